This is an optimization exercise on Yosys and OpenROAD, whose aim is small area and a short achievable clock period, not a production implementation.
Only simulation tests tie the RTL to the original design; equivalence was not proved.
The runs stand in the order in which they began. Some may have run side by side, so a run need not build on the results above it, and the first need not be the original design.
Some runs may be left out. An edit can pass the tests and still lose a function that they never use.
Power figures rest on the tool's default switching activity, not on a simulated workload.

### design/flow/run.sh
#!/bin/bash
# synth_recipe.tcl (not shown) runs the flow's synth.tcl, then flattens the netlist and writes it again
# the make line also repeats each setting of config.mk as NAME=value (left out here)
make -C /OpenROAD-flow-scripts/flow DESIGN_CONFIG=/design/flow/config.mk WORK_HOME=/design/flow/orfs CLKGATE_MAP_FILE= SYNTH_SCRIPT=/design/flow/synth_recipe.tcl finish
### design/flow/config.mk
export PLATFORM = sky130hd
export DESIGN_NAME = CPU
export DESIGN_NICKNAME = CPU
export VERILOG_FILES = /design/flow/design.v
export SDC_FILE = /design/flow/constraint.sdc
export NUM_CORES = 4
export LEC_CHECK = 0
export CAP_MARGIN = 20
export CORE_MARGIN = 2
export CORE_UTILIZATION = 40
export SLEW_MARGIN = 20
### design/flow/constraint.sdc
create_clock -name core_clock -period 15.0 [get_ports {clk}]
set_input_delay 3.0000 -clock core_clock [delete_from_list [all_inputs] [get_ports {clk}]]
set_output_delay 3.0000 -clock core_clock [all_outputs]
set_load 0.01 [all_outputs]
### design/flow/design.v
module reg_32bit(out, in, enable, reset, clk);
output [31:0] out;
reg [31:0] out;
input  [31:0] in;
input enable, clk, reset;
always @(posedge clk)
begin
	if(reset)
		out <= 0;
	else
	if(enable)
		out <= in;
end
endmodule
module reg_32bitne(out, in, reset, clk);
output [31:0] out;
reg [31:0] out;
input  [31:0] in;
input clk, reset;
always @(posedge clk)
begin
	if(reset == 1'b1)
		out <= 0;
	else
		out <= in;
end
endmodule
module reg_2bitne(out, in, reset, clk);
output 	[1:0] 	out;
reg 		[1:0] 	out;
input  	[1:0] 	in;
input 			clk, reset;
always @(posedge clk)
begin
	if(reset == 1'b1)
		out <= 0;
	else
		out <= in;
end
endmodule
module reg_5bitne(out, in, reset, clk);
output 	[4:0] 	out;
reg 		[4:0] 	out;
input  	[4:0] 	in;
input 			clk, reset;
always @(posedge clk)
begin
	if(reset == 1'b1)
		out <= 0;
	else
		out <= in;
end
endmodule
module reg_14bitne(out, in, reset, clk);
output 	[13:0] 	out;
reg 		[13:0] 	out;
input  	[13:0] 	in;
input 			clk, reset;
always @(posedge clk)
begin
	if(reset == 1'b1)
		out <= 0;
	else
		out <= in;
end
endmodule
module mux2to1(out, in0, in1, sel);
output [31:0] out;
reg [31:0] out;
input [31:0] in0, in1;
input sel;
always @(in0, in1, sel)
	out = sel ? in1: in0;
endmodule
module mux2to1_1bit(out, in0, in1, sel);
output  out;
reg  out;
input  in0, in1;
input sel;
always @(in0, in1, sel)
	out = sel ? in1: in0;
endmodule
module mux2to1_5bit(out, in0, in1, sel);
output [4:0] out;
reg [4:0] out;
input [4:0] in0, in1;
input sel;
always @(in0, in1, sel)
	out = sel ? in1: in0;
endmodule
module mux3to1_32bit(out, in0,in1,in2,select);
	output	[31:0] 	out;
	reg		[31:0] 	out;
	input 	[31:0] in0, in1, in2;
	input 	[1:0] select;
always @(select or in0 or in2 or in1)
begin
	 case(select)
	 	0:	out = in0;
		1:	out = in1;
		2:	out = in2;
		default: out = in0;
	endcase
end
endmodule
module incrementer(out, in);
output [31:0] out;
input [31:0] in;
reg [31:0] out;
always @(in)
	out = in + 1;
endmodule
module signextend(extendout, in);
input [15:0] in;
output [31:0] extendout;
reg [31:0] extendout;
always @(in)
if (in[15] == 1)
	extendout = {16'hffff,in};
else
	extendout = {16'h0000,in};
endmodule
module signextend26(extendout, in);
input [25:0] in;
output [31:0] extendout;
reg [31:0] extendout;
always @(in)
if (in[25] == 1)
	extendout = {6'b111111,in};
else
	extendout = {6'b000000,in};
endmodule
module memory2(clk, mem_read, mem_write, address, data_in, data_out);
  input  clk, mem_read, mem_write;
  input  [31:0] address, data_in;
  output [31:0] data_out;
  reg [31:0] mem_array [0:31];
  always @(posedge clk)
  begin
	if(mem_write)
		mem_array[address[4:0]] <= data_in;
  end
  assign data_out = mem_array[address[4:0]];
endmodule
module dmem(clk, reset, mem_write, address, data_in, data_out);
  input  clk, reset, mem_write;
  input  [31:0] address, data_in;
  output [31:0] data_out;
  integer i;
  reg [31:0] mem_array [0:31];
  always @(posedge clk)
  begin
	if(reset)
		for (i=0; i<32; i=i+1)
			mem_array[i] <= i;
	else if(mem_write)
		mem_array[address[4:0]] <= data_in;
  end
  assign data_out = mem_array[address[4:0]];
endmodule
module load_in_counter(countout,clk,reset);
	output 	[31:0]	countout;
	input			clk,reset;
	reg		[31:0]	countout;
always @ (posedge clk)
	if (reset)
	countout <= 0;
	else
	countout <= countout + 1;
endmodule
module RegFile(clk, reset, WriteData, WriteRegister, RegWrite, ReadReg1, ReadReg2, 
			ReadData1, ReadData2);
	output [31:0] ReadData1, ReadData2;
	reg [31:0] ReadData1, ReadData2;
	input reset;
	input [31:0] WriteData;
	input [4:0] WriteRegister, ReadReg1, ReadReg2;
	input RegWrite, clk;
	integer i;
	reg [31:0] Reg_File[31:0];  
	always @(*)
	begin
	ReadData1 = Reg_File[ReadReg1];
	ReadData2 = Reg_File[ReadReg2];
	if (ReadReg1 == WriteRegister && (ReadReg1 != 0) )
		ReadData1 = WriteData;
	if (ReadReg2 == WriteRegister && (ReadReg2 != 0) )
		ReadData2 = WriteData;
	end
	always @(posedge clk)
	begin
	if (reset) 
	begin
		for (i=0; i<32; i=i+1)
		Reg_File[i] <= 0;
	end
	else if (RegWrite)
		begin
		if (WriteRegister != 32'd0)
		Reg_File[WriteRegister] <= WriteData;
		end
	end
endmodule
module alu(a, b, aluop, shamt,  result, hi, lo);
	input signed	[31:0]	a, b;
	input 		[3:0]	aluop;
	input 		[4:0]	shamt;
	output signed  [31:0]	result, hi, lo;
	reg signed		[31:0]	result, hi, lo;
always @(a or b or aluop or shamt)
begin
	lo = 0;
	hi = 0;
	result = 0;
	case (aluop)
		4'b0000:	result = a & b;			 
		4'b0001:	result = a | b;			 
		4'b0010:	result = a+b;				 
		4'b0011:	result = b << shamt;		 
		4'b0100:	result = b >> shamt;	    
		4'b0101:	result = b << 16;   		 
		4'b0110:	result = a-b;				 
		4'b0111:	if (a < b) result = 1;
				else result = 0;			 
		4'b1000:	begin
				{hi,lo} = a*b;				 
				end
		default: 	result =0;
	endcase
end
endmodule
module alucontrol(funct,opcode,aluop, shamt, aluout);
    input		[5:0]	funct,opcode;
    input		[1:0]	aluop;
    output	[8:0]	aluout;
    reg		[3:0]	alu;
    input		[4:0]	shamt;	
assign  aluout = {shamt, alu};
always @(funct or aluop or opcode)
	begin
	case (aluop)
		2'b00:	alu = 4'b0010;	     
		2'b01:	alu = 4'b0110;	     
		2'b10: begin
  			case (funct)
				0:	alu = 4'b0011;		 
				2:	alu = 4'b0100;		 
				32:	alu = 4'b0010;		 
				34:	alu = 4'b0110;		 
				33:	alu = 4'b0010;		 
				35:	alu = 4'b0110;		 
				24: 	alu = 4'b1000;		 
				26:	alu = 4'b1001;		 
				16:	alu = 4'b0010;		 
				18: 	alu = 4'b0010;		 
				36: 	alu = 4'b0000;		 
				37:	alu = 4'b0001;		 
				42:	alu = 4'b0111;		 
 				default: alu = 4'b1111; 
			endcase
		end
		2'b11: begin				 
				case (opcode)
				8:	alu = 4'b0010;		 
				12:	alu = 4'b0000;		 
				13:	alu = 4'b0001;		 
				10:	alu = 4'b0111;		 
				15:	alu = 4'b0101;		 
				default: alu = 4'b1111;
				endcase
			end
		endcase
	end
endmodule
module multiplycontrol(Opcode,Funct,AluMux,HiLoEnable);
	input	[5:0]	Funct, Opcode;
	output	[1:0]	AluMux;
	output			HiLoEnable;
	reg		[1:0]	AluMux;
	reg				HiLoEnable;
always @ (Funct or Opcode)
begin
		AluMux = 0;
		HiLoEnable = 0;
	 if (Opcode == 0)
	 begin
		if (Funct == 24)
			begin
			HiLoEnable = 1;
			AluMux = 0;
			end
		if (Funct == 16)
			begin
				HiLoEnable = 0;
			AluMux = 2'b01;
			end
		if (Funct == 18)
			begin
			HiLoEnable = 0;
			AluMux = 2'b10;
			end
	  end
end
endmodule
module pipecontrol(opcode, equal, RegDst, AluOp, AluSrc, BranchMux, MemRead, MemWrite, ZeroMux, RegWrite, MemToReg, IfFlush);
	input 	[5:0] opcode;
	input		 equal;
	output 	[1:0] AluOp, BranchMux;
	output		 RegDst, AluSrc, MemRead, MemWrite, ZeroMux, RegWrite, MemToReg, IfFlush;
	reg		[1:0] AluOp;
	reg			 RegDst, AluSrc, MemRead, MemWrite, ZeroMux, RegWrite, MemToReg, IfFlush;
	reg		[2:0] caseoperation;
	reg		[1:0] BranchMux;
	parameter rformat = 0;
	parameter	iformat = 1;
	parameter lw	= 2;
	parameter	sw = 3;
	parameter	beq = 4;
	parameter	bne = 5;
	parameter 	j = 6;
always @ (opcode)
	begin
	caseoperation = 0;
	if (opcode == 0)
		caseoperation = rformat;
	if (opcode == 6'd8 || opcode == 6'd10 || opcode == 6'd12 || opcode == 6'd13 || opcode == 6'd15)
		caseoperation = iformat;
	if (opcode == 6'd35)
		caseoperation = lw;
	if (opcode == 6'd43)
		caseoperation = sw;
	if (opcode == 6'd4)
		caseoperation = beq;
	if (opcode == 6'd5)
		caseoperation = bne;
	if (opcode == 6'd2)
		caseoperation = j;
	end 
always @ (caseoperation or equal)
	begin
		case (caseoperation)
			rformat: begin
				RegDst = 1;
				AluOp = 2'b10;
				AluSrc = 0;
				BranchMux = 0;
				MemRead = 0;
				MemWrite = 0;
				ZeroMux = 1;		 
				RegWrite = 1;
				MemToReg = 0;
				IfFlush = 0;
				end
			iformat: begin
				RegDst = 0; 		 
				AluOp = 2'b11;
				AluSrc = 1;
				BranchMux = 0;
				MemRead = 0;
				MemWrite = 0;
				ZeroMux = 1;		 
				RegWrite = 1;
				MemToReg = 0;
				IfFlush = 0;
				end
			lw: begin
				RegDst = 0;
				AluOp = 2'b00;
				AluSrc = 1;
				BranchMux = 0;
				MemRead = 1;
				MemWrite = 0;
				ZeroMux = 1;		 
				RegWrite = 1;
				MemToReg = 1;
				IfFlush = 0;
				end
			sw: begin
				RegDst = 0;			 
				AluOp = 2'b00;
				AluSrc = 1;
				BranchMux = 0;
				MemRead = 0;
				MemWrite = 1;
				ZeroMux = 1;		 
				RegWrite = 0;
				MemToReg = 0;		 
				IfFlush = 0;
				end
			beq: begin
				RegDst = 0;			 
				AluOp = 2'b01;
				AluSrc = 0;
				MemRead = 0;
				MemWrite = 0;
				ZeroMux = 0;		 
				RegWrite = 0;
				MemToReg = 0;		 
				if (equal == 1)
					begin IfFlush = 1; BranchMux = 1; end
				else begin IfFlush = 0; BranchMux = 0; end
				end
			bne: begin
				RegDst = 0;			 
				AluOp = 2'b01;
				AluSrc = 0;
				MemRead = 0;
				MemWrite = 0;
				ZeroMux = 1;		 
				RegWrite = 0;
				MemToReg = 0;		 
				if (equal == 1)
					begin IfFlush = 1; BranchMux = 1; end
				else begin IfFlush = 0; BranchMux = 0; end
				end
			j: begin
				RegDst = 0;			 
				AluOp = 2'b00;		 
				AluSrc = 0;			 
				BranchMux = 2;			
				MemRead = 0;
				MemWrite = 0;		
				ZeroMux = 0;		 
				RegWrite = 0;
				MemToReg = 0;		 
				IfFlush = 1;
				end
			default: begin	 
				RegDst = 1;
				AluOp = 2'b10;
				AluSrc = 0;
				BranchMux = 0;
				MemRead = 0;
				MemWrite = 0;
				ZeroMux = 1;
				RegWrite = 1;
				MemToReg = 0;
				IfFlush = 0;
				end
		endcase
	end
endmodule
module hazardunit(OpCode, IFIDWrite, PCWrite, HazardMux, IDEX_Rt, IFID_Rs, IFID_Rt, MemRead, MemDest, WriteBackDest);
	output 	IFIDWrite, PCWrite, HazardMux;
	input [5:0] OpCode;
	input [4:0] IDEX_Rt;  
	input [4:0] IFID_Rs;  
	input [4:0] IFID_Rt; 
	input [4:0] MemDest;
	input [4:0] WriteBackDest;
	input MemRead;
    assign IFIDWrite = ((MemRead) && ((IDEX_Rt == IFID_Rs) || (IDEX_Rt == IFID_Rt))) ? 0 : 1;
    assign PCWrite   = ((MemRead) && ((IDEX_Rt == IFID_Rs) || (IDEX_Rt == IFID_Rt))) ? 0 : 1;
    assign HazardMux = ((MemRead) && ((IDEX_Rt == IFID_Rs) || (IDEX_Rt == IFID_Rt))) ? 1 : 0;
endmodule
module forwarding_unit( Select_A, Select_B, EX_A, EX_B, EXMEM_Dst, EXMEM_RegWrite, MEMWB_Dst, MEMWB_RegWrite);
    output reg [1:0]    Select_A;
    output reg [1:0]    Select_B;
    input      [4:0]    EX_A;
    input      [4:0]    EX_B;
    input      [4:0]    EXMEM_Dst;
    input               EXMEM_RegWrite;
    input      [4:0]    MEMWB_Dst;
    input               MEMWB_RegWrite;
    always @(*) begin
        if (EXMEM_Dst == EX_A && EXMEM_RegWrite == 1)
            Select_A = 2;
        else if (MEMWB_Dst == EX_A && MEMWB_RegWrite == 1)
            Select_A = 1;
        else
            Select_A = 0;
    end
    always @(*) begin
        if (EXMEM_Dst == EX_B && EXMEM_RegWrite == 1)
            Select_B = 2;
        else if (MEMWB_Dst == EX_B && MEMWB_RegWrite == 1)
            Select_B = 1;
        else
            Select_B = 0;
    end
endmodule
module stallmux(wb, m, ex, MemToReg, RegWrite,
					  MemRead, MemWrite,
					  RegDst, AluOp, AluSrc, AluMux, HiLoEnable,
					  HazardMuxSelect);
output [1:0] wb;
output [1:0] m;
output [13:0] ex;
reg [1:0] wb;
reg [1:0] m;
reg [13:0] ex;
input  MemToReg, RegWrite, MemRead, MemWrite, RegDst, AluSrc, HazardMuxSelect;
input [1:0] AluMux;
input HiLoEnable;
input [8:0] AluOp;
always @(MemToReg or RegWrite or MemRead or MemWrite or RegDst or AluOp or AluSrc or HazardMuxSelect
		or AluMux or HiLoEnable)
begin
	if(~HazardMuxSelect)
	begin
		wb = {MemToReg, RegWrite};
		m  = {MemRead, MemWrite};
		ex =	{RegDst, AluOp, AluSrc, AluMux, HiLoEnable};
	end
	else
	begin
		wb = 0;
		m  = 0;
		ex =	0;
	end
end	
endmodule
module jumpadd(BranchAddress, JOffset, BOffset, OpCode, IDEX_PC);
output         [31:0] BranchAddress;
reg            [31:0] BranchAddress;
input [25:0] JOffset;
input [31:0] IDEX_PC;
input [15:0] BOffset;
input [5:0] OpCode;
always @ (JOffset or BOffset or IDEX_PC or OpCode)
	if(OpCode == 2)
		if(JOffset[25] == 1)
			BranchAddress = {6'b111111,JOffset} + IDEX_PC;
		else
			BranchAddress = {6'b0000,JOffset} + IDEX_PC;
	else
		if(BOffset[15] == 1)
			BranchAddress = {16'hffff,BOffset} + IDEX_PC;
		else
			BranchAddress = {16'h0000,BOffset} + IDEX_PC;
endmodule
module CPU(out, wb_valid, wb_reg, clk, Reset, LoadInstructions, Instruction);
output [31:0] out;
output wb_valid;
output [4:0] wb_reg;
input Reset, LoadInstructions, clk;
input [31:0] Instruction;
wire [31:0] PCIn, PCOut, IncrementedAddress, BranchAddress, InstructionOut;
wire [31:0] LoadAddress, InstructionAddress, JumpAddress;
wire PCWrite, IF_Flush, IF_FlushorReset, IFID_Enable;
wire [1:0]  PCSelect;
wire [31:0] IDEX_Instruction, IDEX_PC;
wire HazardMuxSelect;
wire [5:0] OpCode;
assign OpCode = IDEX_Instruction[31:26];
wire RegDst, Equal, AluSrc, MemRead, MemWrite;
wire ZeroMuxSelect, RegWrite, MemToReg;
wire [1:0] AluOp;
wire [5:0] Funct;
assign Funct = IDEX_Instruction[5:0];
wire [1:0] AluMux;
wire HiLoEnable;
wire [1:0] WBControl, MEMControl;
wire [13:0] EXControl;
wire [15:0] BOffset;
assign BOffset = IDEX_Instruction[15:0];
wire [25:0] JOffset;
assign JOffset	 = IDEX_Instruction[25:0];
wire CompareOut;
assign CompareOut = (RegSrcA == RegSrcB);
wire [4:0] ReadReg1, ReadReg2;
assign ReadReg1 = IDEX_Instruction[25:21];
assign ReadReg2 = IDEX_Instruction[20:16];
wire [31:0] RegSrcA, RegSrcB;
wire [31:0] Immediate;
wire [8:0] AluCntrlOut;
wire [4:0] Shamt;
assign Shamt = IDEX_Instruction[10:6];
wire [1:0] IDEX_WBControl, IDEX_MEMControl;
wire [13:0] IDEX_EXControl;
wire [31:0] IDEX_A, IDEX_B;
wire [31:0] IDEX_Immediate;
wire [4:0]  IDEX_Rs, IDEX_Rt, IDEX_Rd;
wire MemReadEx;
assign MemReadEx = IDEX_MEMControl[1];
wire [1:0] MuxASelect;
wire [1:0] MuxBSelect;
wire [31:0] AluA, AluB, AluIB;
wire EX_AluSrc,  EX_HiLoEnable, EX_RegDst;
wire [8:0] EX_AluCntrlOut;
wire	[1:0] EX_AluMuxSelect;
assign EX_HiLoEnable = IDEX_EXControl[0];
assign EX_AluMuxSelect = IDEX_EXControl[2:1];
assign EX_AluSrc = IDEX_EXControl[3];
assign EX_AluCntrlOut = IDEX_EXControl[12:4];
assign EX_RegDst = 	IDEX_EXControl[13];
wire [31:0] AluResult, Hi, Lo, AluMuxResult;
wire [31:0] HiRegOut, LoRegOut;
wire [4:0] RegDestMuxOut;
wire [1:0] EXMEM_WBControl;
wire [1:0] EXMEM_MEMControl;
wire [31:0] MEM_Data;
wire [31:0] MemAluOut;
wire [4:0] MemDest;
wire 	 MEM_RegWrite;
assign MEM_RegWrite = EXMEM_WBControl[0];   
wire		MEM_MemRead;
wire		MEM_MemWrite;
assign MEM_MemRead = EXMEM_MEMControl[1];
assign MEM_MemWrite = EXMEM_MEMControl[0];
wire [31:0] MemOut;
wire [1:0] WB_WBControl;
wire [31:0] WBMemOut, WBAluOut;
wire RegWriteWB;
assign RegWriteWB =  WB_WBControl[0];
wire MemToRegSelect;
assign MemToRegSelect = WB_WBControl[1];
wire [31:0] WriteBackData;
assign out = WriteBackData;
wire [4:0] WriteBackDest;
assign wb_valid = RegWriteWB && (WriteBackDest != 5'd0);
assign wb_reg = WriteBackDest;
wire [32:0] ALU_A, ALU_B;
reg_32bit 			PC(PCOut, PCIn, PCWrite, Reset, clk);
memory2   			InstructionMem(clk, 1'b1, LoadInstructions, InstructionAddress,
					Instruction, InstructionOut);
mux2to1				AddressMux(InstructionAddress, PCOut, LoadAddress, LoadInstructions);
load_in_counter	AddressCounter(LoadAddress,clk,Reset);
incrementer			Increment(IncrementedAddress, PCOut);
mux3to1_32bit				BranchMux(PCIn, IncrementedAddress, BranchAddress, JumpAddress, PCSelect);
reg_32bit			IFID_PCReg(IDEX_PC, IncrementedAddress, IFID_Enable, IF_FlushorReset, clk);
or 					FlushOr(IF_FlushorReset, IF_Flush, Reset);
reg_32bit			IFID_InstructionReg(IDEX_Instruction, InstructionOut, IFID_Enable, IF_FlushorReset, clk);
hazardunit 	  HazardDetectionUnit(OpCode, IFID_Enable, PCWrite, HazardMuxSelect, IDEX_Rt, IDEX_Instruction[25:21], IDEX_Instruction[20:16], IDEX_MEMControl[1], MemDest, WriteBackDest);
pipecontrol 	  Control(OpCode, Equal, RegDst, AluOp, AluSrc, PCSelect, MemRead, MemWrite,
	  			     ZeroMuxSelect, RegWrite, MemToReg, IF_Flush);
multiplycontrol  MultControl(OpCode,Funct,AluMux,HiLoEnable);
stallmux StalMux(WBControl, MEMControl, EXControl, MemToReg, RegWrite,
					  MemRead, MemWrite,
					  RegDst, AluCntrlOut, AluSrc, AluMux, HiLoEnable,
					  HazardMuxSelect);
jumpadd  SmartAddressAdder(BranchAddress, JOffset, BOffset, OpCode, IDEX_PC);
mux2to1_1bit ZeroMux(Equal, CompareOut, ~CompareOut, ZeroMuxSelect);
RegFile RegisterFile(clk, Reset, WriteBackData, WriteBackDest, RegWriteWB, ReadReg1, ReadReg2, 
			RegSrcA, RegSrcB);
signextend SignExtender(Immediate, BOffset);
signextend26 SignExtender26(JumpAddress, IDEX_Instruction[25:0]);
alucontrol AluCntrl(Funct, OpCode, AluOp , Shamt, AluCntrlOut);
reg_2bitne  IDEX_WBReg(IDEX_WBControl, WBControl, Reset, clk);
reg_2bitne  IDEX_MEMReg(IDEX_MEMControl, MEMControl, Reset, clk);
reg_14bitne IDEX_EXReg(IDEX_EXControl, EXControl, Reset, clk);
reg_32bitne IDEX_RegSrcA(IDEX_A, RegSrcA, Reset, clk);
reg_32bitne IDEX_RegSrcB(IDEX_B, RegSrcB, Reset, clk);
reg_32bitne IDEX_ImmediateReg(IDEX_Immediate, HazardMuxSelect?0:Immediate, Reset, clk);
reg_5bitne  IDEX_RsReg(IDEX_Rs, HazardMuxSelect?0:IDEX_Instruction[25:21], Reset, clk);
reg_5bitne  IDEX_RtReg(IDEX_Rt, HazardMuxSelect?0:IDEX_Instruction[20:16], Reset, clk);
reg_5bitne  IDEX_RdReg(IDEX_Rd, HazardMuxSelect?0:IDEX_Instruction[15:11], Reset, clk);
mux2to1 ImmAluBMux(AluIB, ALU_B, IDEX_Immediate, EX_AluSrc);
alu MarkAlu(ALU_A, AluIB, EX_AluCntrlOut[3:0], EX_AluCntrlOut[8:4],  AluResult, Hi, Lo);
reg_32bit HiReg(HiRegOut, Hi, EX_HiLoEnable, Reset, clk);
reg_32bit LoReg(LoRegOut, Lo, EX_HiLoEnable, Reset, clk);
mux3to1_32bit AluResultMux(AluMuxResult, AluResult, HiRegOut, LoRegOut,  EX_AluMuxSelect);
mux2to1_5bit RegDstMux(RegDestMuxOut, IDEX_Rt, IDEX_Rd, EX_RegDst);
wire [1:0] Forward_A, Forward_B;
mux3to1_32bit forwardA(ALU_A, IDEX_A, out, MemAluOut, Forward_A);
mux3to1_32bit forwardB(ALU_B, IDEX_B, out, MemAluOut, Forward_B);
forwarding_unit forward(
           .Select_A( Forward_A          ),
           .Select_B( Forward_B          ),
               .EX_A( IDEX_Rs            ),
               .EX_B( IDEX_Rt            ),
          .EXMEM_Dst( MemDest            ),
     .EXMEM_RegWrite( EXMEM_WBControl[0] ),
          .MEMWB_Dst( WriteBackDest      ),
     .MEMWB_RegWrite( WB_WBControl[0]    )
);
reg_2bitne  EXMEM_WBReg(EXMEM_WBControl, IDEX_WBControl, Reset, clk);
reg_2bitne  EXMEM_MEMReg(EXMEM_MEMControl, IDEX_MEMControl, Reset, clk);
reg_32bitne EXMEM_ALUReg(MemAluOut, AluMuxResult, Reset, clk);
reg_5bitne  EXMEM_RegDest(MemDest, RegDestMuxOut, Reset, clk);
reg_32bitne EXMEM_MemData(MEM_Data, IDEX_B, Reset, clk);
dmem DataMem(clk, Reset, MEM_MemWrite, MemAluOut, MEM_Data, MemOut);
reg_2bitne  MEMWB_WBControl(WB_WBControl, EXMEM_WBControl, Reset, clk);
reg_32bitne MEMWB_MemDataReg(WBMemOut, MemOut, Reset, clk);
reg_32bitne MEMWB_ALUReg(WBAluOut, MemAluOut, Reset, clk);
reg_5bitne MEMWB_DataMem(WriteBackDest, MemDest, Reset, clk);
mux2to1 MemToRegMux(WriteBackData, WBAluOut, WBMemOut, MemToRegSelect);
endmodule
==> flow_metrics.env, run 1 <==
export IMPL_yosysTopAreaCell="edfxtp_1"
export IMPL_top_layer_used="met5"
export IMPL_cpPeakStageDelay_ps=960
export IMPL_netlist_area_mm2=0.194
export IMPL_grt_max_degree=128
export IMPL_outcome="no timing/DRC/antenna violations"
export IMPL_met1_length_um=262000
export IMPL_whs_path_depth=1
export IMPL_cts_sinks=3428
export IMPL_holdBufCountCts=0
export IMPL_ant_nets=0
export IMPL_rsz0062_at_grt="no"
export IMPL_dp_cells=20700
export IMPL_synth_area_per_cell_um2=13.1
export IMPL_timing_rr_end="HiReg.out[30]"
export IMPL_slowest_stage="and4_1"
export IMPL_crit_type="reg -> reg"
export IMPL_r2r_start="MEMWB_DataMem.out[2]"
export IMPL_grt_pass1_wl_um=983000
export IMPL_dr_pass1_iters=6
export IMPL_synth_most_common_cell="edfxtp_1"
export IMPL_grt_pass1_vias=129000
export IMPL_gp_congestion=1.03
export IMPL_fin_crit_sh_pct=83.6
export IMPL_die_h_um=701
export IMPL_skew_ps=114
export IMPL_synthTopCellsByArea="edfxtp_1 (48%), mux4_2 (11%), fa_1 (11%), nor2_1 (3.8%), dfxtp_1 (3.7%)"
export IMPL_cpMostUsedCell="fa_1"
export IMPL_wl_met3_um=87900
export IMPL_worstMarginPinSlew_ps=1300
export IMPL_yosysWarnings=30
export IMPL_reg_top3="DataMem.mem_array x1024, InstructionMem.mem_array x1024, RegisterFile.Reg_File x1024"
export IMPL_antenna_found_initial=64
export IMPL_clk_pin_slew_ps=70
export IMPL_slew_viol_final=0
export IMPL_cts_buffers=364
export IMPL_dieArea_mm2=0.491
export IMPL_fmax_mhz=79.8
export IMPL_synth_top_cell_area_share_pct=47.5
export IMPL_drc=0
export IMPL_netlist_instances=14900
export IMPL_cts_htree_levels=5
export IMPL_io_buffers=72
export IMPL_ctsResizeCount=0
export IMPL_gr_total_overflow=0
export IMPL_drive_gt1_share_pct=16.0
export IMPL_r2r_cells=34
export IMPL_cts_tree="done"
export IMPL_setup_viol=0
export IMPL_synth_seq_cells=3428
export IMPL_io_pins=73
export IMPL_rrSetupSlack_ps=2470
export IMPL_layout_nets=16000
export IMPL_grt_usage_pct=28.0
export IMPL_cap_violations=0
export IMPL_synth_edf_count=3072
export IMPL_core_mm2=0.483
export IMPL_ys_flop_type="edfxtp_1"
export IMPL_path_depth=34
export IMPL_area_growth_pct=10.8
export IMPL_cpLargestDelayFamily="adder cells"
export IMPL_vias=130000
export IMPL_root_buffer="clkbuf_16"
export IMPL_post_cts_setup_buffers=0
export IMPL_vias_per_cell=6.10
export IMPL_yosysUniqueCellTypes=93
export IMPL_critPathCapture="HiReg.out[30]"
export IMPL_drt_iter0_drc=17400
export IMPL_yosysSeqAreaShare_pct=51.2
export IMPL_critPathCaptureType="flip-flop"
export IMPL_startpoint_type="flip-flop"
export IMPL_wire_per_inst_um=32.6
export IMPL_slew_headroom_pct=13.3
export IMPL_period_needed_ps=12530
export IMPL_fin_cells=21400
export IMPL_fp_dieW_um=701
export IMPL_final_hold_violation_count=0
export IMPL_cp_max_fo=32
export IMPL_synthTopCellsByCount="edfxtp_1 (3072), nor2_1 (1952), inv_1 (1110)"
export IMPL_wl_um=696000
export IMPL_finalSetupTns_ps=0
export IMPL_rows=255
export IMPL_initial_utilization_pct=40.2
export IMPL_worstPathRequired_ps=15920
export IMPL_cp_arrival_ps=13450
export IMPL_wl_met2_um=303000
export IMPL_hold_path_class="reg -> reg"
export IMPL_hpwl_um=451000
export IMPL_cts_max_path_buffers=4
export IMPL_clkLatencyLatePin_ps=1050
export IMPL_cp_startpoint="MEMWB_DataMem.out[2]"
export IMPL_path_buf_inv=8
export IMPL_synth_async_reset_ratio_pct=0
==> how the worst min path moves through the flow <==
stage	endpoint	startpoint
final	MEMWB_ALUReg.out[7]	EXMEM_ALUReg.out[7]
after global routing	EXMEM_WBReg.out[0]	IDEX_WBReg.out[0]
after floorplan	EXMEM_MEMReg.out[0]	IDEX_MEMReg.out[0]
after detailed placement	EXMEM_MEMReg.out[0]	IDEX_MEMReg.out[0]
after CTS	MEMWB_ALUReg.out[7]	EXMEM_ALUReg.out[7]
after global placement	EXMEM_MEMReg.out[0]	IDEX_MEMReg.out[0]
==> placed cells by master, fill, tap and decap left out, types with 70 or more instances in the layout <==
cell type,n
nor2b_1,141
edfxtp_1,3072
nor3_1,101
ha_1,291
and2_1,1001
nand2_1,735
inv_1,1109
clkinv_1,84
nand3_1,112
or3_1,89
xnor2_1,99
dfxtp_1,324
clkbuf_16,372
o221ai_1,70
a221oi_1,111
a31oi_1,82
a22oi_1,297
a21oi_1,354
clkbuf_1,92
buf_4,451
nor2_1,1874
fa_1,1085
mux2i_1,223
mux4_2,981
o21ai_0,240
a22o_1,139
==> routing by layer <==
layer | global-route usage (%) | vias up
li1 | - | 52800
met1 | 37.0 | 67300
met2 | 41.7 | 8279
met3 | 8.77 | 1834
met4 | 14.0 | 48
met5 | 0 | -
==> metrics by stage <==
stage	util, %	hold WS, ps	cell area (um2)	setup slack, ps
5_1_grt	44.5	460	215000	1920
6_report	44.5	429	215000	2470
2_1_floorplan	-	414	194000	5310
3_5_place_dp	42.0	433	203000	2600
3_3_place_gp	42.0	427	203000	2530
4_1_cts	44.5	447	215000	2590
==> cell type report <==
cell class                 instances  area, um2
antenna                           29       72.6
clock buffer                     485       9930
clock inverter                   188       1920
fill                           43200     268000
inverter                        1137       4270
multi-input combinational       9123      86900
sequential                      3428      99400
tap                             6425       8040
timing repair buffer             544       4410
==> logic make-up after synthesis <==
group | share of synthesized area, %
multiplexers | 12.8
flip-flops | 51.2
other | 0.00193
buffers and inverters | 4.80
AO/OA/AOI/OAI | 6.54
AND/OR/NAND/NOR | 10.9
adder cells (fa/ha/maj) | 13.1
XOR/XNOR | 0.722
Power of run 1 is not shown: default switching activity piles up to over one toggle a cycle in this logic, so the estimate is an artifact.
==> run 2: too many edits to list; what changed since run 1 <==
design/flow/design.v: 678 -> 1728 lines; modules unchanged: 0
  mul_tree: new, 1425 lines, shown in part
  mul_sum: new, 135 lines
  CPU: edited, 147 -> 168 lines
  removed: reg_32bit, reg_32bitne, reg_2bitne, reg_5bitne, reg_14bitne, mux2to1, mux2to1_1bit, mux2to1_5bit, mux3to1_32bit, incrementer, signextend, signextend26, memory2, dmem, load_in_counter, RegFile, alu, alucontrol, multiplycontrol, pipecontrol, hazardunit, forwarding_unit, stallmux, jumpadd
==> module mul_tree as of run 2, first 38 of 1425 lines <==
module mul_tree(a, b, v0, v1, v2);
  input [31:0] a, b;
  output [63:0] v0;
  output [63:0] v1;
  output [63:0] v2;
  wire t1 = b[0] ^ 1'b0;
  wire t2 = (b[1] & ~b[0] & ~1'b0) | (~b[1] & b[0] & 1'b0);
  wire t3 = ((t1 & a[0]) | (t2 & 1'b0)) ^ b[1];
  wire t4 = ((t1 & a[1]) | (t2 & a[0])) ^ b[1];
  wire t5 = ((t1 & a[2]) | (t2 & a[1])) ^ b[1];
  wire t6 = ((t1 & a[3]) | (t2 & a[2])) ^ b[1];
  wire t7 = ((t1 & a[4]) | (t2 & a[3])) ^ b[1];
  wire t8 = ((t1 & a[5]) | (t2 & a[4])) ^ b[1];
  wire t9 = ((t1 & a[6]) | (t2 & a[5])) ^ b[1];
  wire t10 = ((t1 & a[7]) | (t2 & a[6])) ^ b[1];
  wire t11 = ((t1 & a[8]) | (t2 & a[7])) ^ b[1];
  wire t12 = ((t1 & a[9]) | (t2 & a[8])) ^ b[1];
  wire t13 = ((t1 & a[10]) | (t2 & a[9])) ^ b[1];
  wire t14 = ((t1 & a[11]) | (t2 & a[10])) ^ b[1];
  wire t15 = ((t1 & a[12]) | (t2 & a[11])) ^ b[1];
  wire t16 = ((t1 & a[13]) | (t2 & a[12])) ^ b[1];
  wire t17 = ((t1 & a[14]) | (t2 & a[13])) ^ b[1];
  wire t18 = ((t1 & a[15]) | (t2 & a[14])) ^ b[1];
  wire t19 = ((t1 & a[16]) | (t2 & a[15])) ^ b[1];
  wire t20 = ((t1 & a[17]) | (t2 & a[16])) ^ b[1];
  wire t21 = ((t1 & a[18]) | (t2 & a[17])) ^ b[1];
  wire t22 = ((t1 & a[19]) | (t2 & a[18])) ^ b[1];
  wire t23 = ((t1 & a[20]) | (t2 & a[19])) ^ b[1];
  wire t24 = ((t1 & a[21]) | (t2 & a[20])) ^ b[1];
  wire t25 = ((t1 & a[22]) | (t2 & a[21])) ^ b[1];
  wire t26 = ((t1 & a[23]) | (t2 & a[22])) ^ b[1];
  wire t27 = ((t1 & a[24]) | (t2 & a[23])) ^ b[1];
  wire t28 = ((t1 & a[25]) | (t2 & a[24])) ^ b[1];
  wire t29 = ((t1 & a[26]) | (t2 & a[25])) ^ b[1];
  wire t30 = ((t1 & a[27]) | (t2 & a[26])) ^ b[1];
  wire t31 = ((t1 & a[28]) | (t2 & a[27])) ^ b[1];
  wire t32 = ((t1 & a[29]) | (t2 & a[28])) ^ b[1];
  wire t33 = ((t1 & a[30]) | (t2 & a[29])) ^ b[1];
==> module mul_sum as of run 2 <==
module mul_sum(v0, v1, v2, p);
  input [63:0] v0;
  input [63:0] v1;
  input [63:0] v2;
  output [63:0] p;
  wire t1 = v0[0] ^ v1[0];
  wire t2 = v0[0] & v1[0];
  wire t3 = v0[1] ^ v1[1] ^ v2[1];
  wire t4 = (v0[1] & v1[1]) | (v0[1] & v2[1]) | (v1[1] & v2[1]);
  wire t5 = v0[2] ^ v1[2] ^ v2[2];
  wire t6 = (v0[2] & v1[2]) | (v0[2] & v2[2]) | (v1[2] & v2[2]);
  wire t7 = v0[3] ^ v1[3] ^ v2[3];
  wire t8 = (v0[3] & v1[3]) | (v0[3] & v2[3]) | (v1[3] & v2[3]);
  wire t9 = v0[4] ^ v1[4] ^ v2[4];
  wire t10 = (v0[4] & v1[4]) | (v0[4] & v2[4]) | (v1[4] & v2[4]);
  wire t11 = v0[5] ^ v1[5] ^ v2[5];
  wire t12 = (v0[5] & v1[5]) | (v0[5] & v2[5]) | (v1[5] & v2[5]);
  wire t13 = v0[6] ^ v1[6] ^ v2[6];
  wire t14 = (v0[6] & v1[6]) | (v0[6] & v2[6]) | (v1[6] & v2[6]);
  wire t15 = v0[7] ^ v1[7] ^ v2[7];
  wire t16 = (v0[7] & v1[7]) | (v0[7] & v2[7]) | (v1[7] & v2[7]);
  wire t17 = v0[8] ^ v1[8] ^ v2[8];
  wire t18 = (v0[8] & v1[8]) | (v0[8] & v2[8]) | (v1[8] & v2[8]);
  wire t19 = v0[9] ^ v1[9] ^ v2[9];
  wire t20 = (v0[9] & v1[9]) | (v0[9] & v2[9]) | (v1[9] & v2[9]);
  wire t21 = v0[10] ^ v1[10] ^ v2[10];
  wire t22 = (v0[10] & v1[10]) | (v0[10] & v2[10]) | (v1[10] & v2[10]);
  wire t23 = v0[11] ^ v1[11] ^ v2[11];
  wire t24 = (v0[11] & v1[11]) | (v0[11] & v2[11]) | (v1[11] & v2[11]);
  wire t25 = v0[12] ^ v1[12] ^ v2[12];
  wire t26 = (v0[12] & v1[12]) | (v0[12] & v2[12]) | (v1[12] & v2[12]);
  wire t27 = v0[13] ^ v1[13] ^ v2[13];
  wire t28 = (v0[13] & v1[13]) | (v0[13] & v2[13]) | (v1[13] & v2[13]);
  wire t29 = v0[14] ^ v1[14] ^ v2[14];
  wire t30 = (v0[14] & v1[14]) | (v0[14] & v2[14]) | (v1[14] & v2[14]);
  wire t31 = v0[15] ^ v1[15] ^ v2[15];
  wire t32 = (v0[15] & v1[15]) | (v0[15] & v2[15]) | (v1[15] & v2[15]);
  wire t33 = v0[16] ^ v1[16] ^ v2[16];
  wire t34 = (v0[16] & v1[16]) | (v0[16] & v2[16]) | (v1[16] & v2[16]);
  wire t35 = v0[17] ^ v1[17] ^ v2[17];
  wire t36 = (v0[17] & v1[17]) | (v0[17] & v2[17]) | (v1[17] & v2[17]);
  wire t37 = v0[18] ^ v1[18] ^ v2[18];
  wire t38 = (v0[18] & v1[18]) | (v0[18] & v2[18]) | (v1[18] & v2[18]);
  wire t39 = v0[19] ^ v1[19] ^ v2[19];
  wire t40 = (v0[19] & v1[19]) | (v0[19] & v2[19]) | (v1[19] & v2[19]);
  wire t41 = v0[20] ^ v1[20] ^ v2[20];
  wire t42 = (v0[20] & v1[20]) | (v0[20] & v2[20]) | (v1[20] & v2[20]);
  wire t43 = v0[21] ^ v1[21] ^ v2[21];
  wire t44 = (v0[21] & v1[21]) | (v0[21] & v2[21]) | (v1[21] & v2[21]);
  wire t45 = v0[22] ^ v1[22] ^ v2[22];
  wire t46 = (v0[22] & v1[22]) | (v0[22] & v2[22]) | (v1[22] & v2[22]);
  wire t47 = v0[23] ^ v1[23] ^ v2[23];
  wire t48 = (v0[23] & v1[23]) | (v0[23] & v2[23]) | (v1[23] & v2[23]);
  wire t49 = v0[24] ^ v1[24] ^ v2[24];
  wire t50 = (v0[24] & v1[24]) | (v0[24] & v2[24]) | (v1[24] & v2[24]);
  wire t51 = v0[25] ^ v1[25] ^ v2[25];
  wire t52 = (v0[25] & v1[25]) | (v0[25] & v2[25]) | (v1[25] & v2[25]);
  wire t53 = v0[26] ^ v1[26] ^ v2[26];
  wire t54 = (v0[26] & v1[26]) | (v0[26] & v2[26]) | (v1[26] & v2[26]);
  wire t55 = v0[27] ^ v1[27] ^ v2[27];
  wire t56 = (v0[27] & v1[27]) | (v0[27] & v2[27]) | (v1[27] & v2[27]);
  wire t57 = v0[28] ^ v1[28] ^ v2[28];
  wire t58 = (v0[28] & v1[28]) | (v0[28] & v2[28]) | (v1[28] & v2[28]);
  wire t59 = v0[29] ^ v1[29] ^ v2[29];
  wire t60 = (v0[29] & v1[29]) | (v0[29] & v2[29]) | (v1[29] & v2[29]);
  wire t61 = v0[30] ^ v1[30] ^ v2[30];
  wire t62 = (v0[30] & v1[30]) | (v0[30] & v2[30]) | (v1[30] & v2[30]);
  wire t63 = v0[31] ^ v1[31] ^ v2[31];
  wire t64 = (v0[31] & v1[31]) | (v0[31] & v2[31]) | (v1[31] & v2[31]);
  wire t65 = v0[32] ^ v1[32] ^ v2[32];
  wire t66 = (v0[32] & v1[32]) | (v0[32] & v2[32]) | (v1[32] & v2[32]);
  wire t67 = v0[33] ^ v1[33] ^ v2[33];
  wire t68 = (v0[33] & v1[33]) | (v0[33] & v2[33]) | (v1[33] & v2[33]);
  wire t69 = v0[34] ^ v1[34] ^ v2[34];
  wire t70 = (v0[34] & v1[34]) | (v0[34] & v2[34]) | (v1[34] & v2[34]);
  wire t71 = v0[35] ^ v1[35] ^ v2[35];
  wire t72 = (v0[35] & v1[35]) | (v0[35] & v2[35]) | (v1[35] & v2[35]);
  wire t73 = v0[36] ^ v1[36] ^ v2[36];
  wire t74 = (v0[36] & v1[36]) | (v0[36] & v2[36]) | (v1[36] & v2[36]);
  wire t75 = v0[37] ^ v1[37] ^ v2[37];
  wire t76 = (v0[37] & v1[37]) | (v0[37] & v2[37]) | (v1[37] & v2[37]);
  wire t77 = v0[38] ^ v1[38] ^ v2[38];
  wire t78 = (v0[38] & v1[38]) | (v0[38] & v2[38]) | (v1[38] & v2[38]);
  wire t79 = v0[39] ^ v1[39] ^ v2[39];
  wire t80 = (v0[39] & v1[39]) | (v0[39] & v2[39]) | (v1[39] & v2[39]);
  wire t81 = v0[40] ^ v1[40] ^ v2[40];
  wire t82 = (v0[40] & v1[40]) | (v0[40] & v2[40]) | (v1[40] & v2[40]);
  wire t83 = v0[41] ^ v1[41] ^ v2[41];
  wire t84 = (v0[41] & v1[41]) | (v0[41] & v2[41]) | (v1[41] & v2[41]);
  wire t85 = v0[42] ^ v1[42] ^ v2[42];
  wire t86 = (v0[42] & v1[42]) | (v0[42] & v2[42]) | (v1[42] & v2[42]);
  wire t87 = v0[43] ^ v1[43] ^ v2[43];
  wire t88 = (v0[43] & v1[43]) | (v0[43] & v2[43]) | (v1[43] & v2[43]);
  wire t89 = v0[44] ^ v1[44] ^ v2[44];
  wire t90 = (v0[44] & v1[44]) | (v0[44] & v2[44]) | (v1[44] & v2[44]);
  wire t91 = v0[45] ^ v1[45] ^ v2[45];
  wire t92 = (v0[45] & v1[45]) | (v0[45] & v2[45]) | (v1[45] & v2[45]);
  wire t93 = v0[46] ^ v1[46] ^ v2[46];
  wire t94 = (v0[46] & v1[46]) | (v0[46] & v2[46]) | (v1[46] & v2[46]);
  wire t95 = v0[47] ^ v1[47] ^ v2[47];
  wire t96 = (v0[47] & v1[47]) | (v0[47] & v2[47]) | (v1[47] & v2[47]);
  wire t97 = v0[48] ^ v1[48] ^ v2[48];
  wire t98 = (v0[48] & v1[48]) | (v0[48] & v2[48]) | (v1[48] & v2[48]);
  wire t99 = v0[49] ^ v1[49] ^ v2[49];
  wire t100 = (v0[49] & v1[49]) | (v0[49] & v2[49]) | (v1[49] & v2[49]);
  wire t101 = v0[50] ^ v1[50] ^ v2[50];
  wire t102 = (v0[50] & v1[50]) | (v0[50] & v2[50]) | (v1[50] & v2[50]);
  wire t103 = v0[51] ^ v1[51] ^ v2[51];
  wire t104 = (v0[51] & v1[51]) | (v0[51] & v2[51]) | (v1[51] & v2[51]);
  wire t105 = v0[52] ^ v1[52] ^ v2[52];
  wire t106 = (v0[52] & v1[52]) | (v0[52] & v2[52]) | (v1[52] & v2[52]);
  wire t107 = v0[53] ^ v1[53] ^ v2[53];
  wire t108 = (v0[53] & v1[53]) | (v0[53] & v2[53]) | (v1[53] & v2[53]);
  wire t109 = v0[54] ^ v1[54] ^ v2[54];
  wire t110 = (v0[54] & v1[54]) | (v0[54] & v2[54]) | (v1[54] & v2[54]);
  wire t111 = v0[55] ^ v1[55] ^ v2[55];
  wire t112 = (v0[55] & v1[55]) | (v0[55] & v2[55]) | (v1[55] & v2[55]);
  wire t113 = v0[56] ^ v1[56] ^ v2[56];
  wire t114 = (v0[56] & v1[56]) | (v0[56] & v2[56]) | (v1[56] & v2[56]);
  wire t115 = v0[57] ^ v1[57] ^ v2[57];
  wire t116 = (v0[57] & v1[57]) | (v0[57] & v2[57]) | (v1[57] & v2[57]);
  wire t117 = v0[58] ^ v1[58] ^ v2[58];
  wire t118 = (v0[58] & v1[58]) | (v0[58] & v2[58]) | (v1[58] & v2[58]);
  wire t119 = v0[59] ^ v1[59] ^ v2[59];
  wire t120 = (v0[59] & v1[59]) | (v0[59] & v2[59]) | (v1[59] & v2[59]);
  wire t121 = v0[60] ^ v1[60] ^ v2[60];
  wire t122 = (v0[60] & v1[60]) | (v0[60] & v2[60]) | (v1[60] & v2[60]);
  wire t123 = v0[61] ^ v1[61] ^ v2[61];
  wire t124 = (v0[61] & v1[61]) | (v0[61] & v2[61]) | (v1[61] & v2[61]);
  wire t125 = v0[62] ^ v1[62] ^ v2[62];
  wire t126 = (v0[62] & v1[62]) | (v0[62] & v2[62]) | (v1[62] & v2[62]);
  wire t127 = v0[63] ^ v1[63] ^ v2[63];
  wire t128 = (v0[63] & v1[63]) | (v0[63] & v2[63]) | (v1[63] & v2[63]);
  assign p = {t126, t124, t122, t120, t118, t116, t114, t112, t110, t108, t106, t104, t102, t100, t98, t96, t94, t92, t90, t88, t86, t84, t82, t80, t78, t76, t74, t72, t70, t68, t66, t64, t62, t60, t58, t56, t54, t52, t50, t48, t46, t44, t42, t40, t38, t36, t34, t32, t30, t28, t26, t24, t22, t20, t18, t16, t14, t12, t10, t8, t6, t4, t2, t1} + {t127, t125, t123, t121, t119, t117, t115, t113, t111, t109, t107, t105, t103, t101, t99, t97, t95, t93, t91, t89, t87, t85, t83, t81, t79, t77, t75, t73, t71, t69, t67, t65, t63, t61, t59, t57, t55, t53, t51, t49, t47, t45, t43, t41, t39, t37, t35, t33, t31, t29, t27, t25, t23, t21, t19, t17, t15, t13, t11, t9, t7, t5, t3, v2[0]};
endmodule
==> module CPU as of run 2 <==
module CPU(out, wb_valid, wb_reg, clk, Reset, LoadInstructions, Instruction);
output [31:0] out;
output wb_valid;
output [4:0] wb_reg;
input Reset, LoadInstructions, clk;
input [31:0] Instruction;
integer i;
reg [4:0]  pc, la;                  
reg [31:0] imem [0:31];
reg [31:0] ir;                      
reg [4:0]  ifpc;                    
reg [31:0] ex_a, ex_b;
reg [15:0] ex_imm;
reg [4:0]  ex_dest, ex_sh;
reg        ex_rw, ex_mr, ex_mw, ex_m2r, ex_hle;
reg        ex_and, ex_or, ex_add, ex_sub, ex_slt, ex_sll, ex_srl, ex_lui, ex_hi, ex_lo;
reg        ex_fa_m, ex_fa_w;        
reg        ex_fb_m, ex_fb_w, ex_bimm;
reg [31:0] mem_alu, mem_sd;
reg [4:0]  mem_dest;
reg        mem_rw, mem_mw, mem_m2r;
reg [31:0] wb_data;
reg [4:0]  wb_dest;
reg        wb_rw, wb_v;
reg [31:0] rf [1:31];
reg [31:0] dmem [0:31];
reg [63:0] hl0, hl1, hl2;           
assign out = wb_data;
assign wb_reg = wb_dest;
assign wb_valid = wb_v;
wire [4:0]  faddr = LoadInstructions ? la : pc;
wire [31:0] finstr = imem[faddr];
always @(posedge clk)
	if (LoadInstructions) imem[la] <= Instruction;
always @(posedge clk)
	la <= Reset ? 5'd0 : la + 5'd1;
wire [5:0] op = ir[31:26];
wire [4:0] rs = ir[25:21];
wire [4:0] rt = ir[20:16];
wire [4:0] rd = ir[15:11];
wire [5:0] fn = ir[5:0];
wire isI   = (op == 6'd8) | (op == 6'd10) | (op == 6'd12) | (op == 6'd13) | (op == 6'd15);
wire isLW  = (op == 6'd35);
wire isSW  = (op == 6'd43);
wire isBEQ = (op == 6'd4);
wire isBNE = (op == 6'd5);
wire isJ   = (op == 6'd2);
wire isR   = ~(isI | isLW | isSW | isBEQ | isBNE | isJ);
wire op0   = (op == 6'd0);
wire [31:0] rfa = rf[rs];
wire [31:0] rfb = rf[rt];
wire [31:0] rda = (rs == 5'd0) ? 32'd0 : (rs == wb_dest) ? wb_data : rfa;
wire [31:0] rdb = (rt == 5'd0) ? 32'd0 : (rt == wb_dest) ? wb_data : rfb;
wire eq = (rda == rdb);
wire taken = (isBEQ & eq) | (isBNE & ~eq);
wire flush = taken | isJ;
wire hazard = ex_mr & ((ex_dest == rs) | (ex_dest == rt));
wire [4:0] pc_inc = pc + 5'd1;
wire [4:0] pc_next = isJ ? ir[4:0] : taken ? (ifpc + ir[4:0]) : pc_inc;
always @(posedge clk)
	if (Reset) pc <= 5'd0;
	else if (~hazard) pc <= pc_next;
always @(posedge clk)
	if (Reset | flush) begin
		ir <= 32'd0;
		ifpc <= 5'd0;
	end else if (~hazard) begin
		ir <= finstr;
		ifpc <= pc_inc;
	end
wire fadd = (fn == 6'd32) | (fn == 6'd33) | (~op0 & ((fn == 6'd16) | (fn == 6'd18)));
wire fsub = (fn == 6'd34) | (fn == 6'd35);
wire d_add = (isR & fadd) | (op == 6'd8) | isLW | isSW | isJ;
wire d_sub = (isR & fsub) | isBEQ | isBNE;
wire d_and = (isR & (fn == 6'd36)) | (op == 6'd12);
wire d_or  = (isR & (fn == 6'd37)) | (op == 6'd13);
wire d_slt = (isR & (fn == 6'd42)) | (op == 6'd10);
wire d_sll = isR & (fn == 6'd0);
wire d_srl = isR & (fn == 6'd2);
wire d_lui = (op == 6'd15);
wire d_hi  = op0 & (fn == 6'd16);
wire d_lo  = op0 & (fn == 6'd18);
wire d_hle = op0 & (fn == 6'd24);
wire d_rw  = isR | isI | isLW;
wire [4:0] d_dest = isR ? rd : rt;
wire fa_m = ex_rw & (ex_dest == rs);
wire fa_w = mem_rw & (mem_dest == rs);
wire fb_m = ex_rw & (ex_dest == rt);
wire fb_w = mem_rw & (mem_dest == rt);
wire bimm = isI | isLW | isSW;
always @(posedge clk) begin
	ex_a   <= rda;
	ex_b   <= rdb;
	ex_imm <= ir[15:0];
	ex_sh  <= ir[10:6];
	ex_and <= d_and; ex_or <= d_or; ex_add <= d_add; ex_sub <= d_sub;
	ex_slt <= d_slt; ex_sll <= d_sll; ex_srl <= d_srl; ex_lui <= d_lui;
	ex_hi  <= d_hi;  ex_lo <= d_lo;
	ex_bimm <= bimm;
	ex_fa_m <= fa_m; ex_fa_w <= fa_w & ~fa_m;
	ex_fb_m <= fb_m; ex_fb_w <= fb_w & ~fb_m;
	ex_m2r <= isLW;
	if (Reset | hazard) begin
		ex_dest <= 5'd0;
		ex_rw <= 1'b0; ex_mr <= 1'b0; ex_mw <= 1'b0; ex_hle <= 1'b0;
	end else begin
		ex_dest <= d_dest;
		ex_rw <= d_rw; ex_mr <= isLW; ex_mw <= isSW; ex_hle <= d_hle;
	end
end
wire [31:0] fwa = ex_fa_m ? mem_alu : ex_fa_w ? wb_data : ex_a;
wire [31:0] fwb = ex_fb_m ? mem_alu : ex_fb_w ? wb_data : ex_b;
wire [31:0] immx = {{16{ex_imm[15]}}, ex_imm};
wire [31:0] opb = ex_bimm ? immx : fwb;
wire        subm = ex_sub | ex_slt;
wire [31:0] sum = fwa + (opb ^ {32{subm}}) + {31'd0, subm};
wire        lt = (fwa[31] ^ opb[31]) ? fwa[31] : sum[31];
wire [63:0] pv0, pv1, pv2, hlsum;
mul_tree mt(.a(fwa), .b(fwb), .v0(pv0), .v1(pv1), .v2(pv2));
mul_sum  ms(.v0(hl0), .v1(hl1), .v2(hl2), .p(hlsum));
wire [31:0] res =
	({32{ex_and}} & (fwa & opb)) |
	({32{ex_or}}  & (fwa | opb)) |
	({32{ex_add | ex_sub}} & sum) |
	({32{ex_slt}} & {31'd0, lt}) |
	({32{ex_sll}} & (opb << ex_sh)) |
	({32{ex_srl}} & (opb >> ex_sh)) |
	({32{ex_lui}} & {ex_imm, 16'd0}) |
	({32{ex_hi}}  & hlsum[63:32]) |
	({32{ex_lo}}  & hlsum[31:0]);
always @(posedge clk)
	if (Reset) begin
		hl0 <= 64'd0; hl1 <= 64'd0; hl2 <= 64'd0;
	end else if (ex_hle) begin
		hl0 <= pv0; hl1 <= pv1; hl2 <= pv2;
	end
always @(posedge clk) begin
	mem_alu <= res;
	mem_sd  <= ex_b;
	mem_m2r <= ex_m2r;
	if (Reset) begin
		mem_dest <= 5'd0; mem_rw <= 1'b0; mem_mw <= 1'b0;
	end else begin
		mem_dest <= ex_dest; mem_rw <= ex_rw; mem_mw <= ex_mw;
	end
end
wire [31:0] mrd = dmem[mem_alu[4:0]];
always @(posedge clk)
	if (Reset) begin
		for (i = 0; i < 32; i = i + 1)
			dmem[i] <= i;
	end else if (mem_mw)
		dmem[mem_alu[4:0]] <= mem_sd;
always @(posedge clk) begin
	wb_data <= mem_m2r ? mrd : mem_alu;
	if (Reset) begin
		wb_dest <= 5'd0; wb_rw <= 1'b0; wb_v <= 1'b0;
	end else begin
		wb_dest <= mem_dest; wb_rw <= mem_rw; wb_v <= mem_rw & (mem_dest != 5'd0);
	end
end
always @(posedge clk)
	if (Reset) begin
		for (i = 1; i < 32; i = i + 1)
			rf[i] <= 32'd0;
	end else if (wb_rw & (wb_dest != 5'd0))
		rf[wb_dest] <= wb_data;
endmodule
==> run 2 against run 1 <==
Effect of this change: clock skew shrank 19 ps; clock-buffer cell count grew 25; die area shrank 0.87%; sequential share of layout area grew 1.4 points; utilization shrank 0.18 points; cell count is essentially flat; largest cell class unchanged; still clean on timing, DRC and antenna; global-route usage shrank 0.33 points; non-clock buffer count grew 82.
==> flow_metrics.env, run 2 <==
export IMPL_io_pins=73
export IMPL_holdBufCountCts=0
export IMPL_hold_start="ex_m2r"
export IMPL_yosysTopAreaCell="edfxtp_1"
export IMPL_r2r_cells=15
export IMPL_io_buffers=72
export IMPL_preCtsSetupSlack_ps=6810
export IMPL_grt_pass1_wl_um=982000
export IMPL_hpwl_um=431000
export IMPL_fin_crit_sh_pct=54.0
export IMPL_cts_max_path_buffers=4
export IMPL_hold_path_class="reg -> reg"
export IMPL_dieArea_mm2=0.487
export IMPL_synthTopCellsByArea="edfxtp_1 (48%), mux4_2 (12%), and2_1 (5.7%), dfxtp_1 (4.6%), fa_1 (4.4%)"
export IMPL_whs_path_depth=0
export IMPL_cp_arrival_ps=8940
export IMPL_grt_usage_pct=27.7
export IMPL_rows=254
export IMPL_fin_area_mm2=0.212
export IMPL_cts_tree="done"
export IMPL_gr_total_overflow=0
export IMPL_rrSetupSlack_ps=6900
export IMPL_hold_end="mem_m2r"
export IMPL_vias_per_cell=6.31
export IMPL_crit_type="reg -> reg"
export IMPL_r2r_start="ir[21]"
export IMPL_antenna_found_initial=48
export IMPL_yosysSeqAreaShare_pct=52.6
export IMPL_cp_startpoint="ir[21]"
export IMPL_synth_top_cell_area_share_pct=47.9
export IMPL_rsz0062_at_grt="no"
export IMPL_outcome="no timing/DRC/antenna violations"
export IMPL_slew_viol_final=0
export IMPL_synthTopCellsByCount="edfxtp_1 (3072), and2_1 (1742), clkbuf_1 (1271)"
export IMPL_finalSetupTns_ps=0
export IMPL_timing_rr_end="ifpc[2]"
export IMPL_reg_top3="dmem x1024, imem x1024, rf x1024"
export IMPL_setup_viol=0
export IMPL_finalWorstSetupSlack_ps=6900
export IMPL_fp_dieW_um=698
export IMPL_synth_area_per_cell_um2=12.7
export IMPL_cp_max_fo=94
export IMPL_ys_flop_type="edfxtp_1"
export IMPL_gp_congestion=1.00
export IMPL_ant_nets=0
export IMPL_drive_gt1_share_pct=17.5
export IMPL_drc=0
export IMPL_wl_um=694000
export IMPL_slew_headroom_pct=9.05
export IMPL_drt_iter0_drc=20100
export IMPL_layout_nets=15200
export IMPL_yosysWarnings=1
export IMPL_grt_max_degree=123
export IMPL_post_cts_setup_buffers=0
export IMPL_worstMarginPinSlew_ps=1330
export IMPL_synth_edf_count=3072
export IMPL_netlist_area_mm2=0.192
export IMPL_yosysUniqueCellTypes=93
export IMPL_fin_util_pct=44.4
export IMPL_die_h_um=698
export IMPL_grt_pass1_vias=129000
export IMPL_wire_per_inst_um=32.5
export IMPL_cap_violations=0
export IMPL_cts_htree_levels=5
export IMPL_ctsResizeCount=0
export IMPL_startpoint_type="flip-flop"
export IMPL_synth_seq_cells=3515
export IMPL_initial_utilization_pct=40.2
export IMPL_final_common_cell="edfxtp_1"
export IMPL_synth_most_common_cell="edfxtp_1"
export IMPL_fmax_mhz=123
export IMPL_area_growth_pct=10.4
export IMPL_clkLatencyLatePin_ps=1020
export IMPL_synth_async_reset_ratio_pct=0
export IMPL_final_hold_violation_count=0
export IMPL_core_mm2=0.479
export IMPL_dr_pass1_iters=10
export IMPL_netlist_instances=15200
export IMPL_worstPathRequired_ps=15840
export IMPL_cts_buffers=378
export IMPL_skew_ps=94.4
export IMPL_critPathCaptureType="flip-flop"
export IMPL_root_buffer="clkbuf_16"
export IMPL_clk_pin_slew_ps=60
export IMPL_period_needed_ps=8100
export IMPL_final_cell_mix="edfxtp_1 (3072), and2_1 (1741), mux4_2 (1052)"
export IMPL_cts_sinks=3515
export IMPL_vias=135000
export IMPL_dpl_instance_area_mm2=0.200
## run 2: cell types whose count changed in the layout (fill, tap and decap cells not counted), sizes merged, moves of 106 or more
cell	change
fa	-665
and2	+735
a22oi	-230
nor3	+134
o21ai	+624
nor4	+106
a21oi	+338
ha	-128
o221ai	+246
nor2	-1160
a22o	-133
o22ai	+165
mux2i	+245
inv	-655
## run 2: area by class of cell
type                       instances  area, um2
multi-input combinational       9626      84000
antenna                           20       50.0
sequential                      3515     101000
tap                             6400       8010
timing repair buffer             626       5010
fill                           42900     267000
clock inverter                   195       1830
inverter                         466       1750
clock buffer                     510      10500
## run 2: through the flow
step / hold slack, ps / instances
2_1_floorplan: 310 / 15200
3_3_place_gp: 313 / 20600
3_5_place_dp: 312 / 20600
4_1_cts: 323 / 21300
5_1_grt: 317 / 21300
6_report: 324 / 21400
## run 2: worst max-delay path, cell delays in order, from the launching register on
cell and delay (ps):
dfxtp_4 470, buf_4 540, buf_12 660, buf_4 840, mux4_2 370, mux2i_1 80
mux2_2 370, a2111oi_2 640, nor4bb_1 350, a31oi_1 60, o21ai_0 320, nand4_1 550
nor4_4 950, mux2i_4 520, nand2_4 510, a2111oi_1 500
## run 2: kinds of logic after synthesis
family                   synth area share [%]
AO/OA/AOI/OAI                            9.86
XOR/XNOR                                0.865
adder cells (fa/ha/maj)                  5.45
buffers and inverters                    4.23
flip-flops                               52.6
multiplexers                             15.6
other                                 0.00195
AND/OR/NAND/NOR                          11.4
## run 2: metal layers
layer	global-route usage [%]	part of all wire (%)	vias to the layer above	wire length [um]
li1	-	-	55800	-
met4	14.0	6.2	24	43000
met2	42.7	45	8573	311000
met1	36.6	38	68400	264000
met3	6.51	11	1907	75400
met5	0	0.020	-	141
## run 2: worst max-delay path by stage
stage / to / slack [ps]
2_1_floorplan: hl1[30] / 9010
3_3_place_gp: ir[27] / 6800
3_5_place_dp: ir[27] / 6810
4_1_cts: ifpc[2] / 7060
5_1_grt: ifpc[0] / 6530
6_report: ifpc[2] / 6900
Power of run 2 is left out for the same reason.
==> run 3: changes to the inputs <==
--- a/design/flow/design.v
+++ b/design/flow/design.v
@@ -1,8 +1,9 @@
-module mul_tree(a, b, v0, v1, v2);
+module mul_tree(a, b, v0, v1, v2, v3);
   input [31:0] a, b;
   output [63:0] v0;
   output [63:0] v1;
   output [63:0] v2;
+  output [63:0] v3;
   wire t1 = b[0] ^ 1'b0;
   wire t2 = (b[1] & ~b[0] & ~1'b0) | (~b[1] & b[0] & 1'b0);
   wire t3 = ((t1 & a[0]) | (t2 & 1'b0)) ^ b[1];
@@ -1307,126 +1308,16 @@
   wire t1302 = (t468 & t501) | (t468 & t535) | (t501 & t535);
   wire t1303 = t502 ^ t536;
   wire t1304 = t502 & t536;
-  wire t1305 = t7 ^ t41;
-  wire t1306 = t7 & t41;
-  wire t1307 = t8 ^ t42;
-  wire t1308 = t8 & t42;
-  wire t1309 = t1105 ^ t77 ^ t111;
-  wire t1310 = (t1105 & t77) | (t1105 & t111) | (t77 & t111);
-  wire t1311 = t1106 ^ t1107 ^ t78;
-  wire t1312 = (t1106 & t1107) | (t1106 & t78) | (t1107 & t78);
-  wire t1313 = t1108 ^ t1109 ^ t1111;
-  wire t1314 = (t1108 & t1109) | (t1108 & t1111) | (t1109 & t1111);
-  wire t1315 = t1110 ^ t1112 ^ t1113;
-  wire t1316 = (t1110 & t1112) | (t1110 & t1113) | (t1112 & t1113);
-  wire t1317 = t1114 ^ t1116 ^ t1117;
-  wire t1318 = (t1114 & t1116) | (t1114 & t1117) | (t1116 & t1117);
-  wire t1319 = t1118 ^ t1120 ^ t1121;
-  wire t1320 = (t1118 & t1120) | (t1118 & t1121) | (t1120 & t1121);
-  wire t1321 = t1122 ^ t1124 ^ t1125;
-  wire t1322 = (t1122 & t1124) | (t1122 & t1125) | (t1124 & t1125);
-  wire t1323 = t1126 ^ t1128 ^ t1129;
-  wire t1324 = (t1126 & t1128) | (t1126 & t1129) | (t1128 & t1129);
-  wire t1325 = t1130 ^ t1132 ^ t1133;
-  wire t1326 = (t1130 & t1132) | (t1130 & t1133) | (t1132 & t1133);
-  wire t1327 = t1134 ^ t1136 ^ t1137;
-  wire t1328 = (t1134 & t1136) | (t1134 & t1137) | (t1136 & t1137);
-  wire t1329 = t1138 ^ t1140 ^ t1141;
-  wire t1330 = (t1138 & t1140) | (t1138 & t1141) | (t1140 & t1141);
-  wire t1331 = t1142 ^ t1144 ^ t1145;
-  wire t1332 = (t1142 & t1144) | (t1142 & t1145) | (t1144 & t1145);
-  wire t1333 = t1146 ^ t1148 ^ t1149;
-  wire t1334 = (t1146 & t1148) | (t1146 & t1149) | (t1148 & t1149);
-  wire t1335 = t1150 ^ t1152 ^ t1153;
-  wire t1336 = (t1150 & t1152) | (t1150 & t1153) | (t1152 & t1153);
-  wire t1337 = t1154 ^ t1156 ^ t1157;
-  wire t1338 = (t1154 & t1156) | (t1154 & t1157) | (t1156 & t1157);
-  wire t1339 = t1158 ^ t1160 ^ t1161;
-  wire t1340 = (t1158 & t1160) | (t1158 & t1161) | (t1160 & t1161);
-  wire t1341 = t1162 ^ t1164 ^ t1165;
-  wire t1342 = (t1162 & t1164) | (t1162 & t1165) | (t1164 & t1165);
-  wire t1343 = t1166 ^ t1168 ^ t1169;
-  wire t1344 = (t1166 & t1168) | (t1166 & t1169) | (t1168 & t1169);
-  wire t1345 = t1170 ^ t1172 ^ t1173;
-  wire t1346 = (t1170 & t1172) | (t1170 & t1173) | (t1172 & t1173);
-  wire t1347 = t1174 ^ t1176 ^ t1177;
-  wire t1348 = (t1174 & t1176) | (t1174 & t1177) | (t1176 & t1177);
-  wire t1349 = t1178 ^ t1180 ^ t1181;
-  wire t1350 = (t1178 & t1180) | (t1178 & t1181) | (t1180 & t1181);
-  wire t1351 = t1182 ^ t1184 ^ t1185;
-  wire t1352 = (t1182 & t1184) | (t1182 & t1185) | (t1184 & t1185);
-  wire t1353 = t1186 ^ t1188 ^ t1189;
-  wire t1354 = (t1186 & t1188) | (t1186 & t1189) | (t1188 & t1189);
-  wire t1355 = t1190 ^ t1192 ^ t1193;
-  wire t1356 = (t1190 & t1192) | (t1190 & t1193) | (t1192 & t1193);
-  wire t1357 = t1194 ^ t1196 ^ t1197;
-  wire t1358 = (t1194 & t1196) | (t1194 & t1197) | (t1196 & t1197);
-  wire t1359 = t1198 ^ t1200 ^ t1201;
-  wire t1360 = (t1198 & t1200) | (t1198 & t1201) | (t1200 & t1201);
-  wire t1361 = t1202 ^ t1204 ^ t1205;
-  wire t1362 = (t1202 & t1204) | (t1202 & t1205) | (t1204 & t1205);
-  wire t1363 = t1206 ^ t1208 ^ t1209;
-  wire t1364 = (t1206 & t1208) | (t1206 & t1209) | (t1208 & t1209);
-  wire t1365 = t1210 ^ t1212 ^ t1213;
-  wire t1366 = (t1210 & t1212) | (t1210 & t1213) | (t1212 & t1213);
-  wire t1367 = t1214 ^ t1216 ^ t1217;
-  wire t1368 = (t1214 & t1216) | (t1214 & t1217) | (t1216 & t1217);
-  wire t1369 = t1218 ^ t1220 ^ t1221;
-  wire t1370 = (t1218 & t1220) | (t1218 & t1221) | (t1220 & t1221);
-  wire t1371 = t1222 ^ t1224 ^ t1225;
-  wire t1372 = (t1222 & t1224) | (t1222 & t1225) | (t1224 & t1225);
-  wire t1373 = t1226 ^ t1228 ^ t1229;
-  wire t1374 = (t1226 & t1228) | (t1226 & t1229) | (t1228 & t1229);
-  wire t1375 = t1230 ^ t1232 ^ t1233;
-  wire t1376 = (t1230 & t1232) | (t1230 & t1233) | (t1232 & t1233);
-  wire t1377 = t1234 ^ t1236 ^ t1237;
-  wire t1378 = (t1234 & t1236) | (t1234 & t1237) | (t1236 & t1237);
-  wire t1379 = t1238 ^ t1240 ^ t1241;
-  wire t1380 = (t1238 & t1240) | (t1238 & t1241) | (t1240 & t1241);
-  wire t1381 = t1242 ^ t1244 ^ t1245;
-  wire t1382 = (t1242 & t1244) | (t1242 & t1245) | (t1244 & t1245);
-  wire t1383 = t1246 ^ t1248 ^ t1249;
-  wire t1384 = (t1246 & t1248) | (t1246 & t1249) | (t1248 & t1249);
-  wire t1385 = t1250 ^ t1252 ^ t1253;
-  wire t1386 = (t1250 & t1252) | (t1250 & t1253) | (t1252 & t1253);
-  wire t1387 = t1254 ^ t1256 ^ t1257;
-  wire t1388 = (t1254 & t1256) | (t1254 & t1257) | (t1256 & t1257);
-  wire t1389 = t1258 ^ t1260 ^ t1261;
-  wire t1390 = (t1258 & t1260) | (t1258 & t1261) | (t1260 & t1261);
-  wire t1391 = t1262 ^ t1264 ^ t1265;
-  wire t1392 = (t1262 & t1264) | (t1262 & t1265) | (t1264 & t1265);
-  wire t1393 = t1266 ^ t1268 ^ t1269;
-  wire t1394 = (t1266 & t1268) | (t1266 & t1269) | (t1268 & t1269);
-  wire t1395 = t1270 ^ t1272 ^ t1273;
-  wire t1396 = (t1270 & t1272) | (t1270 & t1273) | (t1272 & t1273);
-  wire t1397 = t1274 ^ t1276 ^ t1277;
-  wire t1398 = (t1274 & t1276) | (t1274 & t1277) | (t1276 & t1277);
-  wire t1399 = t1278 ^ t1280 ^ t1281;
-  wire t1400 = (t1278 & t1280) | (t1278 & t1281) | (t1280 & t1281);
-  wire t1401 = t1282 ^ t1284 ^ t1285;
-  wire t1402 = (t1282 & t1284) | (t1282 & t1285) | (t1284 & t1285);
-  wire t1403 = t1286 ^ t1288 ^ t1289;
-  wire t1404 = (t1286 & t1288) | (t1286 & t1289) | (t1288 & t1289);
-  wire t1405 = t1290 ^ t1292 ^ t1293;
-  wire t1406 = (t1290 & t1292) | (t1290 & t1293) | (t1292 & t1293);
-  wire t1407 = t1294 ^ t1296 ^ t1297;
-  wire t1408 = (t1294 & t1296) | (t1294 & t1297) | (t1296 & t1297);
-  wire t1409 = t1298 ^ t1300 ^ t1301;
-  wire t1410 = (t1298 & t1300) | (t1298 & t1301) | (t1300 & t1301);
-  wire t1411 = t1302 ^ t1303 ^ t570;
-  wire t1412 = (t1302 & t1303) | (t1302 & t570) | (t1303 & t570);
-  wire t1413 = t1304 ^ t504 ^ t537;
-  wire t1414 = (t1304 & t504) | (t1304 & t537) | (t504 & t537);
-  wire t1415 = t538 ^ t572;
-  wire t1416 = t538 & t572;
-  assign v0 = {1'b1, t576, t574, t1416, t1414, t1412, t1410, t1408, t1406, t1404, t1402, t1400, t1398, t1396, t1394, t1392, t1390, t1388, t1386, t1384, t1382, t1380, t1378, t1376, t1374, t1372, t1370, t1368, t1366, t1364, t1362, t1360, t1358, t1356, t1354, t1352, t1350, t1348, t1346, t1344, t1342, t1340, t1338, t1336, t1334, t1332, t1330, t1328, t1326, t1324, t1322, t1320, t1318, t1316, t1314, t1312, t1310, t1308, t1306, t1305, t6, t5, t4, t3};
-  assign v1 = {1'b0, 1'b0, 1'b1, t540, t1415, t1413, t1411, t1409, t1407, t1405, t1403, t1401, t1399, t1397, t1395, t1393, t1391, t1389, t1387, t1385, t1383, t1381, t1379, t1377, t1375, t1373, t1371, t1369, t1367, t1365, t1363, t1361, t1359, t1357, t1355, t1353, t1351, t1349, t1347, t1345, t1343, t1341, t1339, t1337, t1335, t1333, t1331, t1329, t1327, t1325, t1323, t1321, t1319, t1317, t1315, t1313, t1311, t1309, t1307, t75, t40, t39, 1'b0, b[1]};
-  assign v2 = {1'b0, 1'b0, 1'b0, t573, 1'b1, t571, 1'b1, t569, t1299, t1295, t1291, t1287, t1283, t1279, t1275, t1271, t1267, t1263, t1259, t1255, t1251, t1247, t1243, t1239, t1235, t1231, t1227, t1223, t1219, t1215, t1211, t1207, t1203, t1199, t1195, t1191, t1187, t1183, t1179, t1175, t1171, t1167, t1163, t1159, t1155, t1151, t1147, t1143, t1139, t1135, t1131, t1127, t1123, t1119, t1115, b[9], t112, b[7], t76, b[5], 1'b0, b[3], 1'b0, 1'b0};
+  assign v0 = {1'b1, t576, t574, t540, t538, t1304, t1302, t1298, t1294, t1290, t1286, t1282, t1278, t1274, t1270, t1266, t1262, t1258, t1254, t1250, t1246, t1242, t1238, t1234, t1230, t1226, t1222, t1218, t1214, t1210, t1206, t1202, t1198, t1194, t1190, t1186, t1182, t1178, t1174, t1170, t1166, t1162, t1158, t1154, t1150, t1146, t1142, t1138, t1134, t1130, t1126, t1122, t1118, t1114, t1110, t1108, t1106, t1105, t8, t7, t6, t5, t4, t3};
+  assign v1 = {1'b0, 1'b0, 1'b1, t573, t572, t504, t1303, t1300, t1296, t1292, t1288, t1284, t1280, t1276, t1272, t1268, t1264, t1260, t1256, t1252, t1248, t1244, t1240, t1236, t1232, t1228, t1224, t1220, t1216, t1212, t1208, t1204, t1200, t1196, t1192, t1188, t1184, t1180, t1176, t1172, t1168, t1164, t1160, t1156, t1152, t1148, t1144, t1140, t1136, t1132, t1128, t1124, t1120, t1116, t1112, t1109, t1107, t77, t42, t41, t40, t39, 1'b0, b[1]};
+  assign v2 = {1'b0, 1'b0, 1'b0, 1'b0, 1'b1, t537, t570, t1301, t1297, t1293, t1289, t1285, t1281, t1277, t1273, t1269, t1265, t1261, t1257, t1253, t1249, t1245, t1241, t1237, t1233, t1229, t1225, t1221, t1217, t1213, t1209, t1205, t1201, t1197, t1193, t1189, t1185, t1181, t1177, t1173, t1169, t1165, t1161, t1157, t1153, t1149, t1145, t1141, t1137, t1133, t1129, t1125, t1121, t1117, t1113, t1111, t78, t111, t76, t75, 1'b0, b[3], 1'b0, 1'b0};
+  assign v3 = {1'b0, 1'b0, 1'b0, 1'b0, 1'b0, t571, 1'b1, t569, t1299, t1295, t1291, t1287, t1283, t1279, t1275, t1271, t1267, t1263, t1259, t1255, t1251, t1247, t1243, t1239, t1235, t1231, t1227, t1223, t1219, t1215, t1211, t1207, t1203, t1199, t1195, t1191, t1187, t1183, t1179, t1175, t1171, t1167, t1163, t1159, t1155, t1151, t1147, t1143, t1139, t1135, t1131, t1127, t1123, t1119, t1115, b[9], t112, b[7], 1'b0, b[5], 1'b0, 1'b0, 1'b0, 1'b0};
 endmodule
-module mul_sum(v0, v1, v2, p);
+module mul_sum(v0, v1, v2, v3, p);
   input [63:0] v0;
   input [63:0] v1;
   input [63:0] v2;
+  input [63:0] v3;
   output [63:0] p;
   wire t1 = v0[0] ^ v1[0];
   wire t2 = v0[0] & v1[0];
@@ -1556,7 +1447,135 @@
   wire t126 = (v0[62] & v1[62]) | (v0[62] & v2[62]) | (v1[62] & v2[62]);
   wire t127 = v0[63] ^ v1[63] ^ v2[63];
   wire t128 = (v0[63] & v1[63]) | (v0[63] & v2[63]) | (v1[63] & v2[63]);
-  assign p = {t126, t124, t122, t120, t118, t116, t114, t112, t110, t108, t106, t104, t102, t100, t98, t96, t94, t92, t90, t88, t86, t84, t82, t80, t78, t76, t74, t72, t70, t68, t66, t64, t62, t60, t58, t56, t54, t52, t50, t48, t46, t44, t42, t40, t38, t36, t34, t32, t30, t28, t26, t24, t22, t20, t18, t16, t14, t12, t10, t8, t6, t4, t2, t1} + {t127, t125, t123, t121, t119, t117, t115, t113, t111, t109, t107, t105, t103, t101, t99, t97, t95, t93, t91, t89, t87, t85, t83, t81, t79, t77, t75, t73, t71, t69, t67, t65, t63, t61, t59, t57, t55, t53, t51, t49, t47, t45, t43, t41, t39, t37, t35, t33, t31, t29, t27, t25, t23, t21, t19, t17, t15, t13, t11, t9, t7, t5, t3, v2[0]};
+  wire t129 = t1 ^ v2[0];
+  wire t130 = t1 & v2[0];
+  wire t131 = t2 ^ t3 ^ v3[1];
+  wire t132 = (t2 & t3) | (t2 & v3[1]) | (t3 & v3[1]);
+  wire t133 = t4 ^ t5 ^ v3[2];
+  wire t134 = (t4 & t5) | (t4 & v3[2]) | (t5 & v3[2]);
+  wire t135 = t6 ^ t7 ^ v3[3];
+  wire t136 = (t6 & t7) | (t6 & v3[3]) | (t7 & v3[3]);
+  wire t137 = t8 ^ t9 ^ v3[4];
+  wire t138 = (t8 & t9) | (t8 & v3[4]) | (t9 & v3[4]);
+  wire t139 = t10 ^ t11 ^ v3[5];
+  wire t140 = (t10 & t11) | (t10 & v3[5]) | (t11 & v3[5]);
+  wire t141 = t12 ^ t13 ^ v3[6];
+  wire t142 = (t12 & t13) | (t12 & v3[6]) | (t13 & v3[6]);
+  wire t143 = t14 ^ t15 ^ v3[7];
+  wire t144 = (t14 & t15) | (t14 & v3[7]) | (t15 & v3[7]);
+  wire t145 = t16 ^ t17 ^ v3[8];
+  wire t146 = (t16 & t17) | (t16 & v3[8]) | (t17 & v3[8]);
+  wire t147 = t18 ^ t19 ^ v3[9];
+  wire t148 = (t18 & t19) | (t18 & v3[9]) | (t19 & v3[9]);
+  wire t149 = t20 ^ t21 ^ v3[10];
+  wire t150 = (t20 & t21) | (t20 & v3[10]) | (t21 & v3[10]);
+  wire t151 = t22 ^ t23 ^ v3[11];
+  wire t152 = (t22 & t23) | (t22 & v3[11]) | (t23 & v3[11]);
+  wire t153 = t24 ^ t25 ^ v3[12];
+  wire t154 = (t24 & t25) | (t24 & v3[12]) | (t25 & v3[12]);
+  wire t155 = t26 ^ t27 ^ v3[13];
+  wire t156 = (t26 & t27) | (t26 & v3[13]) | (t27 & v3[13]);
+  wire t157 = t28 ^ t29 ^ v3[14];
+  wire t158 = (t28 & t29) | (t28 & v3[14]) | (t29 & v3[14]);
+  wire t159 = t30 ^ t31 ^ v3[15];
+  wire t160 = (t30 & t31) | (t30 & v3[15]) | (t31 & v3[15]);
+  wire t161 = t32 ^ t33 ^ v3[16];
+  wire t162 = (t32 & t33) | (t32 & v3[16]) | (t33 & v3[16]);
+  wire t163 = t34 ^ t35 ^ v3[17];
+  wire t164 = (t34 & t35) | (t34 & v3[17]) | (t35 & v3[17]);
+  wire t165 = t36 ^ t37 ^ v3[18];
+  wire t166 = (t36 & t37) | (t36 & v3[18]) | (t37 & v3[18]);
+  wire t167 = t38 ^ t39 ^ v3[19];
+  wire t168 = (t38 & t39) | (t38 & v3[19]) | (t39 & v3[19]);
+  wire t169 = t40 ^ t41 ^ v3[20];
+  wire t170 = (t40 & t41) | (t40 & v3[20]) | (t41 & v3[20]);
+  wire t171 = t42 ^ t43 ^ v3[21];
+  wire t172 = (t42 & t43) | (t42 & v3[21]) | (t43 & v3[21]);
+  wire t173 = t44 ^ t45 ^ v3[22];
+  wire t174 = (t44 & t45) | (t44 & v3[22]) | (t45 & v3[22]);
+  wire t175 = t46 ^ t47 ^ v3[23];
+  wire t176 = (t46 & t47) | (t46 & v3[23]) | (t47 & v3[23]);
+  wire t177 = t48 ^ t49 ^ v3[24];
+  wire t178 = (t48 & t49) | (t48 & v3[24]) | (t49 & v3[24]);
+  wire t179 = t50 ^ t51 ^ v3[25];
+  wire t180 = (t50 & t51) | (t50 & v3[25]) | (t51 & v3[25]);
+  wire t181 = t52 ^ t53 ^ v3[26];
+  wire t182 = (t52 & t53) | (t52 & v3[26]) | (t53 & v3[26]);
+  wire t183 = t54 ^ t55 ^ v3[27];
+  wire t184 = (t54 & t55) | (t54 & v3[27]) | (t55 & v3[27]);
+  wire t185 = t56 ^ t57 ^ v3[28];
+  wire t186 = (t56 & t57) | (t56 & v3[28]) | (t57 & v3[28]);
+  wire t187 = t58 ^ t59 ^ v3[29];
+  wire t188 = (t58 & t59) | (t58 & v3[29]) | (t59 & v3[29]);
+  wire t189 = t60 ^ t61 ^ v3[30];
+  wire t190 = (t60 & t61) | (t60 & v3[30]) | (t61 & v3[30]);
+  wire t191 = t62 ^ t63 ^ v3[31];
+  wire t192 = (t62 & t63) | (t62 & v3[31]) | (t63 & v3[31]);
+  wire t193 = t64 ^ t65 ^ v3[32];
+  wire t194 = (t64 & t65) | (t64 & v3[32]) | (t65 & v3[32]);
+  wire t195 = t66 ^ t67 ^ v3[33];
+  wire t196 = (t66 & t67) | (t66 & v3[33]) | (t67 & v3[33]);
+  wire t197 = t68 ^ t69 ^ v3[34];
+  wire t198 = (t68 & t69) | (t68 & v3[34]) | (t69 & v3[34]);
+  wire t199 = t70 ^ t71 ^ v3[35];
+  wire t200 = (t70 & t71) | (t70 & v3[35]) | (t71 & v3[35]);
+  wire t201 = t72 ^ t73 ^ v3[36];
+  wire t202 = (t72 & t73) | (t72 & v3[36]) | (t73 & v3[36]);
+  wire t203 = t74 ^ t75 ^ v3[37];
+  wire t204 = (t74 & t75) | (t74 & v3[37]) | (t75 & v3[37]);
+  wire t205 = t76 ^ t77 ^ v3[38];
+  wire t206 = (t76 & t77) | (t76 & v3[38]) | (t77 & v3[38]);
+  wire t207 = t78 ^ t79 ^ v3[39];
+  wire t208 = (t78 & t79) | (t78 & v3[39]) | (t79 & v3[39]);
+  wire t209 = t80 ^ t81 ^ v3[40];
+  wire t210 = (t80 & t81) | (t80 & v3[40]) | (t81 & v3[40]);
+  wire t211 = t82 ^ t83 ^ v3[41];
+  wire t212 = (t82 & t83) | (t82 & v3[41]) | (t83 & v3[41]);
+  wire t213 = t84 ^ t85 ^ v3[42];
+  wire t214 = (t84 & t85) | (t84 & v3[42]) | (t85 & v3[42]);
+  wire t215 = t86 ^ t87 ^ v3[43];
+  wire t216 = (t86 & t87) | (t86 & v3[43]) | (t87 & v3[43]);
+  wire t217 = t88 ^ t89 ^ v3[44];
+  wire t218 = (t88 & t89) | (t88 & v3[44]) | (t89 & v3[44]);
+  wire t219 = t90 ^ t91 ^ v3[45];
+  wire t220 = (t90 & t91) | (t90 & v3[45]) | (t91 & v3[45]);
+  wire t221 = t92 ^ t93 ^ v3[46];
+  wire t222 = (t92 & t93) | (t92 & v3[46]) | (t93 & v3[46]);
+  wire t223 = t94 ^ t95 ^ v3[47];
+  wire t224 = (t94 & t95) | (t94 & v3[47]) | (t95 & v3[47]);
+  wire t225 = t96 ^ t97 ^ v3[48];
+  wire t226 = (t96 & t97) | (t96 & v3[48]) | (t97 & v3[48]);
+  wire t227 = t98 ^ t99 ^ v3[49];
+  wire t228 = (t98 & t99) | (t98 & v3[49]) | (t99 & v3[49]);
+  wire t229 = t100 ^ t101 ^ v3[50];
+  wire t230 = (t100 & t101) | (t100 & v3[50]) | (t101 & v3[50]);
+  wire t231 = t102 ^ t103 ^ v3[51];
+  wire t232 = (t102 & t103) | (t102 & v3[51]) | (t103 & v3[51]);
+  wire t233 = t104 ^ t105 ^ v3[52];
+  wire t234 = (t104 & t105) | (t104 & v3[52]) | (t105 & v3[52]);
+  wire t235 = t106 ^ t107 ^ v3[53];
+  wire t236 = (t106 & t107) | (t106 & v3[53]) | (t107 & v3[53]);
+  wire t237 = t108 ^ t109 ^ v3[54];
+  wire t238 = (t108 & t109) | (t108 & v3[54]) | (t109 & v3[54]);
+  wire t239 = t110 ^ t111 ^ v3[55];
+  wire t240 = (t110 & t111) | (t110 & v3[55]) | (t111 & v3[55]);
+  wire t241 = t112 ^ t113 ^ v3[56];
+  wire t242 = (t112 & t113) | (t112 & v3[56]) | (t113 & v3[56]);
+  wire t243 = t114 ^ t115 ^ v3[57];
+  wire t244 = (t114 & t115) | (t114 & v3[57]) | (t115 & v3[57]);
+  wire t245 = t116 ^ t117 ^ v3[58];
+  wire t246 = (t116 & t117) | (t116 & v3[58]) | (t117 & v3[58]);
+  wire t247 = t118 ^ t119 ^ v3[59];
+  wire t248 = (t118 & t119) | (t118 & v3[59]) | (t119 & v3[59]);
+  wire t249 = t120 ^ t121 ^ v3[60];
+  wire t250 = (t120 & t121) | (t120 & v3[60]) | (t121 & v3[60]);
+  wire t251 = t122 ^ t123 ^ v3[61];
+  wire t252 = (t122 & t123) | (t122 & v3[61]) | (t123 & v3[61]);
+  wire t253 = t124 ^ t125 ^ v3[62];
+  wire t254 = (t124 & t125) | (t124 & v3[62]) | (t125 & v3[62]);
+  wire t255 = t126 ^ t127 ^ v3[63];
+  wire t256 = (t126 & t127) | (t126 & v3[63]) | (t127 & v3[63]);
+  assign p = {t254, t252, t250, t248, t246, t244, t242, t240, t238, t236, t234, t232, t230, t228, t226, t224, t222, t220, t218, t216, t214, t212, t210, t208, t206, t204, t202, t200, t198, t196, t194, t192, t190, t188, t186, t184, t182, t180, t178, t176, t174, t172, t170, t168, t166, t164, t162, t160, t158, t156, t154, t152, t150, t148, t146, t144, t142, t140, t138, t136, t134, t132, t130, t129} + {t255, t253, t251, t249, t247, t245, t243, t241, t239, t237, t235, t233, t231, t229, t227, t225, t223, t221, t219, t217, t215, t213, t211, t209, t207, t205, t203, t201, t199, t197, t195, t193, t191, t189, t187, t185, t183, t181, t179, t177, t175, t173, t171, t169, t167, t165, t163, t161, t159, t157, t155, t153, t151, t149, t147, t145, t143, t141, t139, t137, t135, t133, t131, v3[0]};
 endmodule
 module CPU(out, wb_valid, wb_reg, clk, Reset, LoadInstructions, Instruction);
 output [31:0] out;
@@ -1564,34 +1583,75 @@
 output [4:0] wb_reg;
 input Reset, LoadInstructions, clk;
 input [31:0] Instruction;
-integer i;
+integer k;
+genvar g;
 reg [4:0]  pc, la;                  
-reg [31:0] imem [0:31];
+reg [31:0] pc_oh;                   
 reg [31:0] ir;                      
 reg [4:0]  ifpc;                    
+reg [31:1] sa, sb;                  
 reg [31:0] ex_a, ex_b;
 reg [15:0] ex_imm;
 reg [4:0]  ex_dest, ex_sh;
 reg        ex_rw, ex_mr, ex_mw, ex_m2r, ex_hle;
 reg        ex_and, ex_or, ex_add, ex_sub, ex_slt, ex_sll, ex_srl, ex_lui, ex_hi, ex_lo;
-reg        ex_fa_m, ex_fa_w;        
-reg        ex_fb_m, ex_fb_w, ex_bimm;
-reg [31:0] mem_alu, mem_sd;
+reg        ex_fa_m, ex_fa_w, ex_fa_r;       
+reg        ex_fb_m, ex_fb_w, ex_fb_r, ex_fb_i;
+reg        ex_ma_m, ex_ma_w, ex_ma_r;       
+reg        ex_mb_m, ex_mb_w, ex_mb_r;
+reg [31:0] mem_alu;
 reg [4:0]  mem_dest;
-reg        mem_rw, mem_mw, mem_m2r;
+reg        mem_rw, mem_m2r;
 reg [31:0] wb_data;
 reg [4:0]  wb_dest;
 reg        wb_rw, wb_v;
-reg [31:0] rf [1:31];
-reg [31:0] dmem [0:31];
-reg [63:0] hl0, hl1, hl2;           
-assign out = wb_data;
-assign wb_reg = wb_dest;
+reg [31:0] out_q;                   
+reg [4:0]  wb_reg_q;                
+reg [31:1] rv;                      
+reg [31:0] dv;                      
+reg        hlv;                     
+reg [63:0] hl0, hl1, hl2, hl3;      
+assign out = out_q;
+assign wb_reg = wb_reg_q;
 assign wb_valid = wb_v;
-wire [4:0]  faddr = LoadInstructions ? la : pc;
-wire [31:0] finstr = imem[faddr];
-always @(posedge clk)
-	if (LoadInstructions) imem[la] <= Instruction;
+wire [31:0] la_oh = 32'd1 << la;
+wire [31:0] wd_oh = 32'd1 << wb_dest;
+wire [31:0] ma_oh = 32'd1 << mem_alu[4:0];
+wire [4:0]  st_addr;                 
+wire [31:0] st_oh = 32'd1 << st_addr;
+wire [31:1] rf_we = {31{wb_rw}} & wd_oh[31:1];
+wire [31:0] dm_we = {32{ex_mw}} & st_oh;
+wire [32*32-1:0] im_q, dm_q;
+wire [32*32-1:0] rf_q;
+assign rf_q[31:0] = 32'd0;
+generate for (g = 0; g < 32; g = g + 1) begin : M
+	reg [31:0] im, dm;
+	always @(posedge clk)
+		if (LoadInstructions & la_oh[g]) im <= Instruction;
+	always @(posedge clk)
+		if (dm_we[g]) dm <= ex_b;
+	assign im_q[32*g +: 32] = im;
+	assign dm_q[32*g +: 32] = dm;
+end endgenerate
+generate for (g = 1; g < 32; g = g + 1) begin : R
+	reg [31:0] r;
+	always @(posedge clk)
+		if (rf_we[g]) r <= wb_data;
+	assign rf_q[32*g +: 32] = r;
+end endgenerate
+wire [31:1] rv_next = Reset ? 31'd0 : (rv | rf_we);
+always @(posedge clk) begin
+	rv <= rv_next;
+	dv <= Reset ? 32'd0 : (dv | dm_we);
+	hlv <= Reset ? 1'b0 : (hlv | ex_hle);
+end
+wire [31:0] f_oh = LoadInstructions ? la_oh : pc_oh;
+reg  [31:0] finstr;
+always @(*) begin
+	finstr = 32'd0;
+	for (k = 0; k < 32; k = k + 1)
+		finstr = finstr | ({32{f_oh[k]}} & im_q[32*k +: 32]);
+end
 always @(posedge clk)
 	la <= Reset ? 5'd0 : la + 5'd1;
 wire [5:0] op = ir[31:26];
@@ -1607,26 +1667,54 @@
 wire isJ   = (op == 6'd2);
 wire isR   = ~(isI | isLW | isSW | isBEQ | isBNE | isJ);
 wire op0   = (op == 6'd0);
-wire [31:0] rfa = rf[rs];
-wire [31:0] rfb = rf[rt];
-wire [31:0] rda = (rs == 5'd0) ? 32'd0 : (rs == wb_dest) ? wb_data : rfa;
-wire [31:0] rdb = (rt == 5'd0) ? 32'd0 : (rt == wb_dest) ? wb_data : rfb;
+reg [31:0] rfa, rfb;
+always @(*) begin
+	rfa = 32'd0;
+	rfb = 32'd0;
+	for (k = 1; k < 32; k = k + 1) begin
+		rfa = rfa | ({32{sa[k]}} & rf_q[32*k +: 32]);
+		rfb = rfb | ({32{sb[k]}} & rf_q[32*k +: 32]);
+	end
+end
+wire wta = (rs == wb_dest) & (rs != 5'd0);
+wire wtb = (rt == wb_dest) & (rt != 5'd0);
+wire [31:0] rda = wta ? wb_data : rfa;
+wire [31:0] rdb = wtb ? wb_data : rfb;
 wire eq = (rda == rdb);
 wire taken = (isBEQ & eq) | (isBNE & ~eq);
 wire flush = taken | isJ;
 wire hazard = ex_mr & ((ex_dest == rs) | (ex_dest == rt));
-wire [4:0] pc_inc = pc + 5'd1;
-wire [4:0] pc_next = isJ ? ir[4:0] : taken ? (ifpc + ir[4:0]) : pc_inc;
+wire [4:0]  pc_inc = pc + 5'd1;
+wire [4:0]  br_tgt = ifpc + ir[4:0];
+wire [31:0] br_oh = 32'd1 << br_tgt;
+wire [31:0] j_oh = 32'd1 << ir[4:0];
+wire [4:0]  pc_next = isJ ? ir[4:0] : taken ? br_tgt : pc_inc;
+wire [31:0] pc_oh_next = isJ ? j_oh : taken ? br_oh : {pc_oh[30:0], pc_oh[31]};
 always @(posedge clk)
-	if (Reset) pc <= 5'd0;
-	else if (~hazard) pc <= pc_next;
+	if (Reset) begin
+		pc <= 5'd0;
+		pc_oh <= 32'd1;
+	end else if (~hazard) begin
+		pc <= pc_next;
+		pc_oh <= pc_oh_next;
+	end
+wire [4:0]  rs_next = hazard ? rs : finstr[25:21];
+wire [4:0]  rt_next = hazard ? rt : finstr[20:16];
+wire [31:0] rs_oh_next = 32'd1 << rs_next;
+wire [31:0] rt_oh_next = 32'd1 << rt_next;
 always @(posedge clk)
 	if (Reset | flush) begin
 		ir <= 32'd0;
 		ifpc <= 5'd0;
-	end else if (~hazard) begin
-		ir <= finstr;
-		ifpc <= pc_inc;
+		sa <= 31'd0;
+		sb <= 31'd0;
+	end else begin
+		if (~hazard) begin
+			ir <= finstr;
+			ifpc <= pc_inc;
+		end
+		sa <= rs_oh_next[31:1] & rv_next;
+		sb <= rt_oh_next[31:1] & rv_next;
 	end
 wire fadd = (fn == 6'd32) | (fn == 6'd33) | (~op0 & ((fn == 6'd16) | (fn == 6'd18)));
 wire fsub = (fn == 6'd34) | (fn == 6'd35);
@@ -1638,15 +1726,16 @@
 wire d_sll = isR & (fn == 6'd0);
 wire d_srl = isR & (fn == 6'd2);
 wire d_lui = (op == 6'd15);
-wire d_hi  = op0 & (fn == 6'd16);
-wire d_lo  = op0 & (fn == 6'd18);
+wire hl_ok = hlv | ex_hle;           
+wire d_hi  = op0 & (fn == 6'd16) & hl_ok;
+wire d_lo  = op0 & (fn == 6'd18) & hl_ok;
 wire d_hle = op0 & (fn == 6'd24);
 wire d_rw  = isR | isI | isLW;
 wire [4:0] d_dest = isR ? rd : rt;
 wire fa_m = ex_rw & (ex_dest == rs);
-wire fa_w = mem_rw & (mem_dest == rs);
+wire fa_w = ~fa_m & mem_rw & (mem_dest == rs);
 wire fb_m = ex_rw & (ex_dest == rt);
-wire fb_w = mem_rw & (mem_dest == rt);
+wire fb_w = ~fb_m & mem_rw & (mem_dest == rt);
 wire bimm = isI | isLW | isSW;
 always @(posedge clk) begin
 	ex_a   <= rda;
@@ -1656,9 +1745,11 @@
 	ex_and <= d_and; ex_or <= d_or; ex_add <= d_add; ex_sub <= d_sub;
 	ex_slt <= d_slt; ex_sll <= d_sll; ex_srl <= d_srl; ex_lui <= d_lui;
 	ex_hi  <= d_hi;  ex_lo <= d_lo;
-	ex_bimm <= bimm;
-	ex_fa_m <= fa_m; ex_fa_w <= fa_w & ~fa_m;
-	ex_fb_m <= fb_m; ex_fb_w <= fb_w & ~fb_m;
+	ex_fa_m <= fa_m; ex_fa_w <= fa_w; ex_fa_r <= ~(fa_m | fa_w);
+	ex_fb_i <= bimm;
+	ex_fb_m <= ~bimm & fb_m; ex_fb_w <= ~bimm & fb_w; ex_fb_r <= ~bimm & ~(fb_m | fb_w);
+	ex_ma_m <= d_hle & fa_m; ex_ma_w <= d_hle & fa_w; ex_ma_r <= d_hle & ~(fa_m | fa_w);
+	ex_mb_m <= d_hle & fb_m; ex_mb_w <= d_hle & fb_w; ex_mb_r <= d_hle & ~(fb_m | fb_w);
 	ex_m2r <= isLW;
 	if (Reset | hazard) begin
 		ex_dest <= 5'd0;
@@ -1668,61 +1759,64 @@
 		ex_rw <= d_rw; ex_mr <= isLW; ex_mw <= isSW; ex_hle <= d_hle;
 	end
 end
-wire [31:0] fwa = ex_fa_m ? mem_alu : ex_fa_w ? wb_data : ex_a;
-wire [31:0] fwb = ex_fb_m ? mem_alu : ex_fb_w ? wb_data : ex_b;
-wire [31:0] immx = {{16{ex_imm[15]}}, ex_imm};
-wire [31:0] opb = ex_bimm ? immx : fwb;
+wire [31:0] fwa = ({32{ex_fa_m}} & mem_alu) | ({32{ex_fa_w}} & wb_data) | ({32{ex_fa_r}} & ex_a);
+wire [31:0] opb = ({32{ex_fb_m}} & mem_alu) | ({32{ex_fb_w}} & wb_data) | ({32{ex_fb_r}} & ex_b) |
+                  ({32{ex_fb_i}} & {{16{ex_imm[15]}}, ex_imm});
+wire [31:0] mua = ({32{ex_ma_m}} & mem_alu) | ({32{ex_ma_w}} & wb_data) | ({32{ex_ma_r}} & ex_a);
+wire [31:0] mub = ({32{ex_mb_m}} & mem_alu) | ({32{ex_mb_w}} & wb_data) | ({32{ex_mb_r}} & ex_b);
+assign st_addr = fwa[4:0] + ex_imm[4:0];
 wire        subm = ex_sub | ex_slt;
 wire [31:0] sum = fwa + (opb ^ {32{subm}}) + {31'd0, subm};
 wire        lt = (fwa[31] ^ opb[31]) ? fwa[31] : sum[31];
-wire [63:0] pv0, pv1, pv2, hlsum;
-mul_tree mt(.a(fwa), .b(fwb), .v0(pv0), .v1(pv1), .v2(pv2));
-mul_sum  ms(.v0(hl0), .v1(hl1), .v2(hl2), .p(hlsum));
+wire [31:0] opb_r, shl, shr;
+generate for (g = 0; g < 32; g = g + 1) begin : REV
+	assign opb_r[g] = opb[31 - g];
+	assign shr[g] = shl[31 - g];
+end endgenerate
+wire [31:0] shin = ex_srl ? opb_r : opb;
+assign shl = shin << ex_sh;
+wire [63:0] pv0, pv1, pv2, pv3, hlsum;
+mul_tree mt(.a(mua), .b(mub), .v0(pv0), .v1(pv1), .v2(pv2), .v3(pv3));
+mul_sum  ms(.v0(hl0), .v1(hl1), .v2(hl2), .v3(hl3), .p(hlsum));
 wire [31:0] res =
 	({32{ex_and}} & (fwa & opb)) |
 	({32{ex_or}}  & (fwa | opb)) |
 	({32{ex_add | ex_sub}} & sum) |
 	({32{ex_slt}} & {31'd0, lt}) |
-	({32{ex_sll}} & (opb << ex_sh)) |
-	({32{ex_srl}} & (opb >> ex_sh)) |
+	({32{ex_sll}} & shl) |
+	({32{ex_srl}} & shr) |
 	({32{ex_lui}} & {ex_imm, 16'd0}) |
 	({32{ex_hi}}  & hlsum[63:32]) |
 	({32{ex_lo}}  & hlsum[31:0]);
 always @(posedge clk)
-	if (Reset) begin
-		hl0 <= 64'd0; hl1 <= 64'd0; hl2 <= 64'd0;
-	end else if (ex_hle) begin
-		hl0 <= pv0; hl1 <= pv1; hl2 <= pv2;
+	if (ex_hle) begin
+		hl0 <= pv0; hl1 <= pv1; hl2 <= pv2; hl3 <= pv3;
 	end
 always @(posedge clk) begin
 	mem_alu <= res;
-	mem_sd  <= ex_b;
 	mem_m2r <= ex_m2r;
 	if (Reset) begin
-		mem_dest <= 5'd0; mem_rw <= 1'b0; mem_mw <= 1'b0;
+		mem_dest <= 5'd0; mem_rw <= 1'b0;
 	end else begin
-		mem_dest <= ex_dest; mem_rw <= ex_rw; mem_mw <= ex_mw;
+		mem_dest <= ex_dest; mem_rw <= ex_rw;
 	end
 end
-wire [31:0] mrd = dmem[mem_alu[4:0]];
-always @(posedge clk)
-	if (Reset) begin
-		for (i = 0; i < 32; i = i + 1)
-			dmem[i] <= i;
-	end else if (mem_mw)
-		dmem[mem_alu[4:0]] <= mem_sd;
+wire [31:0] dsel = ma_oh & dv;
+reg  [31:0] mrd_w;
+always @(*) begin
+	mrd_w = 32'd0;
+	for (k = 0; k < 32; k = k + 1)
+		mrd_w = mrd_w | ({32{dsel[k]}} & dm_q[32*k +: 32]);
+end
+wire [31:0] mrd = mrd_w | {27'd0, (dsel == 32'd0) ? mem_alu[4:0] : 5'd0};
 always @(posedge clk) begin
 	wb_data <= mem_m2r ? mrd : mem_alu;
+	out_q <= Reset ? 32'd0 : (mem_m2r ? mrd : mem_alu);
+	wb_reg_q <= mem_dest;
 	if (Reset) begin
 		wb_dest <= 5'd0; wb_rw <= 1'b0; wb_v <= 1'b0;
 	end else begin
 		wb_dest <= mem_dest; wb_rw <= mem_rw; wb_v <= mem_rw & (mem_dest != 5'd0);
 	end
 end
-always @(posedge clk)
-	if (Reset) begin
-		for (i = 1; i < 32; i = i + 1)
-			rf[i] <= 32'd0;
-	end else if (wb_rw & (wb_dest != 5'd0))
-		rf[wb_dest] <= wb_data;
 endmodule
--- a/design/flow/config.mk
+++ b/design/flow/config.mk
@@ -8,4 +8,6 @@
 export CAP_MARGIN = 20
 export CORE_MARGIN = 2
 export CORE_UTILIZATION = 40
+export CTS_CLUSTER_DIAMETER = 80
+export CTS_CLUSTER_SIZE = 25
 export SLEW_MARGIN = 20
==> run 3 against run 2 <==
Effect of this change: clock-buffer cell count decreased by 205; clock skew increased by 8.4 ps; flip-flop and latch count increased by 190; highest routed layer unchanged; setup slack improved by 890 ps; hold slack got worse by 62 ps; cell count decreased by 10%; synthesized cell count decreased by 9.3%; still clean on timing, DRC and antenna; critical path type is now in -> reg; global-route usage increased by 6.3 points.
==> flow_metrics.env, run 3 <==
export IMPL_startpoint_type="primary input"
export IMPL_hpwl_um=454000
export IMPL_dr_pass1_iters=17
export IMPL_drt_iter0_drc=30000
export IMPL_slew_viol_final=0
export IMPL_whs_path_depth=0
export IMPL_vias=141000
export IMPL_holdBufCountCts=0
export IMPL_wire_per_inst_um=40.7
export IMPL_drc=0
export IMPL_cpPeakStageDelay_ps=760
export IMPL_dp_cells=18800
export IMPL_final_common_cell="edfxtp_1"
export IMPL_worstPathRequired_ps=15860
export IMPL_grt_max_degree=163
export IMPL_grt_pass1_wl_um=1060000
export IMPL_rrSetupSlack_ps=7800
export IMPL_fin_crit_sh_pct=48.0
export IMPL_rows=242
export IMPL_gp_congestion=1.00
export IMPL_wl_um=781000
export IMPL_clk_pin_slew_ps=100
export IMPL_setup_viol=0
export IMPL_synthTopCellsByCount="edfxtp_1 (3272), a22oi_1 (1506), clkbuf_1 (1140)"
export IMPL_cap_violations=0
export IMPL_antenna_found_initial=63
export IMPL_netlist_area_mm2=0.174
export IMPL_finalSetupTns_ps=0
export IMPL_io_buffers=72
export IMPL_ys_flop_type="edfxtp_1"
export IMPL_yosysWarnings=1
export IMPL_yosysUniqueCellTypes=87
export IMPL_synth_edf_count=3272
export IMPL_post_cts_setup_buffers=0
export IMPL_cpMostUsedCell="buf_4"
export IMPL_cts_tree="done"
export IMPL_cts_htree_levels=4
export IMPL_r2r_cells=13
export IMPL_reg_top3="M.dm x1024, M.im x1024, R.r x992"
export IMPL_dieArea_mm2=0.440
export IMPL_yosysTopAreaCell="edfxtp_1"
export IMPL_layout_nets=13900
export IMPL_cts_buffers=192
export IMPL_grt_pass1_vias=129000
export IMPL_synthTopCellsByArea="edfxtp_1 (56%), a22oi_1 (6.5%), dfxtp_1 (5.0%), fa_1 (4.8%), clkbuf_1 (2.5%)"
export IMPL_io_pins=73
export IMPL_fin_cells=19200
export IMPL_core_mm2=0.434
export IMPL_skew_ps=103
export IMPL_fillers=39300
export IMPL_root_buffer="clkbuf_16"
export IMPL_ant_nets=0
export IMPL_initial_utilization_pct=40.1
export IMPL_final_hold_violation_count=0
export IMPL_crit_type="in -> reg"
export IMPL_p_per_area_mw_per_mm2=117
export IMPL_slowest_stage="buf_2"
export IMPL_fp_dieW_um=663
export IMPL_critPathCaptureType="flip-flop"
export IMPL_vias_per_cell=7.32
export IMPL_period_needed_ps=7210
export IMPL_fmax_mhz=139
export IMPL_cpLargestDelayFamily="simple AND/OR/NAND/NOR gates"
export IMPL_drive_gt1_share_pct=8.97
export IMPL_cp_max_fo=33
export IMPL_die_h_um=663
export IMPL_max_vdd_ir_drop_uv=99.2
export IMPL_path_cells="buf_2 > nand3_1 > nor2_4 > buf_4 > a21o_2 > buf_4 > a221oi_1 > nand4_1 > nor3_1 > a21oi_1 > nand4b_1 > nor4_1"
export IMPL_area_growth_pct=8.47
export IMPL_synth_async_reset_ratio_pct=0
export IMPL_netlist_instances=13700
export IMPL_path_buf_inv=3
export IMPL_synth_top_cell_area_share_pct=56.5
export IMPL_final_cell_mix="edfxtp_1 (3272), a22oi_1 (1506), a21oi_1 (774)"
export IMPL_worstMarginPinSlew_ps=1360
export IMPL_outcome="no timing/DRC/antenna violations"
export IMPL_grt_usage_pct=34.0
export IMPL_synth_area_per_cell_um2=12.7
export IMPL_p_leak_uw=0.0589
export IMPL_clkLatencyLatePin_ps=1030
export IMPL_cts_sinks=3705
export IMPL_synth_seq_cells=3705
export IMPL_yosysSeqAreaShare_pct=61.5
export IMPL_hold_path_class="reg -> reg"
export IMPL_gr_total_overflow=0
export IMPL_cp_arrival_ps=8070
export IMPL_ctsResizeCount=0
export IMPL_synth_most_common_cell="edfxtp_1"
export IMPL_slew_headroom_pct=9.09
export IMPL_rsz0062_at_grt="no"
export IMPL_path_depth=12
export IMPL_cts_max_path_buffers=4
[run 3: changes by cell type in the layout (fill, tap and decap cells not counted), moves of 162 or more]
| cell | delta |
|---|---|
| edfxtp_1 | +200 |
| nand4_1 | +337 |
| a22oi_1 | +1439 |
| o21ai_0 | -246 |
| a222oi_1 | +201 |
| a22o_1 | +270 |
| clkbuf_16 | -196 |
| mux4_2 | -1024 |
| nor2_1 | -162 |
| a221oi_1 | +319 |
| and2_1 | -1692 |
| mux2i_1 | -431 |
[run 3: stage by stage]
step | utilization [%] | area, um2 | power, uW | hold slack, ps | setup WS, ps
after floorplan | - | 174000 | 14200 | 310 | 7490
after global placement | 42.1 | 182000 | 15900 | 312 | 7130
after detailed placement | 42.1 | 182000 | 16000 | 324 | 6970
after CTS | 43.5 | 189000 | 21900 | 291 | 7980
after global routing | 43.5 | 189000 | 22500 | 289 | 7630
final | 43.5 | 189000 | 22100 | 262 | 7790
[run 3: final timing paths]
check | startpoint | endpoint
max | LoadInstructions | sb[27]
min | ex_m2r | mem_m2r
max reg2reg | ir[16] | sb[27]
min reg2reg | ex_m2r | mem_m2r
[run 3: final cells by class]
class	count	area, um2	share of cell area [%]
inverters	390	1460	0.776
well taps	5734	7170	3.80
diodes	48	120	0.0637
flip-flops and latches	3705	107000	56.7
multi-input cells	8354	61900	32.8
clock inverters	48	781	0.414
repair buffers	627	4880	2.58
clock buffers	305	5270	2.79
[run 3: logic make-up (layout without fill, tap and decap cells)]
family | count (synthesis) | after routing | share of synthesized area [%]
fa+ha+maj | 588 | 588 | 6.04
xor+xnor | 212 | 212 | 1.07
other cells | 0 | 48 | 0
flops | 3705 | 3705 | 61.5
buf+inv | 1684 | 1370 | 3.69
mux | 107 | 107 | 0.834
compound gates | 4861 | 4861 | 19.7
simple gates | 2586 | 2586 | 7.20
[run 3: worst register-to-register path: cells and delay by family, from the launching register on]
family	cells	cell delay, ps
buffers and inverters	2	1040
muxes	1	840
DFF	1	440
and+or+nand+nor	7	3900
AOI/OAI and AO/OA	2	400
xor gates and xnor gates	1	460
[run 3: routing by layer]
layer	track usage [%]	up-vias	routed length, um
li1	-	53700	-
met1	43.6	69000	267000
met2	49.2	14300	322000
met3	11.8	3578	126000
met4	21.1	48	65300
met5	0.423	-	539
[run 3: power by group]
group,total [uW],leakage [uW],switching (uW),internal (uW)
sequential,12200,0.0329,371,11900
combinational,3740,0.0232,2770,967
clock,6140,0.00287,3580,2570
total,22100,0.0589,6720,15400

==> port drivers added, routing unchanged <==
Ports are ideal in the flow. The routed layouts listed here were re-timed in OpenROAD.
Step 1 assumes that a clkbuf_16 drives the clock port and a buf_2 every other input.
Step 2 times the ports against the registers' clock, not the clock port: input delays grow and output delays shrink by t, the midpoint of the rising clock arrivals with the driver on.
a / b / c = ideal / step 1 / step 2; a / b = the first two.
run | shift t [ns] | slack for setup (ns) | worst setup path at the end | worst slew at a driven data input, ns
run 1 | 1.091 | 2.467 / 2.467 / 2.467 | register to register | 0.19
run 2 | 1.091 | 6.902 / 6.902 / 6.902 | register to register | 0.16
run 3 | 1.095 | 7.795 / 7.692 / 6.596 | input to register | 0.22
After both steps every run listed still meets setup and hold. For run 3, which loses most, drivers alone change the setup slack by -0.103 ns; drivers and shift together by -1.199 ns.
